This design comes from an exercise in tuning for small area on the open sky130 flow, not from production work. The RTL was checked by simulation tests, not by an equivalence proof against the original design. The runs stand in the order in which they began. Some may have run side by side, so a run need not build on the results above it, and the first need not be the original design. Some runs may be left out. An edit can pass the tests and still lose a function that they never use. No activity file was given, so power comes from the tool's default toggle rates.

===== flow/config.mk =====
export PLATFORM = sky130hd
export DESIGN_NAME = Pipeline_CPU
export DESIGN_NICKNAME = Pipeline_CPU
export VERILOG_FILES = /design/flow/design.v
export SDC_FILE = /design/flow/constraint.sdc
export NUM_CORES = 8
export LEC_CHECK = 0
export CAP_MARGIN = 20
export CORE_AREA = 4 4 456 456
export DIE_AREA = 0 0 460 460
export SLEW_MARGIN = 20

===== flow/flow/map_gates.py =====
#!/usr/bin/env python3
"""Replace the behavioural g_<cell> gate modules of the design with wrappers around the
sky130_fd_sc_hd__<cell>_1 library cells, so synthesis keeps the hand-built structure.
usage: map_gates.py design.v out.v"""
import re, sys

src = open(sys.argv[1]).read()
out = []
pos = 0
wrappers = []
for m in re.finditer(r'^\s*module\s+g_(\w+)\s*\((.*?)\);(.*?)^\s*endmodule\b', src, re.S | re.M):
    cell, ports = m.group(1), m.group(2)
    names = re.findall(r'\b(?:input|output)\s+(?:wire\s+)?(\w+)', ports)
    # ports given as "input A, input B, output Y"
    names = [n for n in re.findall(r'(\w+)\s*(?:,|$)', ports) if n not in ('input', 'output', 'wire')]
    out.append(src[pos:m.start()])
    conns = ', '.join(f'.{n}({n})' for n in names)
    wrappers.append(f'module g_{cell}({ports});\n  sky130_fd_sc_hd__{cell}_1 u ({conns});\nendmodule\n')
    pos = m.end()
out.append(src[pos:])
open(sys.argv[2], 'w').write(''.join(out) + '\n' + '\n'.join(wrappers))
print(f'mapped {len(wrappers)} gate modules', file=sys.stderr)

===== flow/flow/abc.script =====
strash
dc2
dch -f
map -a

===== flow/flow/synth.tcl =====
# The standard flow's synthesis (synth_recipe.tcl), with two changes made just before ABC:
# the register file's write-enable multiplexers (left by dfflibmap in front of each
# register-file flip-flop) are mapped to nand2 + o21ai cells, and ABC runs this flow's script.
proc abc {args} {
  yosys select -set rfff {c:Regs_0.rf*}
  yosys select -set rfmux @rfff %ci1:+\[D\] %ci1:+\[Y\] t:\$_MUX_ %i
  yosys log "register-file write muxes: [llength [yosys tee -q -s result.string select -list @rfmux]]"
  yosys techmap -map $::env(FLOW_DIR)/rfmux_map.v @rfmux
  yosys opt_merge
  yosys select -clear
  set i [lsearch -exact $args -script]
  if {$i >= 0} { lset args [expr {$i + 1}] $::env(FLOW_ABC_SCRIPT) }
  yosys abc {*}$args
}
source $::env(FLOW_SYNTH_TCL)

===== flow/constraint.sdc =====
create_clock -name core_clock -period 10.0 [get_ports {clk}]
set_input_delay 2.0000 -clock core_clock [delete_from_list [all_inputs] [get_ports {clk}]]
set_output_delay 2.0000 -clock core_clock [all_outputs]
set_load 0.01 [all_outputs]

===== flow/flow/rfmux_map.v =====
// Register-file write multiplexer y = s ? b : a (a = the register's own output):
// y = o21ai(~s, ~b, nand2(~s, a)); the inverters are shared per register and per bit.
module \$_MUX_ (A, B, S, Y);
  input A, B, S;
  output Y;
  wire wen, wdn, n;
  \$_NOT_ i_s (.A(S), .Y(wen));
  \$_NOT_ i_b (.A(B), .Y(wdn));
  \sky130_fd_sc_hd__nand2_1 u_n (.A(wen), .B(A), .Y(n));
  \sky130_fd_sc_hd__o21ai_1 u_o (.A1(wen), .A2(wdn), .B1(n), .Y(Y));
endmodule

===== flow/flow/run.sh =====
#!/bin/bash
# Own layout flow: the standard flow (standard.sh) with
#  - synthesis: the standard flow's script plus hand-mapped register-file cells (see synth.tcl),
#  - the smallest buffer (buf_1) on every input and output port,
#  - clock tree without dummy loads and with small clock buffers.
# Each tool's full output stays in ORFS's logs under orfs/logs; this folder keeps
# map_gates.log and flow.log (make's output).
set -euo pipefail
W=$PWD
F=$W/flow
python3 "$F/map_gates.py" design.v design_mapped.v > map_gates.log 2>&1
export FLOW_DIR=$F FLOW_ABC_SCRIPT=$F/abc.script FLOW_SYNTH_TCL=$W/synth_recipe.tcl
bash standard.sh \
  VERILOG_FILES="$W/design_mapped.v" \
  SYNTH_SCRIPT="$F/synth.tcl" \
  "BUFFER_PORTS_ARGS=-buffer_cell sky130_fd_sc_hd__buf_1" \
  "CTS_ARGS=-sink_clustering_enable -repair_clock_nets -dont_use_dummy_load -sink_clustering_size 16 -sink_clustering_max_diameter 60 -buf_list {sky130_fd_sc_hd__clkbuf_4 sky130_fd_sc_hd__clkbuf_8}" \
  finish > flow.log 2>&1

===== flow/standard.sh =====
#!/bin/bash
# synth_recipe.tcl (not shown) runs the flow's synth.tcl, then flattens the netlist and writes it again
# the make line also repeats each setting of config.mk as NAME=value (left out here)
make -C /OpenROAD-flow-scripts/flow DESIGN_CONFIG=/design/flow/config.mk WORK_HOME=/design/flow/orfs CLKGATE_MAP_FILE= SYNTH_SCRIPT=/design/flow/synth_recipe.tcl "${@:-finish}"

===== flow/design.v =====
module ALU(
    input [31:0] A,
    input [31:0] B,
    input sub,
    input [2:0] f3,
    output [31:0] sum,
    output reg [31:0] res
    );
    wire [31:0] bx = B ^ {32{sub}};
    wire [32:0] s = {1'b0, A} + {1'b0, bx} + {32'b0, sub};
    assign sum = s[31:0];
    wire lt = ~s[32];
    always @(*) begin
        case (f3)
            3'b010: res = {31'b0, lt};
            3'b100: res = A ^ bx;
            3'b101: res = A >> B[4:0];
            3'b110: res = A | bx;
            3'b111: res = A & bx;
            default: res = sum;
        endcase
    end
endmodule
module Regs_0(
    input clk,
    input rst,
    input [4:0] Rs1_addr,
    input [4:0] Rs2_addr,
    input [4:0] Wt_addr,
    input [31:0] Wt_data,
    input RegWrite,
    output [31:0] Rs1_data,
    output [31:0] Rs2_data,
    output [1023:0] regs_flat
    );
    reg  [1023:32] rf;
    wire [31:1] sel1, sel2;
    genvar g, k;
    generate
        for (g = 1; g < 32; g = g + 1) begin : w
            assign sel1[g] = (Rs1_addr == g);
            assign sel2[g] = (Rs2_addr == g);
            always @(posedge clk or posedge rst) begin
                if (rst)
                    rf[32*g +: 32] <= 32'b0;
                else if (RegWrite && Wt_addr == g)
                    rf[32*g +: 32] <= Wt_data;
            end
        end
    endgenerate
    assign regs_flat = {rf, 32'b0};
    generate
        for (k = 0; k < 32; k = k + 1) begin : rd
            RegRead u1 (.sel(sel1), .q0(rf[32*1+k]),  .q1(rf[32*2+k]),  .q2(rf[32*3+k]),  .q3(rf[32*4+k]),
                        .q4(rf[32*5+k]),  .q5(rf[32*6+k]),  .q6(rf[32*7+k]),  .q7(rf[32*8+k]),
                        .q8(rf[32*9+k]),  .q9(rf[32*10+k]), .q10(rf[32*11+k]), .q11(rf[32*12+k]),
                        .q12(rf[32*13+k]), .q13(rf[32*14+k]), .q14(rf[32*15+k]), .q15(rf[32*16+k]),
                        .q16(rf[32*17+k]), .q17(rf[32*18+k]), .q18(rf[32*19+k]), .q19(rf[32*20+k]),
                        .q20(rf[32*21+k]), .q21(rf[32*22+k]), .q22(rf[32*23+k]), .q23(rf[32*24+k]),
                        .q24(rf[32*25+k]), .q25(rf[32*26+k]), .q26(rf[32*27+k]), .q27(rf[32*28+k]),
                        .q28(rf[32*29+k]), .q29(rf[32*30+k]), .q30(rf[32*31+k]), .y(Rs1_data[k]));
            RegRead u2 (.sel(sel2), .q0(rf[32*1+k]),  .q1(rf[32*2+k]),  .q2(rf[32*3+k]),  .q3(rf[32*4+k]),
                        .q4(rf[32*5+k]),  .q5(rf[32*6+k]),  .q6(rf[32*7+k]),  .q7(rf[32*8+k]),
                        .q8(rf[32*9+k]),  .q9(rf[32*10+k]), .q10(rf[32*11+k]), .q11(rf[32*12+k]),
                        .q12(rf[32*13+k]), .q13(rf[32*14+k]), .q14(rf[32*15+k]), .q15(rf[32*16+k]),
                        .q16(rf[32*17+k]), .q17(rf[32*18+k]), .q18(rf[32*19+k]), .q19(rf[32*20+k]),
                        .q20(rf[32*21+k]), .q21(rf[32*22+k]), .q22(rf[32*23+k]), .q23(rf[32*24+k]),
                        .q24(rf[32*25+k]), .q25(rf[32*26+k]), .q26(rf[32*27+k]), .q27(rf[32*28+k]),
                        .q28(rf[32*29+k]), .q29(rf[32*30+k]), .q30(rf[32*31+k]), .y(Rs2_data[k]));
        end
    endgenerate
endmodule
module RegRead(
    input [31:1] sel,
    input q0, q1, q2, q3, q4, q5, q6, q7, q8, q9, q10, q11, q12, q13, q14, q15,
    input q16, q17, q18, q19, q20, q21, q22, q23, q24, q25, q26, q27, q28, q29, q30,
    output y
    );
    wire [10:0] t;
    wire [2:0] u;
    g_a222oi a0 (.A1(sel[1]),  .A2(q0),  .B1(sel[2]),  .B2(q1),  .C1(sel[3]),  .C2(q2),  .Y(t[0]));
    g_a222oi a1 (.A1(sel[4]),  .A2(q3),  .B1(sel[5]),  .B2(q4),  .C1(sel[6]),  .C2(q5),  .Y(t[1]));
    g_a222oi a2 (.A1(sel[7]),  .A2(q6),  .B1(sel[8]),  .B2(q7),  .C1(sel[9]),  .C2(q8),  .Y(t[2]));
    g_a222oi a3 (.A1(sel[10]), .A2(q9),  .B1(sel[11]), .B2(q10), .C1(sel[12]), .C2(q11), .Y(t[3]));
    g_a222oi a4 (.A1(sel[13]), .A2(q12), .B1(sel[14]), .B2(q13), .C1(sel[15]), .C2(q14), .Y(t[4]));
    g_a222oi a5 (.A1(sel[16]), .A2(q15), .B1(sel[17]), .B2(q16), .C1(sel[18]), .C2(q17), .Y(t[5]));
    g_a222oi a6 (.A1(sel[19]), .A2(q18), .B1(sel[20]), .B2(q19), .C1(sel[21]), .C2(q20), .Y(t[6]));
    g_a222oi a7 (.A1(sel[22]), .A2(q21), .B1(sel[23]), .B2(q22), .C1(sel[24]), .C2(q23), .Y(t[7]));
    g_a222oi a8 (.A1(sel[25]), .A2(q24), .B1(sel[26]), .B2(q25), .C1(sel[27]), .C2(q26), .Y(t[8]));
    g_a222oi a9 (.A1(sel[28]), .A2(q27), .B1(sel[29]), .B2(q28), .C1(sel[30]), .C2(q29), .Y(t[9]));
    g_nand2  n10 (.A(sel[31]), .B(q30), .Y(t[10]));
    g_nand4  m0 (.A(t[0]), .B(t[1]), .C(t[2]),  .D(t[3]), .Y(u[0]));
    g_nand4  m1 (.A(t[4]), .B(t[5]), .C(t[6]),  .D(t[7]), .Y(u[1]));
    g_nand3  m2 (.A(t[8]), .B(t[9]), .C(t[10]), .Y(u[2]));
    g_or3    o  (.A(u[0]), .B(u[1]), .C(u[2]), .X(y));
endmodule
module g_nand2(input A, input B, output Y);
    assign Y = ~(A & B);
endmodule
module g_nand3(input A, input B, input C, output Y);
    assign Y = ~(A & B & C);
endmodule
module g_nand4(input A, input B, input C, input D, output Y);
    assign Y = ~(A & B & C & D);
endmodule
module g_or3(input A, input B, input C, output X);
    assign X = A | B | C;
endmodule
module g_a222oi(input A1, input A2, input B1, input B2, input C1, input C2, output Y);
    assign Y = ~((A1 & A2) | (B1 & B2) | (C1 & C2));
endmodule
module Pipeline_CPU(
    input clk,
    input rst,
    input [31: 0] inst_IF,
    input [31: 0] Data_in,
    output wire [31: 0] PC_out_EX,
    output wire [31: 0] PC_out_ID,
    output wire [31: 0] inst_ID,
    output wire [31: 0] PC_out_IF,
    output wire [31: 0] Addr_out,
    output wire [31: 0] Data_out,
    output wire [31: 0] Data_out_WB,
    output wire MemRW_Mem,
    output wire MemRW_EX,
    output wire [31:0] Reg00,
    output wire [31:0] Reg01,
    output wire [31:0] Reg02,
    output wire [31:0] Reg03,
    output wire [31:0] Reg04,
    output wire [31:0] Reg05,
    output wire [31:0] Reg06,
    output wire [31:0] Reg07,
    output wire [31:0] Reg08,
    output wire [31:0] Reg09,
    output wire [31:0] Reg10,
    output wire [31:0] Reg11,
    output wire [31:0] Reg12,
    output wire [31:0] Reg13,
    output wire [31:0] Reg14,
    output wire [31:0] Reg15,
    output wire [31:0] Reg16,
    output wire [31:0] Reg17,
    output wire [31:0] Reg18,
    output wire [31:0] Reg19,
    output wire [31:0] Reg20,
    output wire [31:0] Reg21,
    output wire [31:0] Reg22,
    output wire [31:0] Reg23,
    output wire [31:0] Reg24,
    output wire [31:0] Reg25,
    output wire [31:0] Reg26,
    output wire [31:0] Reg27,
    output wire [31:0] Reg28,
    output wire [31:0] Reg29,
    output wire [31:0] Reg30,
    output wire [31:0] Reg31
    );
    reg  [31:1] pc;             
    reg         take_M;
    reg  [31:0] x_M;
    always @(posedge clk or posedge rst) begin
        if (rst)
            pc <= 31'b0;
        else if (take_M)
            pc <= x_M[31:1];
        else
            pc <= {pc[31:2] + 30'd1, pc[1]};
    end
    reg [31:1] pc_D;
    reg [31:0] ir_D;
    always @(posedge clk or posedge rst) begin
        if (rst) begin
            pc_D <= 31'b0;
            ir_D <= 32'b0;
        end else begin
            pc_D <= pc;
            ir_D <= inst_IF;
        end
    end
    wire d_jal = ir_D[3];
    wire d_beq = ir_D[6] & ~ir_D[3];
    wire d_sw  = ir_D[5] & ~ir_D[4] & ~ir_D[6];
    wire d_R   = ir_D[5] & ir_D[4];
    wire d_I   = ~ir_D[5] & ir_D[4];
    wire d_lw  = ~ir_D[5] & ~ir_D[4];
    wire d_rw  = ~ir_D[5] | ir_D[4] | ir_D[3];
    wire [2:0] d_f3 = ir_D[14:12];
    wire d_sub = (d_R & ir_D[30] & (d_f3 == 3'b000)) | ((d_R | d_I) & (d_f3 == 3'b010));
    reg  [4:0]  wa_W;
    reg  [31:0] w_W;
    reg         rw_W;
    wire [31:0] rs1, rs2;
    wire [1023:0] regs;
    Regs_0 Regs_0 (
        .clk(clk),
        .rst(rst),
        .Rs1_addr(ir_D[19:15]),
        .Rs2_addr(ir_D[24:20]),
        .Wt_addr(wa_W),
        .Wt_data(w_W),
        .RegWrite(rw_W),
        .Rs1_data(rs1),
        .Rs2_data(rs2),
        .regs_flat(regs)
    );
    wire d_eq = (rs1 == rs2);
    reg [31:0] imm;
    always @(*) begin
        if (d_jal)
            imm = {{12{ir_D[31]}}, ir_D[19:12], ir_D[20], ir_D[30:21], 1'b0};
        else if (d_beq)
            imm = {{20{ir_D[31]}}, ir_D[7], ir_D[30:25], ir_D[11:8], 1'b0};
        else if (d_sw)
            imm = {{21{ir_D[31]}}, ir_D[30:25], ir_D[11:7]};
        else
            imm = {{21{ir_D[31]}}, ir_D[30:20]};
    end
    wire [31:0] opA = (d_beq | d_jal) ? {pc_D, 1'b0} : rs1;
    wire [31:0] opB = d_R ? rs2 : imm;
    wire [31:0] sum, alu_res;
    ALU ALU_0 (
        .A(opA),
        .B(opB),
        .sub(d_sub),
        .f3(d_f3),
        .sum(sum),
        .res(alu_res)
    );
    wire [31:0] link = {pc_D[31:2] + 30'd1, pc_D[1], 1'b0};
    wire [31:0] y_D = d_sw ? rs2 : (d_jal ? link : alu_res);
    reg [31:0] x_E, y_E;
    reg [4:0]  wa_E;
    reg        lw_E;
    reg        rw_E, sw_E, take_E;
    always @(posedge clk) begin
        x_E  <= sum;
        y_E  <= y_D;
        wa_E <= ir_D[11:7];
        lw_E <= d_lw;
    end
    always @(posedge clk or posedge rst) begin
        if (rst) begin
            rw_E   <= 1'b0;
            sw_E   <= 1'b0;
            take_E <= 1'b0;
        end else begin
            rw_E   <= d_rw;
            sw_E   <= d_sw;
            take_E <= d_jal | (d_beq & d_eq);
        end
    end
    reg [31:0] y_M;
    reg [4:0]  wa_M;
    reg        lw_M;
    reg        rw_M, sw_M;
    always @(posedge clk) begin
        x_M  <= x_E;
        y_M  <= y_E;
        wa_M <= wa_E;
        lw_M <= lw_E;
    end
    always @(posedge clk or posedge rst) begin
        if (rst) begin
            rw_M   <= 1'b0;
            sw_M   <= 1'b0;
            take_M <= 1'b0;
        end else begin
            rw_M   <= rw_E;
            sw_M   <= sw_E;
            take_M <= take_E;
        end
    end
    always @(posedge clk) begin
        w_W  <= lw_M ? Data_in : y_M;
        wa_W <= wa_M;
    end
    always @(posedge clk or posedge rst) begin
        if (rst)
            rw_W <= 1'b0;
        else
            rw_W <= rw_M;
    end
    assign PC_out_IF   = {pc, 1'b0};
    assign PC_out_ID   = {pc_D, 1'b0};
    assign inst_ID     = ir_D;
    assign PC_out_EX   = x_E;
    assign MemRW_EX    = sw_E;
    assign MemRW_Mem   = sw_M;
    assign Addr_out    = x_M;
    assign Data_out    = y_M;
    assign Data_out_WB = w_W;
    assign Reg00 = regs[32*0  +: 32];
    assign Reg01 = regs[32*1  +: 32];
    assign Reg02 = regs[32*2  +: 32];
    assign Reg03 = regs[32*3  +: 32];
    assign Reg04 = regs[32*4  +: 32];
    assign Reg05 = regs[32*5  +: 32];
    assign Reg06 = regs[32*6  +: 32];
    assign Reg07 = regs[32*7  +: 32];
    assign Reg08 = regs[32*8  +: 32];
    assign Reg09 = regs[32*9  +: 32];
    assign Reg10 = regs[32*10 +: 32];
    assign Reg11 = regs[32*11 +: 32];
    assign Reg12 = regs[32*12 +: 32];
    assign Reg13 = regs[32*13 +: 32];
    assign Reg14 = regs[32*14 +: 32];
    assign Reg15 = regs[32*15 +: 32];
    assign Reg16 = regs[32*16 +: 32];
    assign Reg17 = regs[32*17 +: 32];
    assign Reg18 = regs[32*18 +: 32];
    assign Reg19 = regs[32*19 +: 32];
    assign Reg20 = regs[32*20 +: 32];
    assign Reg21 = regs[32*21 +: 32];
    assign Reg22 = regs[32*22 +: 32];
    assign Reg23 = regs[32*23 +: 32];
    assign Reg24 = regs[32*24 +: 32];
    assign Reg25 = regs[32*25 +: 32];
    assign Reg26 = regs[32*26 +: 32];
    assign Reg27 = regs[32*27 +: 32];
    assign Reg28 = regs[32*28 +: 32];
    assign Reg29 = regs[32*29 +: 32];
    assign Reg30 = regs[32*30 +: 32];
    assign Reg31 = regs[32*31 +: 32];
endmodule

===== flow/flow/abc.script.pre_abc.il.stat =====

4. Printing statistics.

=== Pipeline_CPU ===

        +----------Local Count, excluding submodules.
        |        +-Local Area, excluding submodules.
        |        | 
     1401        - wires
     3924        - wire bits
       65        - public wires
     2527        - public wire bits
       45        - ports
     1316        - port bits
     1675 1.37E+04 cells
        1        -   Regs_0
        2   17.517   sky130_fd_sc_hd__a2111oi_0
       12   90.086   sky130_fd_sc_hd__a211oi_1
        2   17.517   sky130_fd_sc_hd__a21o_2
       98   490.47   sky130_fd_sc_hd__a21oi_1
       14  122.618   sky130_fd_sc_hd__a221oi_1
       19  142.637   sky130_fd_sc_hd__a22oi_1
       51  319.056   sky130_fd_sc_hd__a31oi_1
        1    10.01   sky130_fd_sc_hd__a32o_1
        3   26.275   sky130_fd_sc_hd__a41oi_1
        4   30.029   sky130_fd_sc_hd__and2_2
      239   897.11   sky130_fd_sc_hd__clkinv_1
      101 2.53E+03   sky130_fd_sc_hd__dfrtp_1
      177 3.54E+03   sky130_fd_sc_hd__dfxtp_1
       67  838.304   sky130_fd_sc_hd__ha_1
       32  360.346   sky130_fd_sc_hd__mux2_2
        2   20.019   sky130_fd_sc_hd__mux2i_1
      278 1.04E+03   sky130_fd_sc_hd__nand2_1
       34  170.163   sky130_fd_sc_hd__nand3_1
        9   56.304   sky130_fd_sc_hd__nand4_1
      135  506.736   sky130_fd_sc_hd__nor2_1
       18   90.086   sky130_fd_sc_hd__nor3_1
        1    7.507   sky130_fd_sc_hd__nor3b_1
        3   18.768   sky130_fd_sc_hd__nor4_1
        3   26.275   sky130_fd_sc_hd__o2111ai_1
       21  157.651   sky130_fd_sc_hd__o211ai_1
        1    7.507   sky130_fd_sc_hd__o21a_1
      213 1.07E+03   sky130_fd_sc_hd__o21ai_0
       10   87.584   sky130_fd_sc_hd__o221ai_1
       19  118.864   sky130_fd_sc_hd__o22ai_1
       12   90.086   sky130_fd_sc_hd__o31ai_1
        7   43.792   sky130_fd_sc_hd__or2_2
       12  105.101   sky130_fd_sc_hd__xnor2_1
       74  648.122   sky130_fd_sc_hd__xor2_1

   Area for cell type \Regs_0 is unknown!

   Chip area for module '\Pipeline_CPU': 13696.886400
     of which used for sequential elements: 6070.822400 (44.32%)


==> results of run 1 <==
[layer usage]
| metal | track usage | wire [µm] | share of wire |
|---|---|---|---|
| met1 | 0.475 | 154000 | 0.37 |
| met2 | 0.530 | 167000 | 0.40 |
| met3 | 0.159 | 60400 | 0.14 |
| met4 | 0.262 | 36200 | 0.087 |
| met5 | 0 | 117 | 0.00028 |
[area by class of cell]
class / instances / area, µm²
Multi-Input combinational cell: 4268 / 25100
Timing Repair Buffer: 1462 / 6260
Tap cell: 2672 / 3340
Antenna cell: 35 / 87.6
Inverter: 288 / 1110
Clock buffer: 136 / 1870
Sequential cell: 1270 / 30900
Fill cell: 21400 / 134000
[cells in the mapped netlist (12+ instances only)]
master | number | share of area
mux2_2 | 32 | 0.0056
dfrtp_1 | 1093 | 0.43
a21oi_1 | 99 | 0.0078
nor3_1 | 46 | 0.0036
or3_1 | 64 | 0.0063
o211ai_1 | 24 | 0.0028
buf_4 | 1027 | 0.12
o21ai_1 | 992 | 0.078
o22ai_1 | 27 | 0.0026
nand4_1 | 143 | 0.014
a211oi_1 | 12 | 0.0014
a222oi_1 | 640 | 0.10
nand2_1 | 1352 | 0.079
nor2_1 | 182 | 0.011
ha_1 | 66 | 0.013
xnor2_1 | 19 | 0.0026
a22oi_1 | 15 | 0.0018
dfxtp_1 | 177 | 0.055
o21ai_0 | 224 | 0.018
nand3_1 | 129 | 0.010
a31oi_1 | 47 | 0.0046
xor2_1 | 63 | 0.0086
clkinv_1 | 288 | 0.017
[critical path, delay by kind of cell (launching register included)]
family          cells  cell delay [ns]
xor+xnor            1             0.21
buf+inv             5             0.73
fa+ha+maj           1             0.40
compound gates     15             3.44
simple gates       21             3.81
flops               1             0.43
[state kept, by name, indices dropped and copies added (netlist names), 31 cells and up]
signal,flops
y_E,32
w_W,32
x_E,32
y_M,32
pc,31
x_M,32
ir_D,32
pc_D,31
Regs_0.rf,992
[path summary, 6_finish.rpt]
check	to	from	depth (start not counted)	slack, ns
worst max-delay path	y_E[0]	ir_D[22]	43	0.77
worst min-delay path	y_M[7]	y_E[7]	0	0.30
worst max register to register	y_E[0]	ir_D[22]	43	0.77
worst min register to register	y_M[7]	y_E[7]	0	0.30
max in group asynchronous	Regs_0.rf[739]	rst	4	6.62
min in group asynchronous	ir_D[31]	rst	2	1.19
[layout by cell type (no fill, tap or decap), types with 9 or more instances in the layout]
master and instances:
nand2_1 1344, nor3_2 25, a211oi_1 12, nor2_1 143, a31oi_1 47, a22oi_1 15
clkbuf_8 136, nor3_1 20, o21ai_0 220, nor2_4 38, o221ai_1 9, xnor2_1 19
a222oi_1 640, nand3_4 24, clkinv_1 280, conb_1 34, mux2_2 32, nand4_1 143
dfrtp_1 1092, o211ai_1 24, or3_1 64, nand3_1 105, dfxtp_1 176, o31ai_1 9
buf_1 1281, xor2_1 63, a21oi_1 99, buf_4 174, o22ai_1 27, diode_2 35
ha_1 66, o21ai_1 993
[through the flow]
stage          worst slack (ns)  power [µW]
6_report                  0.772       19700
3_5_place_dp               1.24       16400
2_1_floorplan             0.623       12800
3_3_place_gp               1.23       16300
4_1_cts                    1.19       19500
5_1_grt                   0.331       20400
[logic make-up after synthesis]
family,after synthesis,share of synthesized area
AOI/OAI and AO/OA,2119,0.222
xor gates and xnor gates,82,0.0112
adders and majority gates,67,0.0132
buffers and inverters,1315,0.138
DFF,1270,0.484
muxes,39,0.00674
other,1,0.0000587
and+or+nand+nor,1927,0.125
[where the power goes]
part	switching, µW	total, µW	internal [µW]
clock	1910	3120	1210
combinational	5380	7150	1770
sequential	2760	9430	6660
total	10100	19700	9640
==> summary.md, run 1 <==
| Metric | Value |
|---|---|
| CP Launch Type | register |
| Unrepaired setup endpoints after global routing | no |
| Final period demand of the worst path | 9.23 ns |
| Sequential area share after synthesis | 0.484 |
| Mapped Avg Cell Area | 9.36 µm² |
| Non-filler cells, final | 10100 |
| Hold Path Class | reg -> reg |
| Grt total ovfl | 0 |
| CP max-delay cell | nor3_2 |
| Layout cells sized above 1 | 0.0630 |
| Cells after Synth | 6820 |
| Top_reg_cell synth | dfrtp_1 |
| GRT Overall Usage | 0.380 |
| Post_cts resized | 0 |
| Slew headroom | 0.130 |
| Die Area | 212000 µm² |
| Utilization after layout | 0.339 |
| Drt first pass iters | 17 |
| Chip Height | 460 µm |
| Top cell by count, worst path | nor2_1 |
| Number of vias per cell | 6.28 |
| Maximum number of pins on one net before global-route repair | 192 |
| Vias in the first global route | 58300 |
| Initial Util | 0.315 |
| CTS H-Tree Depth | 4 |
| Post-route cell area | 68600 µm² |
| Placed Area | 66700 µm² |
| Number of synthesized flops with an enable pin | 0 |
| Worst slew pin tran | 1.27 ns |
| Worst path arrival time | 10.02 ns |
| Critical Path RT | 10.79 ns |
| Nets | 7559 |
| Max Freq | 0.108 GHz |
| Synth async-reset ratio | 0.861 |
| Deepest clock path buffer count | 3 |
| Clock Latency Late Sink | 1.00 ns |
| First-pass GRT wire length | 551000 µm |
| Final Setup Violations | 0 |
| Vias | 63700 |
| Leak | 0.0279 µW |
| Crit end category | register |
| Hold Buf Count CTS | 0 |
| Clock-pin slew on the worst setup and hold paths | 0.08 ns |
| Area Growth Syn to Fin | 7.49% |
| Core area | 203000 µm² |
| DR WL/cell | 41.3 µm |
| Cell Area, Synth | 63900 µm² |
| Sum Neg Setup Slack | 0 ns |
| Setup Skew | 0.103 ns |
| 1st-iter DRT viols | 15000 |
| Final Slew Violations | 0 |
| CTS tree | built |
| CP max stage delay | 0.94 ns |
| Dpl cells | 9960 |
| Synth warnings | 3 |
| Core Rows | 165 |
| Final WL | 418000 µm |
| Crit Path Category | reg -> reg |
| Status | timing/DRC/antenna clean |
| Placer Congestion | 1.05 |
| Power density cells | 287 nW/µm² |
| Synth unique cells | 40 |
| Setup Buffers After CTS | 0 |
| Antenna Nets Post-Route | 0 |
| Hold_ws | 0.298 ns |
| FF+latch count, synth | 1270 |
| # port buffers | 1281 |
| Post-DP HPWL | 325000 µm |
| Crit path max fanout | 9 |
| Clock sinks | 1270 |
| CTS Buf Count | 136 |
| Final Hold Viols | 0 |
| DRC | 0 |
| Root Driver | clkbuf_8 |
| Die width | 460 µm |
| Initial antenna violation count | 55 |
| Max capacitance violation total | 0 |
| Max rail drop VDD | 161 µV |
| # IOs | 1316 |
| Fin crit share | 0.923 |
==> run 2: changes to the inputs <==
--- a/flow/design.v
+++ b/flow/design.v
@@ -4,21 +4,43 @@
     input sub,
     input [2:0] f3,
+    input sel_st,              
+    input sel_link,            
+    input [31:0] st,
+    input [31:0] link,
     output [31:0] sum,
-    output reg [31:0] res
+    output [31:0] y
     );
     wire [31:0] bx = B ^ {32{sub}};
-    wire [32:0] s = {1'b0, A} + {1'b0, bx} + {32'b0, sub};
-    assign sum = s[31:0];
-    wire lt = ~s[32];
+    wire [31:0] p = A ^ bx;
+    wire [31:0] g = A & bx;
+    reg [31:0] G, P;
+    integer i, l;
     always @(*) begin
-        case (f3)
-            3'b010: res = {31'b0, lt};
-            3'b100: res = A ^ bx;
-            3'b101: res = A >> B[4:0];
-            3'b110: res = A | bx;
-            3'b111: res = A & bx;
-            default: res = sum;
-        endcase
+        G = g;
+        P = p;
+        G[0] = g[0] | (p[0] & sub);
+        for (l = 1; l <= 5; l = l + 1)
+            for (i = (1 << l) - 1; i < 32; i = i + (1 << l)) begin
+                G[i] = G[i] | (P[i] & G[i - (1 << (l - 1))]);
+                P[i] = P[i] & P[i - (1 << (l - 1))];
+            end
+        for (l = 4; l >= 1; l = l - 1)
+            for (i = 3 * (1 << (l - 1)) - 1; i < 32; i = i + (1 << l)) begin
+                G[i] = G[i] | (P[i] & G[i - (1 << (l - 1))]);
+                P[i] = P[i] & P[i - (1 << (l - 1))];
+            end
     end
+    wire [31:0] c = {G[30:0], sub};
+    assign sum = p ^ c;
+    wire lt = ~G[31];
+    wire [31:0] sh = A >> B[4:0];
+    wire base   = ~sel_st & ~sel_link;
+    wire s_sum  = base & ~f3[2] & ~f3[1];
+    wire s_lt   = base & ~f3[2] & f3[1];
+    wire s_p    = base & f3[2] & ~f3[0];       
+    wire s_g    = base & f3[2] & f3[1];        
+    wire s_sh   = base & f3[2] & ~f3[1] & f3[0];
+    assign y = ({32{s_sum}} & sum) | ({32{s_p}} & p) | ({32{s_g}} & g) | ({32{s_sh}} & sh)
+             | ({32{sel_st}} & st) | ({32{sel_link}} & link) | {31'b0, s_lt & lt};
 endmodule
 module Regs_0(
@@ -219,5 +241,6 @@
     wire [31:0] opA = (d_beq | d_jal) ? {pc_D, 1'b0} : rs1;
     wire [31:0] opB = d_R ? rs2 : imm;
-    wire [31:0] sum, alu_res;
+    wire [31:0] sum, y_D;
+    wire [31:0] link = {pc_D[31:2] + 30'd1, pc_D[1], 1'b0};
     ALU ALU_0 (
         .A(opA),
@@ -225,9 +248,11 @@
         .sub(d_sub),
         .f3(d_f3),
+        .sel_st(d_sw),
+        .sel_link(d_jal),
+        .st(rs2),
+        .link(link),
         .sum(sum),
-        .res(alu_res)
+        .y(y_D)
     );
-    wire [31:0] link = {pc_D[31:2] + 30'd1, pc_D[1], 1'b0};
-    wire [31:0] y_D = d_sw ? rs2 : (d_jal ? link : alu_res);
     reg [31:0] x_E, y_E;
     reg [4:0]  wa_E;
--- a/flow/flow/run.sh
+++ b/flow/flow/run.sh
@@ -3,7 +3,5 @@
 #  - synthesis: the standard flow's script plus hand-mapped register-file cells (see synth.tcl),
 #  - the smallest buffer (buf_1) on every input and output port,
-#  - clock tree without dummy loads and with small clock buffers.
-# Each tool's full output stays in ORFS's logs under orfs/logs; this folder keeps
-# map_gates.log and flow.log (make's output).
+#  - clock tree without dummy loads and with small clock buffers,
 set -euo pipefail
 W=$PWD
@@ -15,4 +13,5 @@
   SYNTH_SCRIPT="$F/synth.tcl" \
   "BUFFER_PORTS_ARGS=-buffer_cell sky130_fd_sc_hd__buf_1" \
+  "PLACE_PINS_ARGS=-min_distance 1 -min_distance_in_tracks" \
   "CTS_ARGS=-sink_clustering_enable -repair_clock_nets -dont_use_dummy_load -sink_clustering_size 16 -sink_clustering_max_diameter 60 -buf_list {sky130_fd_sc_hd__clkbuf_4 sky130_fd_sc_hd__clkbuf_8}" \
   finish > flow.log 2>&1
==> flow/flow/abc.script.v4_pre.il.stat (new file) <==

4. Printing statistics.

=== Pipeline_CPU ===

        +----------Local Count, excluding submodules.
        |        +-Local Area, excluding submodules.
        |        | 
     5392        - wires
     6830        - wire bits
     2076        - public wires
     3453        - public wire bits
       45        - ports
     1316        - port bits
     5625 5.59E+04 cells
        4   35.034   sky130_fd_sc_hd__a2111oi_0
       11   82.579   sky130_fd_sc_hd__a211oi_1
       50   250.24   sky130_fd_sc_hd__a21oi_1
       15  131.376   sky130_fd_sc_hd__a221oi_1
      640 6.41E+03   sky130_fd_sc_hd__a222oi_1
       22  165.158   sky130_fd_sc_hd__a22oi_1
        1    8.758   sky130_fd_sc_hd__a311oi_1
        6   37.536   sky130_fd_sc_hd__a31oi_1
        1    7.507   sky130_fd_sc_hd__and2_2
       11   82.579   sky130_fd_sc_hd__and3_2
      242  908.371   sky130_fd_sc_hd__clkinv_1
     1093 2.74E+04   sky130_fd_sc_hd__dfrtp_1
      177 3.54E+03   sky130_fd_sc_hd__dfxtp_1
       16  320.307   sky130_fd_sc_hd__fa_1
       94 1.18E+03   sky130_fd_sc_hd__ha_1
       32  360.346   sky130_fd_sc_hd__mux2_2
       10  100.096   sky130_fd_sc_hd__mux2i_1
     1319 4.95E+03   sky130_fd_sc_hd__nand2_1
      123   615.59   sky130_fd_sc_hd__nand3_1
      131  819.536   sky130_fd_sc_hd__nand4_1
      149  559.286   sky130_fd_sc_hd__nor2_1
       35  175.168   sky130_fd_sc_hd__nor3_1
        8   50.048   sky130_fd_sc_hd__nor4_1
        6    52.55   sky130_fd_sc_hd__o2111ai_1
       35  262.752   sky130_fd_sc_hd__o211ai_1
        2   15.014   sky130_fd_sc_hd__o21a_1
      199  995.955   sky130_fd_sc_hd__o21ai_0
      992 4.96E+03   sky130_fd_sc_hd__o21ai_1
        1    7.507   sky130_fd_sc_hd__o21bai_1
        2   22.522   sky130_fd_sc_hd__o221a_2
       24  210.202   sky130_fd_sc_hd__o221ai_1
        1    10.01   sky130_fd_sc_hd__o22a_2
       23  143.888   sky130_fd_sc_hd__o22ai_1
        2   15.014   sky130_fd_sc_hd__o31ai_1
       21  131.376   sky130_fd_sc_hd__or2_2
       64  400.384   sky130_fd_sc_hd__or3_1
       40  350.336   sky130_fd_sc_hd__xnor2_1
       23  201.443   sky130_fd_sc_hd__xor2_1

   Chip area for module '\Pipeline_CPU': 55921.132800
     of which used for sequential elements: 30894.630400 (55.25%)

==> flow/flow/synth.tcl (replaced) <==
# The standard flow's synthesis script (synth_recipe.tcl), run with three changes:
#  - yosys synth is called without ORFS's -extra-map (Kogge-Stone adders), so adders use
#    Yosys's default Brent-Kung carry lookahead;
#  - just before ABC, the register file's write-enable multiplexers (left by dfflibmap in
#    front of each register-file flip-flop) are mapped to nand2 + o21ai cells;
#  - ABC runs this flow's script (abc.script).
# Everything else (including -nofsm -noshare, flattening and renaming) is the standard flow's.
proc abc {args} {
  yosys select -set rfff {c:Regs_0.rf*}
  yosys select -set rfmux @rfff %ci1:+\[D\] %ci1:+\[Y\] t:\$_MUX_ %i
  yosys techmap -map $::env(FLOW_DIR)/rfmux_map.v @rfmux
  yosys opt_merge
  yosys select -clear
  set i [lsearch -exact $args -script]
  if {$i >= 0} { lset args [expr {$i + 1}] $::env(FLOW_ABC_SCRIPT) }
  yosys abc {*}$args
}
set f [open $::env(FLOW_SYNTH_TCL)]
set lines [split [read $f] "\n"]
close $f
if {![string match "proc synth *yosys synth -nofsm -noshare*" [lindex $lines 0]]} {
  error "unexpected first line in synth_recipe.tcl: [lindex $lines 0]"
}
proc synth {args} {
  set i [lsearch -exact $args -extra-map]
  if {$i >= 0} { set args [lreplace $args $i [expr {$i + 1}]] }
  yosys synth -nofsm -noshare {*}$args
}
eval [join [lrange $lines 1 end] "\n"]
--- a/flow/config.mk
+++ b/flow/config.mk
@@ -7,5 +7,5 @@
 export LEC_CHECK = 0
 export CAP_MARGIN = 20
-export CORE_AREA = 4 4 456 456
-export DIE_AREA = 0 0 460 460
+export CORE_AREA = 4 4 336 336
+export DIE_AREA = 0 0 340 340
 export SLEW_MARGIN = 20
==> run 2 against run 1 <==
  * Synthesized cell count down 4.4%
  * Critical path depth shrank 3
  * Synthesized area fell by 1.8%
  * Utilization increased by 26 points
  * Non-clock buffer count decreased by 10
  * Maximum frequency is 4.0% higher
  * Worst hold slack improved by 0.0043 ns
  * Global-route usage up 16 points
  * Still clean
  * Register-to-register slack gained 0.35 ns
  * Die area decreased by 45%
  * Count of clock-buffer cells in the layout fell by 30
==> summary.md, run 2 <==
| Metric | Value |
|---|---|
| Status | timing/DRC/antenna clean |
| Antenna Nets Post-Route | 0 |
| Cells after Synth | 6521 |
| Vias | 62000 |
| Core Rows | 121 |
| Hold Path Class | reg -> reg |
| CP max-delay cell | clkinv_1 |
| CTS H-Tree Depth | 3 |
| Leak | 0.0272 µW |
| Clock-pin slew on the worst setup and hold paths | 0.10 ns |
| Reg2Reg Setup Slack | 1.12 ns |
| Non-filler cells, final | 8582 |
| 1st-iter DRT viols | 16300 |
| Critical Path RT | 10.69 ns |
| DR WL/cell | 37.7 µm |
| Clock Latency Late Sink | 0.85 ns |
| Initial Util | 0.574 |
| Initial antenna violation count | 44 |
| Top_reg_cell synth | dfrtp_1 |
| Max capacitance violation total | 0 |
| Synth warnings | 3 |
| Most common cell after layout, fill and taps aside | nand2_1 |
| Die Area | 116000 µm² |
| Grt total ovfl | 0 |
| Root Driver | clkbuf_8 |
| Post_cts resized | 0 |
| Number of vias per cell | 7.22 |
| Synth async-reset ratio | 0.861 |
| Vias in the first global route | 56400 |
| FF+latch count, synth | 1270 |
| DRC | 0 |
| Setup Buffers After CTS | 0 |
| Mapped Avg Cell Area | 9.61 µm² |
| Maximum number of pins on one net before global-route repair | 159 |
| CTS Buf Count | 106 |
| Fin crit share | 0.888 |
| Final Hold Viols | 0 |
| Largest cells by area after synthesis | dfrtp_1, buf_4, a222oi_1 |
| Worst path arrival time | 9.57 ns |
| CP max stage delay | 0.72 ns |
| Synth unique cells | 37 |
| Dpl cells | 8451 |
| Final WL | 324000 µm |
| Final Slew Violations | 0 |
| Setup Skew | 0.100 ns |
| Final Setup Violations | 0 |
| Sum Neg Setup Slack | 0 ns |
| Deepest clock path buffer count | 3 |
| Cell Area, Synth | 62700 µm² |
| Nets | 7231 |
| Worst slew pin tran | 1.11 ns |
| Most common cell in the netlist | nand2_1 |
| Slew headroom | 0.262 |
| Crit path max fanout | 25 |
| Max reg flops | 992 |
| Drt first pass iters | 20 |
| Final period demand of the worst path | 8.88 ns |
| Clock sinks | 1270 |
| Max rail drop VDD | 217 µV |
| CP Launch Type | register |
| Post-DP HPWL | 229000 µm |
| Chip Height | 340 µm |
| Hold Crit Start | y_E[2] |
| Crit Path Category | reg -> reg |
| Max Freq | 0.113 GHz |
| Most frequent cells in the layout | nand2_1, buf_1, dfrtp_1, o21ai_1, a222oi_1 |
| Placer Congestion | 1.11 |
| Unrepaired setup endpoints after global routing | no |
| Yosys top cell by area | dfrtp_1 |
| FF-to-FF Start | ir_D[19] |
| Worst setup margin | 1.12 ns |
| Hold Buf Count CTS | 0 |
| # port buffers | 1281 |
| Core area | 109000 µm² |
| Die width | 340 µm |
| First-pass GRT wire length | 447000 µm |
| CTS tree | built |
| Yosys top cell area share | 0.436 |
| Most frequent cells after synthesis | nand2_1, dfrtp_1, buf_4, o21ai_1, a222oi_1 |
| Top cell by count, worst path | nand2_1 |
| GRT Overall Usage | 0.541 |
| Layout cells sized above 1 | 0.0604 |
| # IOs | 1316 |
| Top reg by flops | Regs_0.rf |
| Crit path launch | ir_D[19] |
| Post-placement setup slack | 1.40 ns |
| Area Growth Syn to Fin | 4.22% |
| Power density cells | 292 nW/µm² |
| Number of synthesized flops with an enable pin | 0 |
| Sequential area share after synthesis | 0.493 |
| Crit end category | register |
run 2: changes by cell type in the layout (fill, tap and decap cells not counted), moves of 21 or more:
cell      previous run  this run
a31oi_1             47        14
clkbuf_8           136       106
a21oi_1             99        66
nand3_4             24         0
xor2_1              63        42
o21ai_0            220       146
clkinv_1           280       198
nor2_1             143        85
run 2: area by class of cell:
cell class                      instances  area [µm²]
Multi-Input combinational cell       4057       24000
Fill cell                            9826       43800
Antenna cell                           21        52.6
Clock buffer                          106        1460
Inverter                              200         777
Sequential cell                      1270       30900
Timing Repair Buffer                 1452        6280
Tap cell                             1476        1850
run 2: path summary, 6_finish.rpt:
kind	depth (start not counted)	to
worst max-delay path	40	y_E[30]
min in group asynchronous	2	Regs_0.rf[75]
worst min register to register	0	y_M[2]
max in group asynchronous	4	Regs_0.rf[48]
worst max register to register	40	y_E[30]
worst min-delay path	0	y_M[2]
run 2: logic make-up after synthesis:
| logic type | share of synthesized area |
|---|---|
| adder cells (fa/ha/maj) | 0.0175 |
| other | 0.0000598 |
| flip-flops | 0.493 |
| buffers and inverters | 0.135 |
| AO/OA/AOI/OAI | 0.215 |
| multiplexers | 0.00607 |
| AND/OR/NAND/NOR | 0.123 |
| XOR/XNOR | 0.0110 |
run 2: critical path: cells and delay by family, from the launching register on:
kind / cells / cell delay, ns
adder cells (fa/ha/maj): 2 / 0.78
flip-flops: 1 / 0.33
AO/OA/AOI/OAI: 13 / 2.80
buffers and inverters: 3 / 1.32
AND/OR/NAND/NOR: 22 / 3.52
run 2: stage by stage:
step | power [µW] | hold slack (ns) | cell area, µm² | util
after floorplan | 13300 | 0.310 | 62800 | -
after global placement | 15600 | 0.310 | 63600 | 0.583
after detailed placement | 15700 | 0.313 | 63700 | 0.584
after CTS | 18300 | 0.295 | 65200 | 0.597
after global routing | 19600 | 0.298 | 65300 | 0.598
final | 19100 | 0.303 | 65300 | 0.598
run 2: power breakdown:
part | total, µW | switching [µW] | internal, µW
combinational | 6870 | 4950 | 1920
clock | 2630 | 1690 | 941
sequential | 9590 | 2800 | 6790
total | 19100 | 9440 | 9650
run 2: routing by layer:
metal	part of all wire	vias to the layer above	GRT usage
li1	-	24400	-
met1	0.33	29200	0.659
met2	0.39	6566	0.724
met3	0.17	1813	0.244
met4	0.12	30	0.459
met5	0.0014	-	0.0200
==> run 3: changes to the inputs <==
--- a/flow/design.v
+++ b/flow/design.v
@@ -6,4 +6,5 @@
     input sel_st,              
     input sel_link,            
+    input sel_zero,            
     input [31:0] st,
     input [31:0] link,
@@ -11,7 +12,30 @@
     output [31:0] y
     );
+    wire [31:0] p, g;
+    wire cout;
+    AddSub u_add (.A(A), .B(B), .sub(sub), .p(p), .g(g), .sum(sum), .cout(cout));
+    wire lt = ~cout;
+    wire [31:0] sh = A >> B[4:0];
+    wire base   = ~sel_st & ~sel_link & ~sel_zero;
+    wire s_sum  = base & ~f3[2] & ~f3[1];
+    wire s_lt   = base & ~f3[2] & f3[1];
+    wire s_p    = base & f3[2] & ~f3[0];       
+    wire s_g    = base & f3[2] & f3[1];        
+    wire s_sh   = base & f3[2] & ~f3[1] & f3[0];
+    assign y = ({32{s_sum}} & sum) | ({32{s_p}} & p) | ({32{s_g}} & g) | ({32{s_sh}} & sh)
+             | ({32{sel_st}} & st) | ({32{sel_link}} & link) | {31'b0, s_lt & lt};
+endmodule
+module AddSub(
+    input [31:0] A,
+    input [31:0] B,
+    input sub,
+    output [31:0] p,
+    output [31:0] g,
+    output [31:0] sum,
+    output cout
+    );
     wire [31:0] bx = B ^ {32{sub}};
-    wire [31:0] p = A ^ bx;
-    wire [31:0] g = A & bx;
+    assign p = A ^ bx;
+    assign g = A & bx;
     reg [31:0] G, P;
     integer i, l;
@@ -31,16 +55,6 @@
             end
     end
-    wire [31:0] c = {G[30:0], sub};
-    assign sum = p ^ c;
-    wire lt = ~G[31];
-    wire [31:0] sh = A >> B[4:0];
-    wire base   = ~sel_st & ~sel_link;
-    wire s_sum  = base & ~f3[2] & ~f3[1];
-    wire s_lt   = base & ~f3[2] & f3[1];
-    wire s_p    = base & f3[2] & ~f3[0];       
-    wire s_g    = base & f3[2] & f3[1];        
-    wire s_sh   = base & f3[2] & ~f3[1] & f3[0];
-    assign y = ({32{s_sum}} & sum) | ({32{s_p}} & p) | ({32{s_g}} & g) | ({32{s_sh}} & sh)
-             | ({32{sel_st}} & st) | ({32{sel_link}} & link) | {31'b0, s_lt & lt};
+    assign sum = p ^ {G[30:0], sub};
+    assign cout = G[31];
 endmodule
 module Regs_0(
@@ -250,4 +264,5 @@
         .sel_st(d_sw),
         .sel_link(d_jal),
+        .sel_zero(d_lw),
         .st(rs2),
         .link(link),
@@ -298,5 +313,5 @@
     end
     always @(posedge clk) begin
-        w_W  <= lw_M ? Data_in : y_M;
+        w_W  <= y_M | ({32{lw_M}} & Data_in);    
         wa_W <= wa_M;
     end
--- a/flow/flow/run.sh
+++ b/flow/flow/run.sh
@@ -2,4 +2,5 @@
 # Own layout flow: the standard flow (standard.sh) with
 #  - synthesis: the standard flow's script plus hand-mapped register-file cells (see synth.tcl),
+#    with ABC mapping all adders (no full/half-adder cell extraction),
 #  - the smallest buffer (buf_1) on every input and output port,
 #  - clock tree without dummy loads and with small clock buffers,
@@ -12,4 +13,6 @@
   VERILOG_FILES="$W/design_mapped.v" \
   SYNTH_SCRIPT="$F/synth.tcl" \
+  ADDER_MAP_FILE= \
+  SYNTH_KEEP_MODULES=AddSub \
   "BUFFER_PORTS_ARGS=-buffer_cell sky130_fd_sc_hd__buf_1" \
   "PLACE_PINS_ARGS=-min_distance 1 -min_distance_in_tracks" \
==> flow/flow/abc.script (replaced) <==
strash
dc2
dc2
dch -f
amap
==> flow/flow/adder.script (new file) <==
strash
dch -f
map -D 3000
--- a/flow/flow/synth.tcl
+++ b/flow/flow/synth.tcl
@@ -1,8 +1,9 @@
-# The standard flow's synthesis script (synth_recipe.tcl), run with three changes:
+# The standard flow's synthesis script (synth_recipe.tcl), run with these changes:
 #  - yosys synth is called without ORFS's -extra-map (Kogge-Stone adders), so adders use
 #    Yosys's default Brent-Kung carry lookahead;
 #  - just before ABC, the register file's write-enable multiplexers (left by dfflibmap in
 #    front of each register-file flip-flop) are mapped to nand2 + o21ai cells;
-#  - ABC runs this flow's script (abc.script).
+#  - ABC runs this flow's script (abc.script), and adder.script on the adder module
+#    (AddSub, kept apart by SYNTH_KEEP_MODULES) so that it stays fast.
 # Everything else (including -nofsm -noshare, flattening and renaming) is the standard flow's.
 proc abc {args} {
@@ -13,6 +14,13 @@
   yosys select -clear
   set i [lsearch -exact $args -script]
-  if {$i >= 0} { lset args [expr {$i + 1}] $::env(FLOW_ABC_SCRIPT) }
-  yosys abc {*}$args
+  if {![catch {yosys tee -q -s result.string select -list AddSub} r] && $r ne ""} {
+    # the adder, kept as its own module (SYNTH_KEEP_MODULES), is mapped for speed
+    set a $args
+    lset a [expr {$i + 1}] $::env(FLOW_DIR)/adder.script
+    yosys abc {*}$a AddSub
+    yosys select -clear
+  }
+  lset args [expr {$i + 1}] $::env(FLOW_ABC_SCRIPT)
+  yosys abc {*}$args $::env(DESIGN_NAME)
 }
 set f [open $::env(FLOW_SYNTH_TCL)]
removed: flow/flow/abc.script.pre_abc.il.stat
removed: flow/flow/abc.script.v4_pre.il.stat
==> run 3 against run 2 <==
  * Still clean
  * Utilization is 0.55 points lower
  * Critical path depth is 10 lower
  * Via count is 0.58% higher
  * Non-clock buffer count is 6 lower
  * Sequential power is 4.7% lower
  * First-iteration DRC count is 6.9% higher
==> summary.md, run 3 <==
| Metric | Value |
|---|---|
| Status | timing/DRC/antenna clean |
| Max reg flops | 992 |
| Compound-gate portion of the synthesized area | 0.233 |
| Cells after Synth | 6479 |
| Synth Area in Adders | 0 |
| Yosys top cell by area | dfrtp_1 |
| Setup Skew | 0.115 ns |
| Most common cell in the netlist | nand2_1 |
| Die Area | 116000 µm² |
| Crit path max fanout | 32 |
| Hold Buf Count CTS | 0 |
| Crit Path Category | reg -> reg |
| Max capacitance violation total | 0 |
| Number of vias per cell | 7.29 |
| Final Slew Violations | 0 |
| Clock Latency Late Sink | 0.90 ns |
| Worst slew pin tran | 1.26 ns |
| FF+latch count, synth | 1270 |
| Final Setup Violations | 0 |
| Critical Path RT | 10.71 ns |
| Number of synthesized flops with an enable pin | 0 |
| Deepest clock path buffer count | 3 |
| Metal2 WL | 128000 µm |
| DRC | 0 |
| Most frequent cells after synthesis | nand2_1, dfrtp_1, buf_4, o21ai_1, a222oi_1 |
| Multiplexer share of the synthesized area | 0 |
| Fin crit share | 0.836 |
| Core area | 109000 µm² |
| Post-Synth XOR/XNOR Area | 0.0100 |
| # IOs | 1316 |
| Vias in the first global route | 55800 |
| Unrepaired setup endpoints after global routing | no |
| GRT Overall Usage | 0.552 |
| Area Growth Syn to Fin | 4.03% |
| First-pass GRT wire length | 454000 µm |
| Final Hold Viols | 0 |
| R2r worst-path depth | 30 |
| Met3 routed WL | 59000 µm |
| Most frequent cells in the layout | buf_1, nand2_1, dfrtp_1, o21ai_1, a222oi_1 |
| Top_reg_cell synth | dfrtp_1 |
| Maximum number of pins on one net before global-route repair | 164 |
| Initial antenna violation count | 49 |
| Core Rows | 121 |
| Synth async-reset ratio | 0.861 |
| Max rail drop VDD | 174 µV |
| # port buffers | 1281 |
| Top layer in use | met5 |
| Synth warnings | 3 |
| Antenna Nets Post-Route | 0 |
| Top reg by flops | Regs_0.rf |
| Grt total ovfl | 0 |
| Synth Area in Simple Gates | 0.125 |
| Post-DP HPWL | 230000 µm |
| Hold EP | wa_W[3] |
| Worst hold path depth | 0 |
| Clock sinks | 1270 |
| CTS tree | built |
| Placer Congestion | 1.08 |
| Most common cell after layout, fill and taps aside | buf_1 |
| CP max-delay cell | a2111oi_0 |
| Sequential area share after synthesis | 0.497 |
| Power after layout | 19100 µW |
| CTS H-Tree Depth | 3 |
| CP max stage delay | 0.71 ns |
| Combinational family with the most area after synthesis | compound AO/OA/AOI/OAI gates |
| Hold Path Class | reg -> reg |
| Initial Util | 0.570 |
| Synth unique cells | 50 |
| Worst path arrival time | 9.06 ns |
| Layout cells sized above 1 | 0.0539 |
| Power density cells | 296 nW/µm² |
| Mapped Avg Cell Area | 9.60 µm² |
| 1st-iter DRT viols | 17400 |
| Setup Buffers After CTS | 0 |
| Slew headroom | 0.154 |
| Cell Area, Synth | 62200 µm² |
| Clock-pin slew on the worst setup and hold paths | 0.06 ns |
| Hold Crit Start | wa_M[3] |
| Post_cts resized | 0 |
| Met1 WL | 107000 µm |
| Top cell by count, worst path | clkinv_1 |
| Drt first pass iters | 19 |
| Nets | 7106 |
| FF-to-FF End | y_E[0] |
| Crit end category | register |
| Yosys top cell area share | 0.440 |
| Reg2Reg Setup Slack | 1.64 ns |
| DR WL/cell | 38.8 µm |
| Root Driver | clkbuf_8 |
| Max Freq | 0.120 GHz |
| Final WL | 332000 µm |
| CTS Buf Count | 108 |
| Leak | 0.0267 µW |
| Chip Height | 340 µm |
| Die width | 340 µm |
| Sum Neg Setup Slack | 0 ns |
| FF-to-FF Start | ir_D[20] |
| CP Launch Type | register |
| Utilization after layout | 0.593 |
| Vias | 62400 |
| Final period demand of the worst path | 8.36 ns |
| Largest cells by area after synthesis | dfrtp_1, buf_4, a222oi_1 |
-- run 3: cell types whose count changed after synthesis, moves of 36 or more --
| cell | delta |
|---|---|
| ha_1 | -62 |
| nand3_1 | -37 |
| o21ai_0 | -68 |
| nor2_1 | +112 |
| nand2_1 | -166 |
| o22a_1 | +36 |
| o22ai_1 | +62 |
-- run 3: area by class of cell --
cell class	count	area [µm²]
Fill cell	9713	44400
Timing Repair Buffer	1446	6130
Clock buffer	108	1490
Multi-Input combinational cell	4019	23500
Tap cell	1476	1850
Antenna cell	34	85.1
Sequential cell	1270	30900
Inverter	195	758
-- run 3: how the worst max path moves through the flow --
stage / start / end / slack [ns]
after global placement: ir_D[24] / y_E[0] / 2.03
after global routing: ir_D[20] / y_E[0] / 1.22
final: ir_D[20] / y_E[0] / 1.64
after detailed placement: ir_D[24] / y_E[0] / 2.04
after floorplan: rst / Regs_0.rf[1000] / 1.14
after CTS: ir_D[20] / y_E[0] / 1.94
-- run 3: cells by family after synthesis --
group	after synthesis
buf+inv	1223
compound gates	2083
xor+xnor	71
flops	1270
simple gates	1831
other cells	1
-- run 3: metal layers --
metal / track usage / up-vias
li1: - / 24500
met1: 0.659 / 29400
met2: 0.737 / 6630
met3: 0.282 / 1771
met4: 0.448 / 36
met5: 0.0229 / -
-- run 3: stage by stage --
stage,cell area [µm²],setup slack [ns],hold slack (ns),cells
after detailed placement,63100,2.04,0.312,8406
after CTS,64600,1.94,0.307,8514
final,64700,1.64,0.299,8548
after global placement,63100,2.03,0.311,8404
after floorplan,62300,1.14,0.310,6512
after global routing,64700,1.22,0.304,8522
-- run 3: Yosys stat by module, one instance, submodules excluded --
module	copies in the design	flip-flops and latches	cells inside	area, µm²
Pipeline_CPU	1	1270	6174	60600
AddSub	1	0	305	1590
-- run 3: report_power, final --
part,leakage (µW),switching (µW),internal (µW)
registers,0.0156,2340,6800
logic,0.0104,5410,1900
clock network,0.000777,1730,957
-- run 3: worst max-delay path, delay by kind of cell, from the launching register on --
kind,cells,cell delay [ns]
and+or+nand+nor,11,2.89
DFF,1,0.60
buffers and inverters,8,1.61
xor gates and xnor gates,1,0.30
AOI/OAI and AO/OA,10,2.80
==> run 4: changes to the inputs <==
--- a/flow/design.v
+++ b/flow/design.v
@@ -86,4 +86,7 @@
     endgenerate
     assign regs_flat = {rf, 32'b0};
+    wire [31:0] rd1n, rd2n;
+    assign Rs1_data = ~rd1n;
+    assign Rs2_data = ~rd2n;
     generate
         for (k = 0; k < 32; k = k + 1) begin : rd
@@ -95,5 +98,5 @@
                         .q20(rf[32*21+k]), .q21(rf[32*22+k]), .q22(rf[32*23+k]), .q23(rf[32*24+k]),
                         .q24(rf[32*25+k]), .q25(rf[32*26+k]), .q26(rf[32*27+k]), .q27(rf[32*28+k]),
-                        .q28(rf[32*29+k]), .q29(rf[32*30+k]), .q30(rf[32*31+k]), .y(Rs1_data[k]));
+                        .q28(rf[32*29+k]), .q29(rf[32*30+k]), .q30(rf[32*31+k]), .yn(rd1n[k]));
             RegRead u2 (.sel(sel2), .q0(rf[32*1+k]),  .q1(rf[32*2+k]),  .q2(rf[32*3+k]),  .q3(rf[32*4+k]),
                         .q4(rf[32*5+k]),  .q5(rf[32*6+k]),  .q6(rf[32*7+k]),  .q7(rf[32*8+k]),
@@ -103,5 +106,5 @@
                         .q20(rf[32*21+k]), .q21(rf[32*22+k]), .q22(rf[32*23+k]), .q23(rf[32*24+k]),
                         .q24(rf[32*25+k]), .q25(rf[32*26+k]), .q26(rf[32*27+k]), .q27(rf[32*28+k]),
-                        .q28(rf[32*29+k]), .q29(rf[32*30+k]), .q30(rf[32*31+k]), .y(Rs2_data[k]));
+                        .q28(rf[32*29+k]), .q29(rf[32*30+k]), .q30(rf[32*31+k]), .yn(rd2n[k]));
         end
     endgenerate
@@ -111,5 +114,5 @@
     input q0, q1, q2, q3, q4, q5, q6, q7, q8, q9, q10, q11, q12, q13, q14, q15,
     input q16, q17, q18, q19, q20, q21, q22, q23, q24, q25, q26, q27, q28, q29, q30,
-    output y
+    output yn
     );
     wire [10:0] t;
@@ -129,5 +132,5 @@
     g_nand4  m1 (.A(t[4]), .B(t[5]), .C(t[6]),  .D(t[7]), .Y(u[1]));
     g_nand3  m2 (.A(t[8]), .B(t[9]), .C(t[10]), .Y(u[2]));
-    g_or3    o  (.A(u[0]), .B(u[1]), .C(u[2]), .X(y));
+    g_nor3   o  (.A(u[0]), .B(u[1]), .C(u[2]), .Y(yn));
 endmodule
 module g_nand2(input A, input B, output Y);
@@ -140,6 +143,6 @@
     assign Y = ~(A & B & C & D);
 endmodule
-module g_or3(input A, input B, input C, output X);
-    assign X = A | B | C;
+module g_nor3(input A, input B, input C, output Y);
+    assign Y = ~(A | B | C);
 endmodule
 module g_a222oi(input A1, input A2, input B1, input B2, input C1, input C2, output Y);
--- a/flow/config.mk
+++ b/flow/config.mk
@@ -7,5 +7,5 @@
 export LEC_CHECK = 0
 export CAP_MARGIN = 20
-export CORE_AREA = 4 4 336 336
-export DIE_AREA = 0 0 340 340
+export CORE_AREA = 4 4 376 376
+export DIE_AREA = 0 0 380 380
 export SLEW_MARGIN = 20
==> run 4 against run 3 <==
  * Sequential power grew 4.2%
  * Worst hold slack better by 0.0066 ns
  * Largest power group unchanged
  * Die area rose by 25%
  * Total power rose by 1.6%
  * Synthesized cell count up 0.12%
  * Via count fell by 1.6%
  * Still clean
  * Maximum frequency shrank 9.3%
  * Final cell count increased by 4.1%
  * Non-clock buffer count is 42 higher
  * Utilization decreased by 12 points
  * Critical path depth is 1 higher
  * Largest cell class unchanged
  * Routed wire length increased by 6.1%
==> summary.md, run 4 <==
| Metric | Value |
|---|---|
| Yosys top cell area share | 0.440 |
| Worst slew pin tran | 1.29 ns |
| FF+latch count, synth | 1270 |
| Final Hold Viols | 0 |
| Top reg by flops | Regs_0.rf |
| Met1 GRT Util | 0.587 |
| Crit Path Category | reg -> reg |
| Most common cell after layout, fill and taps aside | buf_1 |
| Largest cells by area after synthesis | dfrtp_1, buf_4, a222oi_1 |
| Max Freq | 0.109 GHz |
| Die Area | 144000 µm² |
| Mapped Avg Cell Area | 9.58 µm² |
| Max reg flops | 992 |
| Area Growth Syn to Fin | 5.37% |
| Antenna Nets Post-Route | 0 |
| Most frequent cells after synthesis | nand2_1, dfrtp_1, buf_4, o21ai_1, a222oi_1 |
| Dpl cells | 8773 |
| Synth unique cells | 50 |
| Core Rows | 136 |
| # IOs | 1316 |
| Clock-pin slew on the worst setup and hold paths | 0.10 ns |
| Number of vias per cell | 6.90 |
| Initial antenna violation count | 20 |
| Crit path max fanout | 17 |
| CTS Buf Count | 115 |
| Post-DP HPWL | 258000 µm |
| Worst path arrival time | 9.98 ns |
| Critical Path RT | 10.76 ns |
| CP Launch Type | register |
| Layout cells sized above 1 | 0.0607 |
| Max rail drop VDD | 184 µV |
| Yosys top cell by area | dfrtp_1 |
| First-pass GRT wire length | 477000 µm |
| Sequential area share after synthesis | 0.497 |
| Die width | 380 µm |
| Final Setup Violations | 0 |
| Top Usage Layer GRT | met2 |
| Vias | 61400 |
| Hold_ws | 0.306 ns |
| Grt total ovfl | 0 |
| Crit end category | register |
| CP max-delay cell | nor3_1 |
| Fillers | 13400 |
| Number of synthesized flops with an enable pin | 0 |
| Most frequent cells in the layout | buf_1, nand2_1, dfrtp_1, o21ai_1, a222oi_1 |
| Reg2Reg Setup Slack | 0.78 ns |
| Met3 GRT Util | 0.215 |
| Max capacitance violation total | 0 |
| Post-route cell area | 65500 µm² |
| 1st-iter DRT viols | 15200 |
| # port buffers | 1281 |
| Power density cells | 297 nW/µm² |
| Cells after Synth | 6487 |
| Maximum number of pins on one net before global-route repair | 164 |
| CP max stage delay | 1.13 ns |
| Core area | 137000 µm² |
| Slew headroom | 0.136 |
| DRC | 0 |
| Non-filler cells, final | 8900 |
| Vias in the first global route | 55900 |
| Initial Util | 0.452 |
| CTS H-Tree Depth | 3 |
| Synth warnings | 3 |
| Fin crit share | 0.922 |
| Final WL | 352000 µm |
| Most common cell in the netlist | nand2_1 |
| Sum Neg Setup Slack | 0 ns |
| Setup Buffers After CTS | 0 |
| Final Slew Violations | 0 |
| Root Driver | clkbuf_8 |
| Cell Area, Synth | 62100 µm² |
| Drt first pass iters | 17 |
| Setup Skew | 0.139 ns |
| Hold Buf Count CTS | 0 |
| Hold Path Class | reg -> reg |
| Status | timing/DRC/antenna clean |
| Placed Area | 63800 µm² |
| DR WL/cell | 39.5 µm |
| CTS tree | built |
| Synth async-reset ratio | 0.861 |
| Final period demand of the worst path | 9.22 ns |
| Met2 Resource Use GR | 0.649 |
| Leak | 0.0268 µW |
| Placer Congestion | 1.09 |
| Deepest clock path buffer count | 3 |
| Power after layout | 19400 µW |
| Chip Height | 380 µm |
| Nets | 7163 |
| Clock Latency Late Sink | 0.95 ns |
| Unrepaired setup endpoints after global routing | no |
| Clock sinks | 1270 |
| Post_cts resized | 0 |
| Top_reg_cell synth | dfrtp_1 |
| GRT Overall Usage | 0.466 |
## run 4: changes by cell type in the layout (fill, tap and decap cells not counted), moves of 6 or more
cell,previous run,this run
a2111oi_0,2,8
a222oi_1,668,659
a22o_1,12,2
buf_4,158,196
clkbuf_8,108,115
clkinv_1,194,183
diode_2,34,11
nand2_1,1196,1216
nor2_1,175,167
nor3_1,12,71
o221ai_1,4,10
or3_1,71,9
## run 4: cell type report
| class | count | area (µm²) | share of cell area |
|---|---|---|---|
| flip-flops and latches | 1270 | 30900 | 0.472 |
| well taps | 1794 | 2240 | 0.0343 |
| diodes | 11 | 27.5 | 0.000420 |
| multi-input cells | 4037 | 23500 | 0.359 |
| inverters | 185 | 721 | 0.0110 |
| repair buffers | 1488 | 6500 | 0.0993 |
| clock buffers | 115 | 1580 | 0.0242 |
## run 4: path summary, 6_finish.rpt
path | endpoint | depth (start not counted) | from
setup / recovery | y_E[0] | 31 | ir_D[20]
hold / removal | y_M[31] | 0 | y_E[31]
setup reg to reg | y_E[0] | 31 | ir_D[20]
hold reg to reg | y_M[31] | 0 | y_E[31]
max in group asynchronous | pc[4] | 4 | rst
min in group asynchronous | Regs_0.rf[273] | 2 | rst
## run 4: cells by family (layout without fill, tap and decap cells)
group,after synthesis,in the layout,share of synthesized area
compound gates,2083,2083,0.232
simple gates,1849,1849,0.125
flops,1270,1270,0.497
buf+inv,1213,1788,0.135
xor+xnor,71,71,0.0100
other cells,1,45,0.0000603
## run 4: critical path, delay by kind of cell (launching register included)
family | cells | cell delay (ns)
AO/OA/AOI/OAI | 12 | 3.76
AND/OR/NAND/NOR | 13 | 3.41
buffers and inverters | 6 | 1.35
flip-flops | 1 | 0.58
## run 4: report_power, final
group          internal (µW)  switching, µW
combinational           1910           5240
sequential              6800           2720
clock                   1010           1770
## run 4: metal layers
layer,vias up,wire (µm)
met4,30,28000
met3,1275,57200
met2,5727,140000
met5,-,930
met1,29700,125000
li1,24600,-
## run 4: modules after synthesis, one instance, submodules excluded
module | copies in the design | cells inside | flip-flops and latches
AddSub | 1 | 305 | 0
Pipeline_CPU | 1 | 6182 | 1270
## run 4: through the flow
step,utilization,setup slack (ns)
after floorplan,-,1.14
after detailed placement,0.464,1.36
after global routing,0.476,0.476
after CTS,0.476,1.38
final,0.476,0.784
after global placement,0.464,1.45
==> run 5: changes to the inputs <==
==> flow/flow/adder.script (replaced) <==
strash
dch -f
map -D 3000
amap
--- a/flow/config.mk
+++ b/flow/config.mk
@@ -7,5 +7,5 @@
 export LEC_CHECK = 0
 export CAP_MARGIN = 20
-export CORE_AREA = 4 4 376 376
-export DIE_AREA = 0 0 380 380
+export CORE_AREA = 4 4 336 336
+export DIE_AREA = 0 0 340 340
 export SLEW_MARGIN = 20
==> run 5 against run 4 <==
  * Setup slack improved by 0.087 ns
  * Total power down 3.8%
  * Design area shrank 1.2%
  * Combinational power decreased by 4.8%
  * Register-to-register slack better by 0.09 ns
  * Clock skew rose by 0.0045 ns
  * Global-route usage is 8.1 points higher
  * Routed wire length down 6.5%
  * Sequential power is 3.5% lower
  * Sequential share of layout area grew 0.59 points
  * Maximum frequency is 0.95% higher
  * Final cell count fell by 3.8%
==> summary.md, run 5 <==
| Metric | Value |
|---|---|
| Max rail drop VDD | 234 µV |
| Status | timing/DRC/antenna clean |
| GRT Overall Usage | 0.547 |
| Number of synthesized flops with an enable pin | 0 |
| Most common cell after layout, fill and taps aside | buf_1 |
| Setup Skew | 0.144 ns |
| Unrepaired setup endpoints after global routing | no |
| Crit path max fanout | 32 |
| Hold EP | y_M[25] |
| Worst slew pin tran | 1.26 ns |
| Drt first pass iters | 28 |
| Most frequent cells after synthesis | nand2_1, dfrtp_1, buf_4, o21ai_1, a222oi_1 |
| Max reg flops | 992 |
| Worst path arrival time | 9.83 ns |
| Max Freq | 0.110 GHz |
| Nets | 7148 |
| Deepest clock path buffer count | 3 |
| Fin crit share | 0.913 |
| Die width | 340 µm |
| Cell Area, Synth | 62000 µm² |
| Most frequent cells in the layout | buf_1, nand2_1, dfrtp_1, o21ai_1, a222oi_1 |
| Worst hold path depth | 0 |
| Max capacitance violation total | 0 |
| Number of vias per cell | 7.25 |
| # port buffers | 1281 |
| Initial Util | 0.568 |
| Sum Neg Setup Slack | 0 ns |
| Initial antenna violation count | 16 |
| Cells after Synth | 6498 |
| Crit end category | register |
| Hold Buf Count CTS | 0 |
| CP Launch Type | register |
| Top_reg_cell synth | dfrtp_1 |
| Post_cts resized | 0 |
| Yosys top cell by area | dfrtp_1 |
| R2r worst-path depth | 26 |
| Most common cell in the netlist | nand2_1 |
| Clock Latency Late Sink | 0.89 ns |
| Chip Height | 340 µm |
| Dpl cells | 8445 |
| FF-to-FF End | y_E[30] |
| First-pass GRT wire length | 451000 µm |
| Synth warnings | 3 |
| Yosys top cell area share | 0.441 |
| Mapped Avg Cell Area | 9.54 µm² |
| CTS H-Tree Depth | 3 |
| Post-DP HPWL | 228000 µm |
| Final WL | 329000 µm |
| Die Area | 116000 µm² |
| Crit Path Category | reg -> reg |
| Final Slew Violations | 0 |
| # IOs | 1316 |
| Reg2Reg Setup Slack | 0.87 ns |
| Setup Buffers After CTS | 0 |
| CTS Buf Count | 110 |
| Placer Congestion | 1.09 |
| Sequential area share after synthesis | 0.498 |
| Area Growth Syn to Fin | 4.28% |
| Non-filler cells, final | 8565 |
| Critical Path RT | 10.70 ns |
| Slew headroom | 0.151 |
| DR WL/cell | 38.4 µm |
| Leak | 0.0266 µW |
| Final Setup Violations | 0 |
| Final Hold Viols | 0 |
| Clock sinks | 1270 |
| Power density cells | 289 nW/µm² |
| Grt total ovfl | 0 |
| Hold Path Class | reg -> reg |
| Layout cells sized above 1 | 0.0578 |
| Largest cells by area after synthesis | dfrtp_1, buf_4, a222oi_1 |
| Core area | 109000 µm² |
| Clock-pin slew on the worst setup and hold paths | 0.11 ns |
| Crit path launch | ir_D[19] |
| FF+latch count, synth | 1270 |
| 1st-iter DRT viols | 17200 |
| Hold Crit Start | y_E[25] |
| Synth unique cells | 50 |
| Synth async-reset ratio | 0.861 |
| CTS tree | built |
| FF-to-FF Start | ir_D[19] |
| Final period demand of the worst path | 9.13 ns |
| Core Rows | 121 |
| Maximum number of pins on one net before global-route repair | 167 |
| DRC | 0 |
| Vias | 62100 |
| Power after layout | 18700 µW |
| Vias in the first global route | 56400 |
| Hold_ws | 0.282 ns |
| Top reg by flops | Regs_0.rf |
| Antenna Nets Post-Route | 0 |
| Root Driver | clkbuf_8 |
run 5: per-module statistics from Yosys, one instance, submodules excluded:
module        times used  area, µm²
Pipeline_CPU           1      60500
AddSub                 1       1470
run 5: worst max path at each step:
stage | cells after the start | endpoint | slack, ns
4_1_cts | 26 | y_E[30] | 1.33
5_1_grt | 26 | y_E[30] | 0.54
6_report | 26 | y_E[30] | 0.87
2_1_floorplan | 1 | Regs_0.rf[1000] | 1.14
3_5_place_dp | 26 | y_E[30] | 1.37
3_3_place_gp | 27 | y_E[31] | 1.54
run 5: routing by layer:
layer,share of wire,wire (µm),global-route usage
met2,0.39,127000,0.740
met3,0.18,58700,0.286
met1,0.32,105000,0.642
met5,0.0022,725,0.0442
met4,0.11,37800,0.440
run 5: cell type report:
cell class / count / area, µm²
fill: 9839 / 44500
sequential: 1270 / 30900
multi-input combinational: 4075 / 23400
timing repair buffer: 1467 / 6340
tap: 1476 / 1850
clock buffer: 110 / 1510
inverter: 158 / 622
antenna: 9 / 22.5
run 5: cell families (layout without fill, tap and decap cells):
family | Yosys count | after routing | share of synthesized area
AO/OA/AOI/OAI | 2163 | 2163 | 0.240
XOR/XNOR | 5 | 5 | 0.000706
buffers and inverters | 1186 | 1735 | 0.134
flip-flops | 1270 | 1270 | 0.498
other | 1 | 43 | 0.0000605
AND/OR/NAND/NOR | 1873 | 1873 | 0.127
run 5: metrics by stage:
step | worst slack [ns] | util | instance area (µm²)
floorplan | 1.14 | - | 62100
global route | 0.537 | 0.592 | 64700
detailed placement | 1.37 | 0.578 | 63100
CTS | 1.33 | 0.592 | 64600
global placement | 1.54 | 0.577 | 63000
finish | 0.871 | 0.592 | 64700
run 5: power breakdown:
group          leakage (µW)  internal, µW  switching, µW
Combinational        0.0102          1810           4990
Sequential           0.0156          6750           2450
Clock              0.000791           974           1740
Total                0.0266          9530           9180
run 5: worst max-delay path, stage by stage (launching register included):
cell and delay [ns]:
dfrtp_1 0.83, clkinv_1 0.87, nand3_1 0.53, nor2_2 0.05
buf_4 0.30, a222oi_1 0.42, nand4_1 0.34, nor3_1 1.07
o22ai_1 0.42, o21ai_0 0.41, clkinv_1 0.18, a31oi_1 0.34
clkinv_1 0.16, a31oi_1 0.53, o221ai_1 0.25, buf_4 0.23
nand3_1 0.10, o311ai_0 0.27, nand4_1 0.20, o311ai_0 0.30
nand3_1 0.18, o21ai_0 0.13, nor2_1 0.11, nor2_1 0.06
nor2b_1 0.12, a2111oi_0 0.34, o311ai_0 0.21
==> run 6: changes to the inputs <==
--- a/flow/design.v
+++ b/flow/design.v
@@ -72,9 +72,13 @@
     reg  [1023:32] rf;
     wire [31:1] sel1, sel2;
+    wire [3:0] h1 = 4'b1 << Rs1_addr[4:3];
+    wire [3:0] h2 = 4'b1 << Rs2_addr[4:3];
+    wire [7:0] l1 = 8'b1 << Rs1_addr[2:0];
+    wire [7:0] l2 = 8'b1 << Rs2_addr[2:0];
     genvar g, k;
     generate
         for (g = 1; g < 32; g = g + 1) begin : w
-            assign sel1[g] = (Rs1_addr == g);
-            assign sel2[g] = (Rs2_addr == g);
+            g_and2_2 u_s1 (.A(h1[g >> 3]), .B(l1[g & 7]), .X(sel1[g]));
+            g_and2_2 u_s2 (.A(h2[g >> 3]), .B(l2[g & 7]), .X(sel2[g]));
             always @(posedge clk or posedge rst) begin
                 if (rst)
@@ -134,4 +138,7 @@
     g_nor3   o  (.A(u[0]), .B(u[1]), .C(u[2]), .Y(yn));
 endmodule
+module g_and2_2(input A, input B, output X);
+    assign X = A & B;
+endmodule
 module g_nand2(input A, input B, output Y);
     assign Y = ~(A & B);
--- a/flow/flow/map_gates.py
+++ b/flow/flow/map_gates.py
@@ -1,5 +1,5 @@
 #!/usr/bin/env python3
 """Replace the behavioural g_<cell> gate modules of the design with wrappers around the
-sky130_fd_sc_hd__<cell>_1 library cells, so synthesis keeps the hand-built structure.
+sky130_fd_sc_hd__<cell>_1 library cells (or sky130_fd_sc_hd__<cell> when the name ends in a drive strength), so synthesis keeps the hand-built structure.
 usage: map_gates.py design.v out.v"""
 import re, sys
@@ -16,5 +16,6 @@
     out.append(src[pos:m.start()])
     conns = ', '.join(f'.{n}({n})' for n in names)
-    wrappers.append(f'module g_{cell}({ports});\n  sky130_fd_sc_hd__{cell}_1 u ({conns});\nendmodule\n')
+    lib = cell if re.search(r'_\d+$', cell) else cell + '_1'   # g_and2_2 -> and2_2, g_nand2 -> nand2_1
+    wrappers.append(f'module g_{cell}({ports});\n  sky130_fd_sc_hd__{lib} u ({conns});\nendmodule\n')
     pos = m.end()
 out.append(src[pos:])
==> flow/flow/rfmux_map.v (replaced) <==
// Register-file write multiplexer y = s ? b : a (a = the register's own output):
// y = o21ai(~s, ~b, nand2(~s, a)). The inverters are shared (opt_merge -share_all) per
// register (~s, inv_4 for its 64 loads) and per bit (~b, inv_2 for its 31 loads).
module \$_MUX_ (A, B, S, Y);
  input A, B, S;
  output Y;
  wire wen, wdn, n;
  \sky130_fd_sc_hd__inv_4 i_s (.A(S), .Y(wen));
  \sky130_fd_sc_hd__inv_2 i_b (.A(B), .Y(wdn));
  \sky130_fd_sc_hd__nand2_1 u_n (.A(wen), .B(A), .Y(n));
  \sky130_fd_sc_hd__o21ai_1 u_o (.A1(wen), .A2(wdn), .B1(n), .Y(Y));
endmodule
--- a/flow/flow/synth.tcl
+++ b/flow/flow/synth.tcl
@@ -3,5 +3,6 @@
 #    Yosys's default Brent-Kung carry lookahead;
 #  - just before ABC, the register file's write-enable multiplexers (left by dfflibmap in
-#    front of each register-file flip-flop) are mapped to nand2 + o21ai cells;
+#    front of each register-file flip-flop) are mapped to nand2 + o21ai cells, with shared
+#    inverters strong enough for their fanout (rfmux_map.v);
 #  - ABC runs this flow's script (abc.script), and adder.script on the adder module
 #    (AddSub, kept apart by SYNTH_KEEP_MODULES) so that it stays fast.
@@ -11,5 +12,5 @@
   yosys select -set rfmux @rfff %ci1:+\[D\] %ci1:+\[Y\] t:\$_MUX_ %i
   yosys techmap -map $::env(FLOW_DIR)/rfmux_map.v @rfmux
-  yosys opt_merge
+  yosys opt_merge -share_all
   yosys select -clear
   set i [lsearch -exact $args -script]
==> run 6 against run 5 <==
  * Still clean on timing, DRC and antenna
  * Final cell count fell by 0.51%
  * Sequential power is 1% higher
  * Maximum frequency up 9.0%
  * Clock skew fell by 0.026 ns
  * Utilization fell by 0.68 points
  * Routed wire length shrank 4.7%
  * Design area shrank 1.1%
  * Synthesized cell count increased by 0.49%
  * Count of clock-buffer cells in the layout rose by 3
  * Critical path type unchanged
==> summary.md, run 6 <==
| Metric | Value |
|---|---|
| Clock-pin slew on the worst setup and hold paths | 0.11 ns |
| Slew headroom | 0.207 |
| Worst path arrival time | 9.07 ns |
| Max Freq | 0.119 GHz |
| Hold Path Class | reg -> reg |
| Status | timing/DRC/antenna clean |
| Final period demand of the worst path | 8.37 ns |
| CTS H-Tree Depth | 3 |
| Number of synthesized flops with an enable pin | 0 |
| Vias | 60900 |
| Worst slew pin tran | 1.18 ns |
| Post-placement setup slack | 2.10 ns |
| Yosys top cell area share | 0.439 |
| Cells after Synth | 6530 |
| CP Launch Type | register |
| Layout cells sized above 1 | 0.0509 |
| Grt total ovfl | 0 |
| # IOs | 1316 |
| Nets | 7103 |
| Sequential area share after synthesis | 0.496 |
| Most frequent cells after synthesis | nand2_1, dfrtp_1, buf_4, o21ai_1, a222oi_1 |
| Die Area | 116000 µm² |
| Final WL | 313000 µm |
| Power density cells | 288 nW/µm² |
| Synth warnings | 3 |
| Initial Util | 0.571 |
| Top_reg_cell synth | dfrtp_1 |
| CTS Buf Count | 113 |
| FF+latch count, synth | 1270 |
| Max rail drop VDD | 165 µV |
| Die width | 340 µm |
| Antenna Nets Post-Route | 0 |
| Utilization after layout | 0.586 |
| Initial antenna violation count | 23 |
| Most common cell in the netlist | nand2_1 |
| Clock Latency Late Sink | 0.88 ns |
| GRT Overall Usage | 0.518 |
| Maximum number of pins on one net before global-route repair | 141 |
| Yosys top cell by area | dfrtp_1 |
| DRC | 0 |
| Crit path max fanout | 36 |
| 1st-iter DRT viols | 16200 |
| Most frequent cells in the layout | buf_1, nand2_1, dfrtp_1, o21ai_1, a222oi_1 |
| Chip Height | 340 µm |
| Setup Buffers After CTS | 0 |
| Synth async-reset ratio | 0.861 |
| Sum Neg Setup Slack | 0 ns |
| Max reg flops | 992 |
| First-pass GRT wire length | 430000 µm |
| CP max stage delay | 0.80 ns |
| Worst setup margin | 1.63 ns |
| Most common cell after layout, fill and taps aside | buf_1 |
| Hold Buf Count CTS | 0 |
| CP max-delay cell | nor3_1 |
| Final Slew Violations | 0 |
| Placer Congestion | 1.12 |
| Drt first pass iters | 21 |
| Clock sinks | 1270 |
| # port buffers | 1281 |
| Max capacitance violation total | 0 |
| Critical Path RT | 10.70 ns |
| Post-DP HPWL | 222000 µm |
| Deepest clock path buffer count | 3 |
| Final Setup Violations | 0 |
| Mapped Avg Cell Area | 9.54 µm² |
| Leak | 0.0264 µW |
| Final Hold Viols | 0 |
| Top reg by flops | Regs_0.rf |
| DR WL/cell | 36.7 µm |
| Core area | 109000 µm² |
| Synth unique cells | 53 |
| Post_cts resized | 0 |
| Crit end category | register |
| Unrepaired setup endpoints after global routing | no |
| Largest cells by area after synthesis | dfrtp_1, buf_4, a222oi_1 |
| Vias in the first global route | 54800 |
| Cell Area, Synth | 62300 µm² |
| Setup Skew | 0.118 ns |
| Root Driver | clkbuf_8 |
| Fin crit share | 0.837 |
| Crit Path Category | reg -> reg |
| Area Growth Syn to Fin | 2.59% |
| CTS tree | built |
| Core Rows | 121 |
| Number of vias per cell | 7.14 |
-- run 6: cell count changes after synthesis, sizes merged, moves of 9 or more --
cell / before / now
nand3: 78 / 69
or2: 35 / 9
nor2: 221 / 205
nor3: 73 / 84
clkinv: 158 / 136
inv: 0 / 63
a21oi: 87 / 78
and2: 6 / 67
nand4: 162 / 135
o21ai: 1127 / 1136
-- run 6: cell families (layout without fill, tap and decap cells) --
family          Yosys count  after routing  synth area share
compound gates         2163           2163             0.239
xor+xnor                  5              5          0.000703
buf+inv                1227           1699             0.137
flops                  1270           1270             0.496
other cells               1             44         0.0000602
simple gates           1864           1864             0.128
-- run 6: final cells by class --
| class | count | area [µm²] |
|---|---|---|
| fill | 9909 | 45200 |
| tap | 1476 | 1850 |
| inverter | 199 | 851 |
| antenna | 10 | 25.0 |
| multi-input combinational | 4066 | 23100 |
| clock buffer | 113 | 1560 |
| sequential | 1270 | 30900 |
| timing repair buffer | 1387 | 5670 |
-- run 6: metal layers --
metal	GRT usage	share of wire
met1	0.628	0.33
met2	0.720	0.40
met3	0.250	0.17
met5	0.0238	0.0018
met4	0.367	0.10
-- run 6: worst paths after layout --
check / from / to / slack (ns) / cells after the start
worst max-delay path: ir_D[20] / y_E[31] / 1.63 / 29
worst min-delay path: y_E[27] / y_M[27] / 0.28 / 0
worst max register to register: ir_D[20] / y_E[31] / 1.63 / 29
worst min register to register: y_E[27] / y_M[27] / 0.28 / 0
max in group asynchronous: rst / Regs_0.rf[488] / 6.57 / 4
min in group asynchronous: rst / Regs_0.rf[211] / 1.30 / 2
-- run 6: worst max-delay path, delay by kind of cell (launching register included) --
kind,cells,cell delay (ns)
and+or+nand+nor,10,2.55
buffers and inverters,6,1.46
DFF,1,0.53
AOI/OAI and AO/OA,13,3.64
-- run 6: power by group --
part	leakage [µW]	switching, µW	internal (µW)
logic	0.0100	4640	1730
clock network	0.000813	1740	1000
registers	0.0156	2570	6740
total	0.0264	8950	9470
-- run 6: modules after synthesis (local to each module, per instance) --
| module | cells inside | flops+latches | times used |
|---|---|---|---|
| AddSub | 316 | 0 | 1 |
| Pipeline_CPU | 6214 | 1270 | 1 |
-- run 6: stage by stage --
| step | hold WS, ns | area (µm²) | std cells | power, µW |
|---|---|---|---|---|
| after floorplan | 0.310 | 62400 | 6563 | 13000 |
| after global placement | 0.310 | 62300 | 8398 | 15100 |
| after detailed placement | 0.312 | 62300 | 8398 | 15200 |
| after CTS | 0.276 | 63900 | 8511 | 17800 |
| after global routing | 0.273 | 63900 | 8514 | 18900 |
| final | 0.275 | 63900 | 8521 | 18400 |
==> run 7: changes to the inputs <==
--- a/flow/design.v
+++ b/flow/design.v
@@ -79,6 +79,6 @@
     generate
         for (g = 1; g < 32; g = g + 1) begin : w
-            g_and2_2 u_s1 (.A(h1[g >> 3]), .B(l1[g & 7]), .X(sel1[g]));
-            g_and2_2 u_s2 (.A(h2[g >> 3]), .B(l2[g & 7]), .X(sel2[g]));
+            g_and2_4 u_s1 (.A(h1[g >> 3]), .B(l1[g & 7]), .X(sel1[g]));
+            g_and2_4 u_s2 (.A(h2[g >> 3]), .B(l2[g & 7]), .X(sel2[g]));
             always @(posedge clk or posedge rst) begin
                 if (rst)
@@ -138,5 +138,5 @@
     g_nor3   o  (.A(u[0]), .B(u[1]), .C(u[2]), .Y(yn));
 endmodule
-module g_and2_2(input A, input B, output X);
+module g_and2_4(input A, input B, output X);
     assign X = A & B;
 endmodule
==> run 7 against run 6 <==
  * Final cell count fell by 0.49%
  * Design area fell by 0.44%
  * Largest power group unchanged
  * Maximum frequency decreased by 5.9%
  * Still clean on timing, DRC and antenna
  * Total power down 0.41%
  * First-iteration DRC count up 0.80%
==> summary.md, run 7 <==
| Metric | Value |
|---|---|
| Status | timing/DRC/antenna clean |
| Unrepaired setup endpoints after global routing | no |
| Sequential area share after synthesis | 0.495 |
| R2r worst-path depth | 32 |
| Final period demand of the worst path | 8.89 ns |
| DRC | 0 |
| Clock-pin slew on the worst setup and hold paths | 0.10 ns |
| Utilization after layout | 0.583 |
| Sum Neg Setup Slack | 0 ns |
| Final Slew Violations | 0 |
| Reg2Reg Setup Slack | 1.11 ns |
| Post-route cell area | 63600 µm² |
| Top cell by count, worst path | clkinv_1 |
| Placer Congestion | 1.15 |
| Slew headroom | 0.188 |
| Core area | 109000 µm² |
| Final Setup Violations | 0 |
| Most frequent cells in the layout | buf_1, nand2_1, dfrtp_1, o21ai_1, a222oi_1 |
| Root Driver | clkbuf_8 |
| # IOs | 1316 |
| Clock Latency Late Sink | 0.88 ns |
| Clock sinks | 1270 |
| Drt first pass iters | 21 |
| 1st-iter DRT viols | 16400 |
| Hold Path Class | reg -> reg |
| Synth async-reset ratio | 0.861 |
| Die Area | 116000 µm² |
| Core Rows | 121 |
| Top reg by flops | Regs_0.rf |
| FF+latch count, synth | 1270 |
| CP max-delay cell | nor3_1 |
| Worst slew pin tran | 1.21 ns |
| Die width | 340 µm |
| Area Growth Syn to Fin | 2.02% |
| Crit Path Category | reg -> reg |
| Crit end category | register |
| Number of synthesized flops with an enable pin | 0 |
| Final Hold Viols | 0 |
| Non-filler cells, final | 8479 |
| Initial antenna violation count | 15 |
| Yosys top cell by area | dfrtp_1 |
| Max reg flops | 992 |
| Grt total ovfl | 0 |
| Deepest clock path buffer count | 3 |
| Yosys top cell area share | 0.438 |
| Antenna Nets Post-Route | 0 |
| Most common cell in the netlist | nand2_1 |
| Power density cells | 288 nW/µm² |
| Synth unique cells | 53 |
| Fin crit share | 0.889 |
| CTS Buf Count | 111 |
| Fillers | 9810 |
| Setup Skew | 0.122 ns |
| Most common cell after layout, fill and taps aside | buf_1 |
| Most frequent cells after synthesis | nand2_1, dfrtp_1, buf_4, o21ai_1, a222oi_1 |
| Worst hold path depth | 0 |
| Max capacitance violation total | 0 |
| Placed Area | 62100 µm² |
| Initial Util | 0.572 |
| Hold Buf Count CTS | 0 |
| Cell Area, Synth | 62400 µm² |
| Cells after Synth | 6530 |
| GRT Overall Usage | 0.511 |
| Mapped Avg Cell Area | 9.55 µm² |
| Vias in the first global route | 54600 |
| CTS tree | built |
| Power after layout | 18300 µW |
| Max rail drop VDD | 177 µV |
| Max Freq | 0.112 GHz |
| Vias | 61600 |
| FF-to-FF End | y_E[0] |
| # port buffers | 1281 |
| Critical Path RT | 10.73 ns |
| Post-DP HPWL | 218000 µm |
| Worst path arrival time | 9.63 ns |
| CP max stage delay | 0.95 ns |
| FF-to-FF Start | ir_D[20] |
| Layout cells sized above 1 | 0.0438 |
| First-pass GRT wire length | 426000 µm |
| Crit path max fanout | 35 |
| Dpl cells | 8350 |
| Top_reg_cell synth | dfrtp_1 |
| Setup Buffers After CTS | 0 |
| Largest cells by area after synthesis | dfrtp_1, buf_4, a222oi_1 |
| Hold Crit Start | y_E[27] |
| Leak | 0.0262 µW |
| Chip Height | 340 µm |
| Final WL | 311000 µm |
| Nets | 7054 |
| CP Launch Type | register |
| Post_cts resized | 0 |
| CTS H-Tree Depth | 3 |
| DR WL/cell | 36.7 µm |
| Maximum number of pins on one net before global-route repair | 175 |
| Hold EP | y_M[27] |
| Synth warnings | 3 |
| Number of vias per cell | 7.26 |
-- run 7: cells by family after synthesis --
group	after synthesis	share of synthesized area
buffers and inverters	1227	0.137
and+or+nand+nor	1864	0.129
other	1	0.0000601
xor gates and xnor gates	5	0.000702
AOI/OAI and AO/OA	2163	0.238
DFF	1270	0.495
-- run 7: area by class of cell --
| class | instances | area (µm²) | share of cell area |
|---|---|---|---|
| flip-flops and latches | 1270 | 30900 | 0.485 |
| multi-input cells | 4066 | 23100 | 0.364 |
| inverters | 199 | 851 | 0.0134 |
| repair buffers | 1340 | 5330 | 0.0838 |
| diodes | 17 | 42.5 | 0.000668 |
| clock buffers | 111 | 1530 | 0.0240 |
| well taps | 1476 | 1850 | 0.0290 |
-- run 7: worst max path at each step --
stage / startpoint / end / slack [ns] / cells after the start
5_1_grt: ir_D[20] / y_E[0] / 0.89 / 32
3_3_place_gp: ir_D[20] / y_E[0] / 1.93 / 32
6_report: ir_D[20] / y_E[0] / 1.11 / 32
3_5_place_dp: ir_D[20] / y_E[0] / 1.90 / 32
2_1_floorplan: rst / Regs_0.rf[1000] / 1.14 / 1
4_1_cts: ir_D[20] / y_E[0] / 1.82 / 32
-- run 7: per-module statistics from Yosys (local to each module, per instance) --
| module | area, µm² | cells inside | copies in the design |
|---|---|---|---|
| AddSub | 1470 | 316 | 1 |
| Pipeline_CPU | 60900 | 6214 | 1 |
-- run 7: through the flow --
step,setup WS [ns],hold WS [ns]
final,1.11,0.276
after detailed placement,1.90,0.312
after global placement,1.93,0.310
after global routing,0.888,0.285
after floorplan,1.14,0.310
after CTS,1.82,0.277
-- run 7: worst max-delay path: cells and delay by family (launching register included) --
kind            cells  cell delay, ns
compound gates     15            3.96
flops               1            0.48
buf+inv             8            1.46
simple gates        9            2.85
-- run 7: routing by layer --
layer,share of wire,track usage
met2,0.40,0.723
met3,0.17,0.222
met4,0.099,0.346
met5,0.00046,0.00208
met1,0.33,0.631
-- run 7: power by group --
part           internal [µW]  switching [µW]  total, µW
Clock                    982            1740       2720
Sequential              6740            2450       9190
Combinational           1750            4690       6430
Total                   9470            8880      18300

-- re-timing with driven ports --
Ports are ideal in the flow. The routed layouts listed here were re-timed in OpenROAD. Step 1 (the two cells are an assumption about what drives the block):
set clk [get_ports {clk}]
set_driving_cell -lib_cell sky130_fd_sc_hd__clkbuf_16 $clk
set_driving_cell -lib_cell sky130_fd_sc_hd__buf_2 [delete_from_list [all_inputs] $clk]
Step 2 also shifts input and output timing later by t, the mid clock arrival at the registers, as if the neighbouring blocks saw the same clock. Slacks: ideal ports / drivers / drivers and shift; pairs: ideal ports / drivers.
run | shift t [ns] | setup WS [ns] | latest minus earliest clock arrival (ns) | slew at the worst register clock pin (ns)
run 1 | 1.045 | 0.772 / 0.772 / 0.772 | 0.107 / 0.106 | 0.11 / 0.11
run 2 | 0.883 | 1.125 / 1.125 / 1.125 | 0.101 / 0.101 | 0.11 / 0.11
run 3 | 0.918 | 1.644 / 1.644 / 1.644 | 0.115 / 0.115 | 0.12 / 0.12
run 4 | 0.954 | 0.784 / 0.784 / 0.784 | 0.141 / 0.141 | 0.11 / 0.11
run 5 | 0.897 | 0.871 / 0.871 / 0.871 | 0.145 / 0.145 | 0.11 / 0.11
run 6 | 0.901 | 1.628 / 1.628 / 1.628 | 0.118 / 0.118 | 0.11 / 0.11
run 7 | 0.896 | 1.105 / 1.105 / 1.105 | 0.130 / 0.130 | 0.11 / 0.11
After both steps every run listed still meets setup and hold.
